Source: an optimization exercise on an open RTL-to-GDS flow (aim: small area). Production flows keep margins and buffers that such runs may drop. Where RTL was checked, it was by simulation tests only, not by an equivalence proof against the original. Runs are listed by start time; runs that overlapped did not see each other's results, and the first one shown may already differ from the original design. The series may have gaps, and a smaller design here may also do less where the tests do not look. Function not checked in run 7: the RTL went through the layout flow alone. The flow treats the clock pin as an ideal source, which a real chip does not have. Power figures rest on the tool's default switching activity, not on a simulated workload.

$ cat config.mk
export PLATFORM = sky130hd
export DESIGN_NAME = pong
export DESIGN_NICKNAME = pong
export VERILOG_FILES = /design/flow/design.v
export SDC_FILE = /design/flow/constraint.sdc
export NUM_CORES = 4
export LEC_CHECK = 0
export CAP_MARGIN = 20
export CORE_MARGIN = 2
export CORE_UTILIZATION = 40
export SLEW_MARGIN = 20
$ cat constraint.sdc
create_clock -name core_clock -period 10.0 [get_ports {clk}]
set_input_delay 2.0000 -clock core_clock [delete_from_list [all_inputs] [get_ports {clk}]]
set_output_delay 2.0000 -clock core_clock [all_outputs]
set_load 0.01 [all_outputs]
$ cat design.v
`timescale 1ns / 1ps
module debouncer(    
    output reg clean,
    input button, clk
    );
 reg [2:0]count_val;
    wire max_val = &count_val;
    always @ (posedge clk)
        begin
            if (button == clean)
                count_val <= 0;
            else 
                count_val <= count_val + 4'd1;
                if (max_val) clean <= button;
        end    
endmodule
`timescale 1ns / 1ps
module vga_controller(
    input clk,   
    input reset,        
    output video_on,    
    output hsync,      
    output vsync,     
    output p_pixel,     
    output [9:0] x,     
    output [9:0] y     
    );
    parameter h_display = 640;              
    parameter h_front = 48;               
    parameter h_back = 16;               
    parameter h_retrace = 96;               
    parameter h_max = h_display + h_front + h_back + h_retrace - 1;  
    parameter v_display = 480;              
    parameter v_front = 10;               
    parameter v_back = 33;               
    parameter v_retrace = 2;                
    parameter v_max = v_display + v_front + v_back + v_retrace - 1;  
	reg  [1:0] r_25MHz;
	wire w_25MHz;
	always @(posedge clk or posedge reset)
		if(reset)
		  r_25MHz <= 0;
		else
		  r_25MHz <= r_25MHz + 1;
	assign w_25MHz = (r_25MHz == 0) ? 1 : 0;  
    reg [9:0] h_count_reg, h_count_next;
    reg [9:0] v_count_reg, v_count_next;
    reg v_sync_reg, h_sync_reg;
    wire v_sync_next, h_sync_next;
    always @(posedge clk or posedge reset)
        if(reset) begin
            v_count_reg <= 0;
            h_count_reg <= 0;
            v_sync_reg  <= 1'b0;
            h_sync_reg  <= 1'b0;
        end
        else begin
            v_count_reg <= v_count_next;
            h_count_reg <= h_count_next;
            v_sync_reg  <= v_sync_next;
            h_sync_reg  <= h_sync_next;
        end
    always @(posedge clk or posedge reset)
        if(reset) begin
            h_count_next <= 0;
            v_count_next <= 0;
        end
        else if(r_25MHz == 2'd3) begin
            if(h_count_next == h_max)                 
                h_count_next <= 0;
            else
                h_count_next <= h_count_next + 1;
            if(h_count_next == h_max)                 
                if((v_count_next == v_max))           
                    v_count_next <= 0;
                else
                    v_count_next <= v_count_next + 1;
        end
    assign h_sync_next = (h_count_reg >= (h_display+h_back) && h_count_reg <= (h_display+h_back+h_retrace-1));
    assign v_sync_next = (v_count_reg >= (v_display+v_back) && v_count_reg <= (v_display+v_back+v_retrace-1));
    assign video_on = (h_count_reg < h_display) && (v_count_reg < v_display);  
    assign hsync  = h_sync_reg;
    assign vsync  = v_sync_reg;
    assign x      = h_count_reg;
    assign y      = v_count_reg;
    assign p_pixel = w_25MHz;
endmodule
`timescale 1ns / 1ps
module pixel(
    input clk,  
    input reset,    
    input up,
    input down,
    input video_on,
    input [9:0] x,
    input [9:0] y,
    output reg [11:0] rgb,
    output reg [15:0] score_keep
    );
    parameter X_MAX = 639;
    parameter Y_MAX = 479;
    wire frame_refresh;
    assign frame_refresh = ((y == 481) && (x == 0)) ? 1 : 0; 
    parameter WALL_LEFT = 77;    
    parameter WALL_RIGHT = 84; 
    parameter PADDLE_LEFT = 620;
    parameter PADDLE_RIGHT = 624;    
    wire [9:0] paddle_top, paddle_bottom;
    parameter PADDLE_HEIGHT = 98;  
    reg [9:0] paddle_pos_reg, paddle_pos_next;
    parameter PADDLE_SPEED = 2;   
    reg [7:0] speed_counter;
    parameter BALL_DIMENSION = 12;  
    wire [9:0] ball_left, ball_right;    
    wire [9:0] ball_top, ball_bottom;
    reg [9:0] ball_pos_y_reg, ball_pos_x_reg;  
    wire [9:0] ball_pos_y_next, ball_pos_x_next;  
    reg signed [9:0] x_velocity_reg, x_velocity_next;  
    reg signed [9:0] y_velocity_reg, y_velocity_next;  
    parameter signed BALL_SPEED_POS = 2;  
    parameter signed BALL_SPEED_NEG = -2;
    wire [3:0] rom_address, ball_column;    
    reg [11:0] rom_data;              
    wire ball_pixel;                    
    always @(posedge clk or posedge reset)
        if(reset) begin
            paddle_pos_reg <= 0;
            ball_pos_x_reg <= 0;
            ball_pos_y_reg <= 0;
            x_velocity_reg <= 10'h002;
            y_velocity_reg <= 10'h002;
            speed_counter <= 0;   
            score_keep <= 16'b0000000000000000;
        end
        else begin
            paddle_pos_reg <= paddle_pos_next;
            ball_pos_x_reg <= ball_pos_x_next;
            ball_pos_y_reg <= ball_pos_y_next;
            x_velocity_reg <= x_velocity_next;
            y_velocity_reg <= y_velocity_next;
        if ((PADDLE_LEFT <= ball_right) && (ball_right <= PADDLE_RIGHT) &&
            (paddle_top <= ball_bottom) && (ball_top <= paddle_bottom) && (x_velocity_reg > 0)) begin
            speed_counter <= speed_counter + 1;
            score_keep <= score_keep + 16'b0000000000000001;
        end
        if (ball_right >= X_MAX) begin
            speed_counter <= 0;  
            score_keep <= 16'b0000000000000000;
        end
    end
    always @*
        case(rom_address)
            4'b0000 : rom_data = 12'b000111111000;  
            4'b0001 : rom_data = 12'b001111111100; 
            4'b0010 : rom_data = 12'b111111111111;
            4'b0011 : rom_data = 12'b111111111111;
            4'b0100 : rom_data = 12'b001111111100; 
            4'b0101 : rom_data = 12'b100011110001;
            4'b0110 : rom_data = 12'b110000000011;
            4'b0111 : rom_data = 12'b111111111111; 
            4'b1000 : rom_data = 12'b111111111111;
            4'b1001 : rom_data = 12'b001111111100;
            4'b1010 : rom_data = 12'b000111111000;
            default : rom_data = 12'b000000000000;
        endcase
    wire wall_active, paddle_active, square_ball_active, ball_active;
    wire [11:0] wall_color, paddle_color, ball_color, background_color;
    assign wall_active = ((WALL_LEFT <= x) && (x <= WALL_RIGHT)) ? 1 : 0;
    assign wall_color = 12'h111;       
    assign paddle_color = 12'h111;        
    assign ball_color = 12'h1FF;       
    assign background_color = 12'hCCC;        
    assign paddle_top = paddle_pos_reg;                              
    assign paddle_bottom = paddle_top + PADDLE_HEIGHT - 1;               
    assign paddle_active = (PADDLE_LEFT <= x) && (x <= PADDLE_RIGHT) &&      
                           (paddle_top <= y) && (y <= paddle_bottom);
    always @* begin
        paddle_pos_next = paddle_pos_reg;      
        if(frame_refresh)
            if(up & (paddle_top > PADDLE_SPEED))
                paddle_pos_next = paddle_pos_reg - PADDLE_SPEED;   
            else if(down & (paddle_bottom < (Y_MAX - PADDLE_SPEED)))
                paddle_pos_next = paddle_pos_reg + PADDLE_SPEED;   
    end
    assign ball_left = ball_pos_x_reg;
    assign ball_top = ball_pos_y_reg;
    assign ball_right = ball_left + BALL_DIMENSION - 1;
    assign ball_bottom = ball_top + BALL_DIMENSION - 1;
    assign square_ball_active = (ball_left <= x) && (x <= ball_right) &&
                                (ball_top <= y) && (y <= ball_bottom);
    assign rom_address = y[3:0] - ball_top[3:0];    
    assign ball_column = x[3:0] - ball_left[3:0];     
    assign ball_pixel = rom_data[ball_column];          
    assign ball_active = square_ball_active & ball_pixel;      
    assign ball_pos_x_next = (frame_refresh) ? ball_pos_x_reg + x_velocity_reg : ball_pos_x_reg;
    assign ball_pos_y_next = (frame_refresh) ? ball_pos_y_reg + y_velocity_reg : ball_pos_y_reg;
    always @* begin
        x_velocity_next = x_velocity_reg;
        y_velocity_next = y_velocity_reg;
        if(ball_top < 1) begin
            y_velocity_next = BALL_SPEED_POS;  
        end else if(ball_bottom > Y_MAX) begin
            y_velocity_next = BALL_SPEED_NEG;  
        end else if(ball_left <= WALL_RIGHT) begin
            x_velocity_next = BALL_SPEED_POS;  
            x_velocity_next = x_velocity_next + speed_counter;
        end else if ((PADDLE_LEFT <= ball_right) && (ball_right <= PADDLE_RIGHT) &&
             (paddle_top <= ball_bottom) && (ball_top <= paddle_bottom)) begin
            if (x_velocity_reg > 0) begin
                x_velocity_next = -(x_velocity_reg + speed_counter);
            end 
            y_velocity_next = y_velocity_reg;
        end
    end
    always @*
        if(~video_on)
            rgb = 12'h000;       
        else
            if(wall_active)
                rgb = wall_color;      
            else if(paddle_active)
                rgb = paddle_color;       
            else if(ball_active)
                rgb = ball_color;      
            else
                rgb = background_color;        
endmodule
`timescale 1ns / 1ps
module pong(
    input clk,       
    input reset,            
    input up,               
    input down,             
    output hsync,           
    output vsync,           
    output [11:0] rgb,
    output [15:0] score
    );
    wire wire_reset, w_up, w_down, w_vid_on, wire_pixel;
    wire [9:0] wire_x, wire_y;
    reg [11:0] reg_rgb;
    wire [11:0] wire_rgb;
    wire [15:0] wire_score;
    vga_controller vga(.clk(clk), .reset(wire_reset), .video_on(w_vid_on), .hsync(hsync), .vsync(vsync), .p_pixel(wire_pixel), .x(wire_x), .y(wire_y));
    pixel pix(.clk(clk), .reset(wire_reset), .up(w_up), .down(w_down), .video_on(w_vid_on), .x(wire_x), .y(wire_y), .rgb(wire_rgb), .score_keep(wire_score));
    debouncer dbright(.clk(clk), .button(reset), .clean(wire_reset));
    debouncer dbup(.clk(clk), .button(up), .clean(w_up));
    debouncer dbdown(.clk(clk), .button(down), .clean(w_down));
    always @(posedge clk)
        if(wire_pixel)
            reg_rgb <= wire_rgb;
    assign rgb = reg_rgb;
    assign score = wire_score;
endmodule
$ cat run.sh
#!/bin/bash
# synth_recipe.tcl (not shown) runs the flow's synth.tcl, then flattens the netlist and writes it again
# the make line also repeats each setting of config.mk as NAME=value (left out here)
make -C /OpenROAD-flow-scripts/flow DESIGN_CONFIG=/design/flow/config.mk WORK_HOME=/design/flow/orfs CLKGATE_MAP_FILE= SYNTH_SCRIPT=/design/flow/synth_recipe.tcl finish
==> results of run 1 <==
[cell type report]
| class | count | area [sq um] | area share |
|---|---|---|---|
| clock buffer | 23 | 478 | 0.0461 |
| clock inverter | 9 | 88.8 | 0.00856 |
| inverter | 91 | 344 | 0.0332 |
| multi-input combinational | 761 | 5690 | 0.549 |
| sequential | 123 | 3070 | 0.296 |
| tap | 285 | 357 | 0.0344 |
| timing repair buffer | 35 | 343 | 0.0331 |
[kinds of logic after synthesis]
| logic type | Yosys count | synth area share |
|---|---|---|
| AND/OR/NAND/NOR | 321 | 0.181 |
| AO/OA/AOI/OAI | 195 | 0.137 |
| adder cells (fa/ha/maj) | 142 | 0.197 |
| flip-flops | 123 | 0.332 |
| buffers and inverters | 118 | 0.0534 |
| XOR/XNOR | 89 | 0.0843 |
| multiplexers | 13 | 0.0150 |
| other | 1 | 0.000405 |
[cell usage after synthesis, types with 5 or more instances]
master / n / area share
a211oi_1: 9 / 0.0073
a21o_1: 21 / 0.017
a21oi_1: 46 / 0.025
a31oi_1: 9 / 0.0061
and2_1: 9 / 0.0061
and3_1: 7 / 0.0047
buf_2: 5 / 0.0027
buf_4: 8 / 0.0065
clkbuf_1: 12 / 0.0049
dfrtp_1: 106 / 0.29
dfxtp_1: 9 / 0.019
edfxtp_1: 7 / 0.023
fa_1: 6 / 0.013
ha_1: 136 / 0.18
inv_1: 91 / 0.037
mux2i_1: 6 / 0.0065
nand2_1: 63 / 0.026
nand2b_1: 10 / 0.0068
nand3_1: 32 / 0.017
nand4_1: 29 / 0.020
nand4b_1: 6 / 0.0057
nor2_1: 74 / 0.030
nor2b_1: 16 / 0.011
nor3_1: 26 / 0.014
nor4_1: 15 / 0.010
o21ai_0: 53 / 0.029
o221a_1: 6 / 0.0073
o22ai_1: 5 / 0.0034
o31ai_1: 5 / 0.0041
or2_2: 6 / 0.0041
or4_1: 5 / 0.0041
xnor2_1: 60 / 0.057
xor2_1: 29 / 0.027
[routing by layer]
layer | GRT usage | wire length, microns
met5 | 0 | 0
met1 | 0.279 | 11000
met3 | 0.0328 | 979
met4 | 0.0485 | 243
met2 | 0.276 | 9260
[final timing paths]
kind / endpoint / slack [ns]
max: pix.x_velocity_reg[8] / 6.17
min reg2reg: vga.v_count_next[6] / 0.39
max in group asynchronous: pix.ball_pos_x_reg[1] / 8.31
min: vga.v_count_next[6] / 0.39
min in group core_clock: dbup.count_val[0] / 0.42
max reg2reg: pix.x_velocity_reg[8] / 6.17
[per-stage QoR]
| step | setup slack [ns] | utilization | hold WS, ns | area [sq um] | std cells |
|---|---|---|---|---|---|
| detailed placement | 6.24 | 0.433 | 0.412 | 9810 | 1295 |
| global placement | 6.34 | 0.433 | 0.410 | 9810 | 1295 |
| CTS | 6.21 | 0.458 | 0.421 | 10400 | 1327 |
| global route | 5.93 | 0.458 | 0.447 | 10400 | 1327 |
| floorplan | 6.76 | - | 0.393 | 9250 | 1002 |
| finish | 6.17 | 0.458 | 0.394 | 10400 | 1327 |
[worst max-delay path: cells and delay by family (launching register included)]
kind,cells,cell delay [ns]
AOI/OAI and AO/OA,4,0.70
xor gates and xnor gates,1,0.29
adders and majority gates,2,0.62
DFF,1,0.49
muxes,1,0.24
and+or+nand+nor,4,1.41
==> run summary, run 1 <==
root buffer cell=clkbuf_16; Post-Syn Nets=1148; #FFs+latches synth=123; H-tree Lvls=4; Core ar.=22600 sq um; die area=24400 sq um; crit path DAT=4.16 ns; CTS max path bufs=2; setup TNS=0 ns; syn avg cell area=9.23 sq um; critical path class=reg2reg; Max Slew Vio Count=0; Max Fanout on Critical Path=9; die width=156 microns; cts repair resizes=0; Max stage delay on crit path=0.64 ns; Max Cap Viol=0; vias in the first global route=6845; residual DRC count=0; CTS sink cnt=123; Crit path top cell by count=ha_1; Final nets=1175; Achievable Freq=0.261 GHz; leading cell types in the layout, fill and taps excluded=136 x ha_1, 106 x dfrtp_1, 90 x inv_1; commonest non-fill, non-tap cell in the layout=ha_1; Mapped Cells=1002; worst min path class=reg2async; Post-synth EDFFs=7; Hold Fails Final Rpt=0; CP max-delay cell=or4_4; num ports=34; Skew-Pair Late Insertion Delay=0.42 ns; global placement routability congestion=0.891; R2R Path Start=pix.ball_pos_y_reg[1]; max reg flops=16; number of I/O port buffers=32; Post-DRT Antenna Nets=0; Die Span Y=156 microns; # hold bufs at CTS=0; vias=7266; Post-CTS Setup Inserts=0; Final period util=0.383; antenna violations before repair=0; Post-synth top flop=dfrtp_1; post-synthesis cell type count=76; CP Launch Point=pix.ball_pos_y_reg[1]; gr ovfl total=0; post-synthesis sequential area ratio=0.332; layout cell share with drive strength beyond 1=0.0528; CP required=10.33 ns; largest net degree at the start of global routing=71; Post-synth ARST share=0.870; ant diodes=0; Clock Pin Slew Worst Setup and Hold Paths=0.06 ns; clk_skew=0.0122 ns; Crit. End Element=flip-flop; Reg2Reg Depth=12; run status=finished clean; DP Wirelength=16200 microns; Tot GR Track Use=0.186; Synth-to-Final Area Change=12.1%; Synth Warn #=4; Starting Density=0.409; Max-slew headroom=0.404; CTS buffer count=17; crit start category=flip-flop; fill count=2123; post-synthesis cell area=9250 sq um; first-pass iteration count of the detailed router=5; Routed WL=21500 microns; Reg with most FFs=pix.score_keep; row count=55; WL per Instance=16.2 microns; CTS tree=yes; iteration-0 DRC count of the detailed router=574; RSZ-0062 raised after global routing=false; Setup-failing EPs final=0; post-layout minimum cycle time=3.83 ns; Vias per Instance=5.48; first-pass GRT wire length=35900 microns; Least-Margin Pin Slew=0.894 ns; crit-path cells=ha_1 > o21ai_0 > xor2_1 > ha_1 > a21oi_1 > o22a_1 > nand3_1 > nor4_4 > nand2_2 > or4_4 > o21ai_4 > mux2i_1
Power of run 1 is not shown: the default activity estimate is doubtful for this run.
==> run 2, diff against run 1 <==
==> design.v (replaced) <==
`timescale 1ns / 1ps
module debouncer(
    output reg clean,
    input button, clk
    );
    reg [2:0] count_val;
    always @(posedge clk) begin
        if (button == clean)
            count_val <= 3'd0;
        else
            count_val <= count_val + 3'd1;
        if (&count_val)
            clean <= button;
    end
endmodule
`timescale 1ns / 1ps
module vga_controller(
    input clk,
    input reset,
    output video_on,
    output reg hsync,
    output reg vsync,
    output p_pixel,
    output reg [9:0] x,
    output reg [9:0] y
    );
    reg [1:0] phase;
    reg started;
    assign p_pixel = (phase == 2'd0);
    wire advance = p_pixel & started;
    wire h_end = (x == 10'd799);
    wire v_end = (y == 10'd524);
    always @(posedge clk or posedge reset)
        if (reset) begin
            phase   <= 2'd0;
            started <= 1'b0;
            x       <= 10'd0;
            y       <= 10'd0;
            hsync   <= 1'b0;
            vsync   <= 1'b0;
        end
        else begin
            phase <= phase + 2'd1;
            if (p_pixel)
                started <= 1'b1;
            if (advance) begin
                x <= h_end ? 10'd0 : x + 10'd1;
                if (h_end)
                    y <= v_end ? 10'd0 : y + 10'd1;
            end
            hsync <= (x >= 10'd656) && (x <= 10'd751);
            vsync <= (y >= 10'd513) && (y <= 10'd514);
        end
    assign video_on = (x < 10'd640) && (y < 10'd480);
endmodule
`timescale 1ns / 1ps
module pixel(
    input clk,
    input reset,
    input up,
    input down,
    input video_on,
    input [9:0] x,
    input [9:0] y,
    output [1:0] col,
    output reg [15:0] score_keep
    );
    reg [9:0] bx;         
    reg [8:0] by;         
    reg       vneg;       
    reg [9:0] vx;         
    reg [7:0] pad;        
    wire [7:0] speed = score_keep[7:0];
    wire frame_refresh = (y == 10'd481) && (x == 10'd0);
    wire top_hit = (by[7:0] == 8'd0);
    wire bot_hit = by[7] & by[6] & by[5] & ~by[4] & by[3] & (by[2] | (by[1] & by[0]));
    wire left_hit = (bx <= 10'd84);
    wire right_hit = (bx >= 10'd628) && (bx <= 10'd1012);
    wire [9:0] dpy = {1'b0, by} + 10'd5 - {2'b00, pad};
    wire pad_x = (bx >= 10'd609) && (bx <= 10'd613);
    wire pad_hit = pad_x && (dpy <= 10'd53) && ~vx[9];
    always @(posedge clk or posedge reset)
        if (reset) begin
            bx <= 10'd0;
            by <= 9'd0;
            vneg <= 1'b0;
            vx <= 10'd2;
            pad <= 8'd0;
            score_keep <= 16'd0;
        end
        else begin
            if (frame_refresh) begin
                bx <= bx + vx;
                by <= vneg ? by - 9'd1 : by + 9'd1;
                if (up & (pad[7:1] != 7'd0))
                    pad <= pad - 8'd1;
                else if (down & ~(pad[7] & pad[5] & pad[4] & pad[3] & pad[2] & pad[1]))
                    pad <= pad + 8'd1;
            end
            if (top_hit)
                vneg <= 1'b0;
            else if (bot_hit)
                vneg <= 1'b1;
            else if (left_hit)
                vx <= 10'd2 + {2'b00, speed};
            else if (pad_hit)
                vx <= -(vx + {2'b00, speed});
            if (right_hit)
                score_keep <= 16'd0;
            else if (pad_hit)
                score_keep <= score_keep + 16'd1;
        end
    wire wall_active = (x >= 10'd77) && (x <= 10'd84);
    wire [8:0] py = y[9:1] - {1'b0, pad};
    wire [9:0] ppy = {1'b0, y[9:1]} - {2'b00, pad};
    wire paddle_active = (x >= 10'd620) && (x <= 10'd624) && (ppy <= 10'd48);
    wire [10:0] dx = {1'b0, x} - {1'b0, bx};
    wire [9:0] dy = {1'b0, y[9:1]} - {1'b0, by};
    wire [3:0] row = {dy[2:0], y[0]};
    wire [3:0] column = dx[3:0];
    reg [11:0] rom_data;
    always @*
        case (row)
            4'b0000 : rom_data = 12'b000111111000;
            4'b0001 : rom_data = 12'b001111111100;
            4'b0010 : rom_data = 12'b111111111111;
            4'b0011 : rom_data = 12'b111111111111;
            4'b0100 : rom_data = 12'b001111111100;
            4'b0101 : rom_data = 12'b100011110001;
            4'b0110 : rom_data = 12'b110000000011;
            4'b0111 : rom_data = 12'b111111111111;
            4'b1000 : rom_data = 12'b111111111111;
            4'b1001 : rom_data = 12'b001111111100;
            4'b1010 : rom_data = 12'b000111111000;
            default : rom_data = 12'b000000000000;
        endcase
    wire ball_active = (dx <= 11'd11) && (dy <= 10'd5) && rom_data[column];
    wire dark = wall_active | paddle_active;
    assign col[0] = video_on & (dark | ball_active);
    assign col[1] = video_on & ~dark;
endmodule
`timescale 1ns / 1ps
module pong(
    input clk,
    input reset,
    input up,
    input down,
    output hsync,
    output vsync,
    output [11:0] rgb,
    output [15:0] score
    );
    wire wire_reset, w_up, w_down, w_vid_on, wire_pixel;
    wire [9:0] wire_x, wire_y;
    wire [1:0] wire_col;
    reg  [1:0] reg_col;
    vga_controller vga(.clk(clk), .reset(wire_reset), .video_on(w_vid_on), .hsync(hsync), .vsync(vsync), .p_pixel(wire_pixel), .x(wire_x), .y(wire_y));
    pixel pix(.clk(clk), .reset(wire_reset), .up(w_up), .down(w_down), .video_on(w_vid_on), .x(wire_x), .y(wire_y), .col(wire_col), .score_keep(score));
    debouncer dbright(.clk(clk), .button(reset), .clean(wire_reset));
    debouncer dbup(.clk(clk), .button(up), .clean(w_up));
    debouncer dbdown(.clk(clk), .button(down), .clean(w_down));
    always @(posedge clk)
        if (wire_pixel)
            reg_col <= wire_col;
    wire c111 = reg_col[0];
    wire c1ff = reg_col[0] & reg_col[1];
    wire cccc = reg_col[1];
    wire cc00 = reg_col[1] & ~reg_col[0];
    assign rgb = {cc00, cc00, 1'b0, c111, cccc, cccc, c1ff, c111, cccc, cccc, c1ff, c111};
endmodule
==> run 2 against run 1 <==
  * First-iteration DRC count fell by 50%
  * Still clean on timing, DRC and antenna
  * Synthesized cell count fell by 15%
  * Largest cell class unchanged
  * Non-clock buffer count grew 1
  * Hold slack better by 0.014 ns
  * Cell area decreased by 20%
  * Cell count is 16% lower
  * Clock skew increased by 0.0018 ns
  * Critical endpoint is now pix.vx[0]
  * Register-to-register slack better by 0.23 ns
==> run summary, run 2 <==
crit path DAT=3.90 ns; critical path class=reg2reg; register area=2310 sq um; Post-DRT Antenna Nets=0; number of I/O port buffers=32; cts repair resizes=0; max reg flops=16; post-synthesis sequential area ratio=0.307; layout cell share with drive strength beyond 1=0.0533; leading cell types in the layout, fill and taps excluded=100 x ha_1, 78 x inv_1, 78 x dfrtp_1; root buffer cell=clkbuf_16; Max Cap Viol=0; fill count=1804; Reg with most FFs=pix.score_keep; Mapped Cells=855; Vias per Instance=5.30; Area contributors post-synth=dfrtp_1 26%, ha_1 17%, xnor2_1 5.6%, inv_1 3.9%, xor2_1 3.8%; Post-synth EDFFs=5; Placed Cells=1099; #FFs+latches synth=93; crit start category=flip-flop; Post-Syn Nets=966; WL per Instance=15.0 microns; cell taking the most area after synthesis=dfrtp_1; largest net degree at the start of global routing=80; worst min path class=reg2reg; antenna violations before repair=0; Max Slew Vio Count=0; Layout Cells excl Fill=1115; post-layout minimum cycle time=3.60 ns; Die Span Y=141 microns; Skew-Pair Late Insertion Delay=0.36 ns; CTS sink cnt=93; H-tree Lvls=3; ant diodes=0; global placement routability congestion=0.822; area of the multi-input gates=4780 sq um; Final nets=987; Max Fanout on Critical Path=17; row count=50; CTS tree=yes; post-synthesis cell area=7530 sq um; first-pass iteration count of the detailed router=5; Final period util=0.360; Synth Warn #=4; first-pass GRT wire length=28800 microns; Clock Pin Slew Worst Setup and Hold Paths=0.08 ns; Achievable Freq=0.278 GHz; iteration-0 DRC count of the detailed router=288; # hold bufs at CTS=0; met2 usage=0.292; Synth top cells by count=100 x ha_1, 79 x inv_1, 78 x dfrtp_1, 73 x nand2_1, 56 x nor2_1; CTS max path bufs=2; residual DRC count=0; DP Wirelength=12500 microns; met3 usage in global routing=0.0302; clk_skew=0.0140 ns; Starting Density=0.405; Post-synth top flop=dfrtp_1; run status=finished clean; post-synthesis cell type count=63; met1 usage=0.241; Routed WL=16800 microns; CP required=10.30 ns; Hold Fails Final Rpt=0; CTS buffer count=9; setup TNS=0 ns; Synth top area share=0.259; commonest non-fill, non-tap cell in the layout=ha_1; vias in the first global route=5842; Max-slew headroom=0.487; gr ovfl total=0; Tot GR Track Use=0.178; Synth-to-Final Area Change=10.7%; die width=141 microns; die area=19900 sq um; most frequent cell after synthesis=ha_1; Post-CTS Setup Inserts=0; Core ar.=18600 sq um; Setup-failing EPs final=0; Post-synth ARST share=0.849; num ports=34; vias=5904; syn avg cell area=8.80 sq um; RSZ-0062 raised after global routing=false; Least-Margin Pin Slew=0.770 ns; gr busiest metal=met2; Crit. End Element=flip-flop
-- run 2: cell types whose count changed in the layout (fill, tap and decap cells not counted), moves of 8 or more --
cell	previous run	this run
a21o_1	21	13
clkbuf_16	17	9
dfrtp_1	106	78
ha_1	136	100
inv_1	90	78
nand2_1	63	73
nand3_1	32	19
nand4_1	29	17
nor2_1	74	56
nor4_1	15	7
xnor2_1	60	48
-- run 2: area by class of cell --
| class | count | share of cell area |
|---|---|---|
| inverter | 79 | 0.0358 |
| timing repair buffer | 36 | 0.0425 |
| clock buffer | 9 | 0.0270 |
| clock inverter | 7 | 0.00886 |
| multi-input combinational | 657 | 0.574 |
| sequential | 93 | 0.277 |
| tap | 234 | 0.0352 |
-- run 2: layer usage --
metal,up-vias,part of all wire,wire [microns]
met4,0,0.017,281
li1,3039,-,-
met1,2762,0.49,8280
met5,-,0,0
met2,83,0.46,7650
met3,20,0.033,547
-- run 2: cells by family after synthesis --
| kind of cell | count (synthesis) | synth area share |
|---|---|---|
| xor+xnor | 81 | 0.0943 |
| mux | 8 | 0.0110 |
| buf+inv | 105 | 0.0585 |
| compound gates | 184 | 0.158 |
| simple gates | 276 | 0.186 |
| flops | 93 | 0.307 |
| fa+ha+maj | 107 | 0.185 |
| other cells | 1 | 0.000498 |
-- run 2: path summary, 6_finish.rpt --
kind	from	slack (ns)	endpoint	cells after the start
min in group asynchronous	dbright.clean	0.54	vga.started	2
max in group asynchronous	dbright.clean	8.89	vga.y[0]	2
min	vga.phase[0]	0.41	vga.phase[0]	1
max	pix.by[1]	6.40	pix.vx[0]	15
max reg2reg	pix.by[1]	6.40	pix.vx[0]	15
min reg2reg	vga.phase[0]	0.41	vga.phase[0]	1
-- run 2: critical path, cell delays in order, from the launching register on --
cell	delay [ns]
dfrtp_1	0.47
inv_1	0.13
ha_1	0.29
inv_1	0.06
ha_1	0.22
inv_1	0.07
fa_1	0.40
nor2b_1	0.21
o31ai_1	0.14
o2bb2ai_1	0.16
xnor2_1	0.16
nor4_4	0.28
buf_4	0.29
nand2_2	0.17
o21ai_2	0.22
o221a_2	0.27
-- run 2: through the flow --
step / setup slack [ns] / instance area [sq um] / hold slack, ns / utilization
2_1_floorplan: 6.77 / 7530 / 0.386 / -
3_3_place_gp: 6.50 / 8030 / 0.396 / 0.432
3_5_place_dp: 6.44 / 8030 / 0.400 / 0.432
4_1_cts: 6.43 / 8330 / 0.411 / 0.448
5_1_grt: 6.09 / 8330 / 0.432 / 0.448
6_report: 6.40 / 8330 / 0.407 / 0.448
Power of run 2 is not shown: the default activity estimate is doubtful for this run.
==> run 3, diff against run 2 <==
==> design.v (replaced) <==
`timescale 1ns / 1ps
module debouncer(
    output reg clean,
    output clean_next,
    input button, clk
    );
    reg [2:0] count_val;
    wire differ = button ^ clean;
    assign clean_next = (&count_val) ? button : clean;
    always @(posedge clk) begin
        count_val[0] <= differ & ~count_val[0];
        count_val[1] <= differ & (count_val[1] ^ count_val[0]);
        count_val[2] <= differ & (count_val[2] ^ (count_val[1] & count_val[0]));
        clean <= clean_next;
    end
endmodule
`timescale 1ns / 1ps
module vga_controller(
    input clk,
    input reset,
    output video_on,
    output reg hsync,
    output reg vsync,
    output p_pixel,
    output reg [9:0] x,
    output reg [9:0] y
    );
    function [9:0] inc10;
        input [9:0] a;
        input ci;
        integer i;
        reg c;
        begin
            c = ci;
            for (i = 0; i < 10; i = i + 1) begin
                inc10[i] = a[i] ^ c;
                c = a[i] & c;
            end
        end
    endfunction
    reg [1:0] phase;
    reg started;
    assign p_pixel = (phase == 2'd0);
    wire advance = p_pixel & started;
    wire h_end = (x == 10'd799);
    wire v_end = (y == 10'd524);
    wire h_wrap = advance & h_end;
    always @(posedge clk)
        if (reset) begin
            phase   <= 2'd0;
            started <= 1'b0;
            x       <= 10'd0;
            y       <= 10'd0;
            hsync   <= 1'b0;
            vsync   <= 1'b0;
        end
        else begin
            phase <= {phase[1] ^ phase[0], ~phase[0]};
            if (p_pixel)
                started <= 1'b1;
            x <= inc10(x, advance) & {10{~h_wrap}};
            y <= inc10(y, h_wrap) & {10{~(h_wrap & v_end)}};
            hsync <= (x >= 10'd656) && (x <= 10'd751);
            vsync <= (y >= 10'd513) && (y <= 10'd514);
        end
    assign video_on = (x < 10'd640) && (y < 10'd480);
endmodule
`timescale 1ns / 1ps
module pixel(
    input clk,
    input reset,
    input up,
    input down,
    input video_on,
    input [9:0] x,
    input [9:0] y,
    output [1:0] col,
    output reg [15:0] score_keep
    );
    function [10:0] add10;
        input [9:0] a;
        input [9:0] b;
        input ci;
        integer i;
        reg c;
        begin
            c = ci;
            for (i = 0; i < 10; i = i + 1) begin
                add10[i] = a[i] ^ b[i] ^ c;
                c = (a[i] & b[i]) | (c & (a[i] ^ b[i]));
            end
            add10[10] = c;
        end
    endfunction
    function [15:0] inc16;
        input [15:0] a;
        input ci;
        integer i;
        reg c;
        begin
            c = ci;
            for (i = 0; i < 16; i = i + 1) begin
                inc16[i] = a[i] ^ c;
                c = a[i] & c;
            end
        end
    endfunction
    reg [9:0] bx;         
    reg [8:0] by;         
    reg       vneg;       
    reg [9:0] vx;         
    reg [7:0] pad;        
    wire [7:0] speed = score_keep[7:0];
    wire frame_refresh = (y == 10'd481) && (x == 10'd0);
    wire vx_neg = vx[9] | (vx[8] & vx[7]);
    wire top_hit = (by[7:0] == 8'd0);
    wire bot_hit = by[7] & by[6] & by[5] & ~by[4] & by[3] & (by[2] | (by[1] & by[0]));
    wire left_hit = (bx <= 10'd84);
    wire right_hit = (bx >= 10'd628) && (bx <= 10'd1012);
    wire [10:0] dpy = add10({1'b0, by}, ~{2'b00, pad}, 1'b1);
    wire pad_rows = (dpy[9:0] >= 10'h3fb) || (dpy[9:0] <= 10'd48);
    wire pad_x = (bx >= 10'd609) && (bx <= 10'd613);
    wire pad_hit = pad_x && pad_rows && ~vx_neg;
    wire [8:0] ny = ~y[9:1];
    wire pad_up = up & (pad[7:1] != 7'd0);
    wire pad_down = down & ~(pad[7] & pad[5] & pad[4] & pad[3] & pad[2] & pad[1]);
    wire [10:0] sx = add10(bx, frame_refresh ? vx : ~x, frame_refresh & vx_neg);
    wire [10:0] sy = add10({1'b0, by}, {1'b0, frame_refresh ? {{8{vneg}}, 1'b1} : ny}, 1'b0);
    wire [10:0] sp = add10({2'b00, pad}, {1'b0, frame_refresh ? {{8{pad_up}}, pad_up | pad_down} : ny}, 1'b0);
    wire [10:0] sv = add10(left_hit ? 10'd2 : vx, {2'b00, speed}, 1'b0);
    wire vx_load = ~top_hit & ~bot_hit & (left_hit | pad_hit);
    always @(posedge clk)
        if (reset) begin
            bx <= 10'd0;
            by <= 9'd0;
            vneg <= 1'b0;
            vx <= 10'd2;
            pad <= 8'd0;
            score_keep <= 16'd0;
        end
        else begin
            if (frame_refresh) begin
                bx <= sx[9:0];
                by <= sy[8:0];
                pad <= sp[7:0];
            end
            if (top_hit)
                vneg <= 1'b0;
            else if (bot_hit)
                vneg <= 1'b1;
            if (vx_load)
                vx <= sv[9:0] ^ {10{~left_hit}};
            score_keep <= inc16(score_keep, pad_hit) & {16{~right_hit}};
        end
    wire wall_active = (x >= 10'd77) && (x <= 10'd84);
    wire paddle_active = (x >= 10'd620) && (x <= 10'd624) && ~sp[9] && (sp[8:0] >= 9'd463);
    wire ball_x = ~sx[10] && (sx[9:0] >= 10'd1012);
    wire ball_y = ~sy[9] && (sy[8:0] >= 9'd506);
    wire [3:0] row = {~sy[2:0], y[0]};
    wire [3:0] column = ~sx[3:0];
    reg [11:0] rom_data;
    always @*
        case (row)
            4'b0000 : rom_data = 12'b000111111000;
            4'b0001 : rom_data = 12'b001111111100;
            4'b0010 : rom_data = 12'b111111111111;
            4'b0011 : rom_data = 12'b111111111111;
            4'b0100 : rom_data = 12'b001111111100;
            4'b0101 : rom_data = 12'b100011110001;
            4'b0110 : rom_data = 12'b110000000011;
            4'b0111 : rom_data = 12'b111111111111;
            4'b1000 : rom_data = 12'b111111111111;
            4'b1001 : rom_data = 12'b001111111100;
            4'b1010 : rom_data = 12'b000111111000;
            default : rom_data = 12'b000000000000;
        endcase
    wire ball_active = ball_x && ball_y && rom_data[column];
    wire dark = wall_active | paddle_active;
    assign col[0] = video_on & (dark | ball_active);
    assign col[1] = video_on & ~dark;
endmodule
`timescale 1ns / 1ps
module pong(
    input clk,
    input reset,
    input up,
    input down,
    output hsync,
    output vsync,
    output [11:0] rgb,
    output [15:0] score
    );
    wire rst_now, rst_next;
    wire wire_reset, w_up, w_down, w_vid_on, wire_pixel;
    wire [9:0] wire_x, wire_y;
    wire [1:0] wire_col;
    reg  [1:0] reg_col;
    vga_controller vga(.clk(clk), .reset(wire_reset), .video_on(w_vid_on), .hsync(hsync), .vsync(vsync), .p_pixel(wire_pixel), .x(wire_x), .y(wire_y));
    pixel pix(.clk(clk), .reset(wire_reset), .up(w_up), .down(w_down), .video_on(w_vid_on), .x(wire_x), .y(wire_y), .col(wire_col), .score_keep(score));
    debouncer dbright(.clk(clk), .button(reset), .clean(rst_now), .clean_next(rst_next));
    assign wire_reset = rst_now | rst_next;
    debouncer dbup(.clk(clk), .button(up), .clean(w_up), .clean_next());
    debouncer dbdown(.clk(clk), .button(down), .clean(w_down), .clean_next());
    always @(posedge clk)
        if (wire_pixel)
            reg_col <= wire_col;
    wire c111 = reg_col[0];
    wire c1ff = reg_col[0] & reg_col[1];
    wire cccc = reg_col[1];
    wire cc00 = reg_col[1] & ~reg_col[0];
    assign rgb = {cc00, cc00, 1'b0, c111, cccc, cccc, c1ff, c111, cccc, cccc, c1ff, c111};
endmodule
==> run 3 against run 2 <==
  * Utilization increased by 1.0 points
  * Register-to-register slack got worse by 3.5 ns
  * Count of clock-buffer cells in the layout increased by 1
  * Synthesized cell count decreased by 29%
  * Sequential cell count unchanged
  * Critical endpoint is now pix.score_keep[15]
  * Routed wire length decreased by 25%
  * Non-clock buffer count unchanged
  * Still clean on timing, DRC and antenna
==> run summary, run 3 <==
commonest non-fill, non-tap cell in the layout=dfxtp_1; post-synthesis cell area=5660 sq um; crit start category=flip-flop; Reg2Reg Depth=34; Synth-to-Final Area Change=12.1%; vias=4254; #FFs+latches synth=93; post-layout minimum cycle time=7.09 ns; gr ovfl total=0; number of I/O port buffers=32; Max stage delay on crit path=0.70 ns; layout cell share with drive strength beyond 1=0.0561; Least-Margin Pin Slew=0.943 ns; Synth top area share=0.315; post-synthesis sequential area ratio=0.336; Crit path top cell by count=ha_1; worst min path class=reg2reg; cts repair resizes=0; ant diodes=0; syn avg cell area=9.29 sq um; Hold Path Depth=1; Synth Warn #=4; setup TNS=0 ns; crit path DAT=7.38 ns; Skew-Pair Late Insertion Delay=0.35 ns; Max Slew Vio Count=0; maximum VDD drop=129 uV; Post-DRT Antenna Nets=0; setup ws final=2.91 ns; Die Span Y=123 microns; Mapped Cells=609; critical path class=reg2reg; WL met2=5730 microns; CP max-delay cell=a211oi_2; internal reg-to-reg setup slack=2.91 ns; residual DRC count=0; Leak=0.00270 uW; DP Wirelength=9240 microns; M1 wire length=6070 microns; Tot GR Track Use=0.179; vias in the first global route=4142; Post-synth EDFFs=4; Max-slew headroom=0.372; Final period util=0.709; Post-Syn Nets=703; CTS tree=yes; die width=123 microns; run status=finished clean; Clock Pin Slew Worst Setup and Hold Paths=0.07 ns; Achievable Freq=0.141 GHz; Hold EP=dbup.count_val[0]; R2R Path Start=pix.by[0]; global placement routability congestion=0.877; Vias per Instance=5.29; Setup-failing EPs final=0; # hold bufs at CTS=0; Reg with most FFs=pix.score_keep; iteration-0 DRC count of the detailed router=311; H-tree Lvls=3; met3 routed WL=474 microns; leading cell types in the layout, fill and taps excluded=89 x dfxtp_1, 56 x nand2_1, 54 x inv_1; root buffer cell=clkbuf_16; Starting Density=0.409; CP required=10.29 ns; first-pass GRT wire length=20800 microns; clk_skew=0.00932 ns; Core ar.=13800 sq um; die area=15100 sq um; Post-synth top flop=dfxtp_1; Max Fanout on Critical Path=12; Final nets=714; WL per Instance=15.5 microns; post-synthesis cell type count=53; Min-Delay Startpoint=dbup.count_val[0]; Synth top cells by count=89 x dfxtp_1, 56 x nand2_1, 54 x inv_1, 51 x ha_1, 49 x a21oi_1; RSZ-0062 raised after global routing=false; Max Cap Viol=0; num ports=34; worst slack at placement=2.94 ns; Routed WL=12500 microns; Power per Cell Area=336 nW/um^2; most frequent cell after synthesis=dfxtp_1; Top Metal Used=met4; CTS sink cnt=93; largest net degree at the start of global routing=45; Post-synth ARST share=0; cell taking the most area after synthesis=dfxtp_1; max reg flops=16; Post-CTS Setup Inserts=0; Crit. End Element=flip-flop; RR Endpoint=pix.score_keep[15]; CTS max path bufs=2; row count=43; Hold Fails Final Rpt=0; CTS buffer count=9; Area contributors post-synth=dfxtp_1 31%, fa_1 14%, ha_1 11%, and2_1 5.0%, a21oi_1 4.3%; first-pass iteration count of the detailed router=4; antenna violations before repair=0
[run 3: cell types whose count changed after synthesis, sizes merged, moves of 18 or more]
cell | before | now
dfxtp | 9 | 89
nand3 | 20 | 2
ha | 100 | 51
dfrtp | 78 | 0
o21ai | 56 | 26
inv | 79 | 54
xnor2 | 48 | 2
nand2 | 74 | 56
and2 | 10 | 45
xor2 | 33 | 5
fa | 7 | 39
nor2 | 56 | 38
[run 3: worst max-delay path by stage]
stage	end	startpoint	slack, ns	cells after the start
detailed placement	pix.score_keep[15]	pix.by[0]	2.94	34
finish	pix.score_keep[15]	pix.by[0]	2.91	34
CTS	pix.score_keep[15]	pix.by[0]	2.88	34
global placement	pix.score_keep[15]	pix.by[0]	3.05	34
global route	pix.score_keep[15]	pix.by[0]	2.39	34
floorplan	pix.score_keep[15]	pix.by[0]	3.35	35
[run 3: cell type report]
cell class              instances  area [sq um]
fillers                      1270          7480
multi-input cells             426          3360
flip-flops and latches         93          1900
repair buffers                 36           350
clock buffers                  10           239
well taps                     180           225
inverters                      54           203
clock inverters                 5          60.1
[run 3: cells by family after synthesis]
family	count (synthesis)	share of synthesized area
AND/OR/NAND/NOR	200	0.185
AO/OA/AOI/OAI	123	0.134
flip-flops	93	0.336
adder cells (fa/ha/maj)	90	0.251
buffers and inverters	90	0.0707
XOR/XNOR	7	0.0108
multiplexers	5	0.0119
other	1	0.000663
[run 3: metal layers]
metal  vias to the layer above  track usage
met5                         -            0
met2                        87        0.276
met4                         0       0.0632
met1                      2064        0.251
li1                       2086            -
met3                        17       0.0346
[run 3: worst max-delay path: cells and delay by family, from the launching register on]
family                   cells  cell delay (ns)
adder cells (fa/ha/maj)     24             5.05
AND/OR/NAND/NOR              2             0.18
flip-flops                   1             0.35
buffers and inverters        5             0.32
XOR/XNOR                     1             0.14
AO/OA/AOI/OAI                2             1.02
[run 3: power by group]
group          leakage (uW)  switching (uW)  internal [uW]
registers          0.000760             112            470
logic               0.00179             689            512
clock network      0.000145             146            200
[run 3: per-stage QoR]
stage          hold WS (ns)  cells  total power, uW  utilization  area, sq um
2_1_floorplan         0.393    609             1470            -         5660
3_3_place_gp          0.404    789             1740        0.437         6040
3_5_place_dp          0.411    789             1790        0.437         6040
4_1_cts               0.421    804             2150        0.459         6340
5_1_grt               0.432    804             2350        0.459         6340
6_report              0.418    804             2130        0.459         6340
==> run 4, diff against run 3 <==
==> flow/run.sh (new file) <==
#!/bin/bash
# Standard synthesis unchanged, then the standard ORFS layout with:
#  - port buffers of the smallest buffer cell (buf_1) instead of the default choice
#  - a clock tree built from clkbuf_8 cells, without dummy load cells
set -euo pipefail
bash standard.sh synth > synth.log 2>&1
bash standard.sh \
  BUFFER_PORTS_ARGS="-buffer_cell sky130_fd_sc_hd__buf_1" \
  CTS_ARGS="-sink_clustering_enable -repair_clock_nets -dont_use_dummy_load -buf_list sky130_fd_sc_hd__clkbuf_8" \
  finish > layout.log 2>&1
==> standard.sh (new file) <==
#!/bin/bash
# synth_recipe.tcl (not shown) runs the flow's synth.tcl, then flattens the netlist and writes it again
# the make line also repeats each setting of config.mk as NAME=value (left out here)
make -C /OpenROAD-flow-scripts/flow DESIGN_CONFIG=/design/flow/config.mk WORK_HOME=/design/flow/orfs CLKGATE_MAP_FILE= SYNTH_SCRIPT=/design/flow/synth_recipe.tcl "${@:-finish}"
--- a/config.mk
+++ b/config.mk
@@ -7,5 +7,5 @@
 export LEC_CHECK = 0
 export CAP_MARGIN = 20
 export CORE_MARGIN = 2
-export CORE_UTILIZATION = 40
+export CORE_UTILIZATION = 65
 export SLEW_MARGIN = 20
removed: run.sh
==> run 4 against run 3 <==
  * Synthesized cell count did not move
  * Die area shrank 37%
  * Global-route usage rose by 8.2 points
  * Cell area decreased by 7.3%
  * Sequential cell count unchanged
  * Combinational power down 3%
  * Maximum frequency grew 1.9%
  * Critical path type unchanged
  * Highest routed layer unchanged
==> run summary, run 4 <==
root buffer cell=clkbuf_8; Starting Density=0.659; final instance area=5880 sq um; maximum VDD drop=131 uV; Least-Margin Pin Slew=0.947 ns; Post-synth ARST share=0; syn avg cell area=9.29 sq um; RSZ-0062 raised after global routing=false; Synth top area share=0.315; Post-synth EDFFs=4; Max-slew headroom=0.369; most frequent cell after synthesis=dfxtp_1; die width=97.3 microns; max reg flops=16; die area=9470 sq um; first-pass GRT wire length=19900 microns; Hold Path Depth=1; setup ws final=3.05 ns; Post-synth top flop=dfxtp_1; Mapped Cells=609; DP Wirelength=8550 microns; post-layout minimum cycle time=6.95 ns; layout cell share with drive strength beyond 1=0.0469; crit path DAT=7.22 ns; Tot GR Track Use=0.261; commonest non-fill, non-tap cell in the layout=dfxtp_1; # hold bufs at CTS=0; Core ar.=8590 sq um; post-synthesis cell type count=53; number of I/O port buffers=32; Hold Fails Final Rpt=0; vias=4257; row count=34; Power per Cell Area=331 nW/um^2; Placed Cells=717; Synth top cells by count=89 x dfxtp_1, 56 x nand2_1, 54 x inv_1, 51 x ha_1, 49 x a21oi_1; Reg2Reg Depth=34; CTS sink cnt=93; CP required=10.26 ns; Achievable Freq=0.144 GHz; CP max-delay cell=a211oi_2; run status=finished clean; CTS tree=yes; iteration-0 DRC count of the detailed router=215; setup TNS=0 ns; Max stage delay on crit path=0.69 ns; Leak=0.00254 uW; largest net degree at the start of global routing=45; Max Fanout on Critical Path=12; fill count=751; Final period util=0.695; Crit. End Element=flip-flop; Synth-to-Final Area Change=3.85%; crit start category=flip-flop; Crit path top cell by count=ha_1; Post-CTS Setup Inserts=0; Post-Syn Nets=703; Skew-Pair Late Insertion Delay=0.36 ns; #FFs+latches synth=93; Max Slew Vio Count=0; Setup-failing EPs final=0; WL per Instance=15.8 microns; area of the multi-input gates=3360 sq um; Vias per Instance=5.86; clk_skew=0.0325 ns; Layout Cells excl Fill=726; CTS buffer count=9; register area=1900 sq um; Reg with most FFs=pix.score_keep; Routed WL=11500 microns; Post-DRT Antenna Nets=0; post-synthesis cell area=5660 sq um; H-tree Lvls=3; Final nets=714; first-pass iteration count of the detailed router=5; Die Span Y=97.3 microns; gr ovfl total=0; Clock Pin Slew Worst Setup and Hold Paths=0.09 ns; cts repair resizes=0; ant diodes=0; worst slack at placement=3.03 ns; Area contributors post-synth=dfxtp_1 31%, fa_1 14%, ha_1 11%, and2_1 5.0%, a21oi_1 4.3%; critical path class=reg2reg; worst min path class=reg2reg; internal reg-to-reg setup slack=3.05 ns; Synth Warn #=4; cell taking the most area after synthesis=dfxtp_1; CTS max path bufs=2; Max Cap Viol=0; post-synthesis sequential area ratio=0.336; global placement routability congestion=0.872; leading cell types in the layout, fill and taps excluded=89 x dfxtp_1, 56 x nand2_1, 54 x inv_1; num ports=34; antenna violations before repair=0; vias in the first global route=4192; placed cell areas=5750 sq um; residual DRC count=0
## run 4: changes by cell type in the layout (fill, tap and decap cells not counted), sizes merged
| cell | before | now |
|---|---|---|
| clkinvlp | 1 | 0 |
| buf | 4 | 36 |
| clkbuf | 10 | 9 |
| inv | 55 | 54 |
| clkdlybuf4s50 | 32 | 0 |
| bufinv | 1 | 0 |
| clkinv | 2 | 0 |
## run 4: cell type report
class                      count  area share
tap                          108      0.0230
sequential                    93       0.324
clock buffer                   9      0.0211
timing repair buffer          36      0.0255
inverter                      54      0.0345
multi-input combinational    426       0.572
## run 4: cell families after synthesis
family / Yosys count / share of synthesized area
compound gates: 123 / 0.134
xor+xnor: 7 / 0.0108
fa+ha+maj: 90 / 0.251
buf+inv: 90 / 0.0707
flops: 93 / 0.336
mux: 5 / 0.0119
other cells: 1 / 0.000663
simple gates: 200 / 0.185
## run 4: path summary, 6_finish.rpt
check | start | to
setup / recovery | pix.by[0] | pix.score_keep[15]
hold / removal | vga.phase[0] | vga.phase[0]
setup reg to reg | pix.by[0] | pix.score_keep[15]
hold reg to reg | vga.phase[0] | vga.phase[0]
## run 4: worst max-delay path: cells and delay by family (launching register included)
family	cells	cell delay [ns]
XOR/XNOR	1	0.06
flip-flops	1	0.35
adder cells (fa/ha/maj)	24	4.94
buffers and inverters	5	0.32
AND/OR/NAND/NOR	2	0.20
AO/OA/AOI/OAI	2	1.01
## run 4: per-stage QoR
step | power, uW | hold WS (ns) | utilization
CTS | 1960 | 0.426 | 0.684
finish | 1950 | 0.422 | 0.684
global route | 2150 | 0.437 | 0.684
global placement | 1710 | 0.401 | 0.669
detailed placement | 1750 | 0.415 | 0.669
floorplan | 1470 | 0.393 | -
## run 4: where the power goes
part	internal [uW]	switching, uW
registers	470	116
logic	492	670
clock network	81.0	117
## run 4: routing by layer
metal,vias to the layer above,GRT usage,share of wire
li1,2076,-,-
met1,2031,0.378,0.46
met2,139,0.415,0.47
met3,11,0.0424,0.062
met4,0,0.0684,0.0094
met5,-,0,0
==> run 5, diff against run 4 <==
--- a/config.mk
+++ b/config.mk
@@ -7,5 +7,5 @@
 export LEC_CHECK = 0
 export CAP_MARGIN = 20
 export CORE_MARGIN = 2
-export CORE_UTILIZATION = 65
+export CORE_UTILIZATION = 40
 export SLEW_MARGIN = 20
==> run 5 against run 4 <==
  * Still clean on timing, DRC and antenna
  * Count of clock-buffer cells in the layout is the same
  * Global-route usage shrank 8.4 points
  * Sequential share of layout area shrank 0.49 points
  * Hold slack lost 0.0072 ns
  * Combinational power is essentially flat
  * Clock power grew 3%
  * Synthesized area is the same
  * Critical path type unchanged
  * Highest routed layer unchanged
==> run summary, run 5 <==
Post-synth top flop=dfxtp_1; switching pwr=917 uW; Max Cap Viol=0; Synth-to-Final Area Change=5.44%; Tot GR Track Use=0.178; Power per Cell Area=330 nW/um^2; largest net degree at the start of global routing=46; iteration-0 DRC count of the detailed router=423; CP required=10.29 ns; fill count=1329; CTS tree=yes; Crit path top cell by count=ha_1; Max-slew headroom=0.384; Area contributors post-synth=dfxtp_1 31%, fa_1 14%, ha_1 11%, and2_1 5.0%, a21oi_1 4.3%; critical path class=reg2reg; CP max-delay cell=a211oi_2; max reg flops=16; die area=15100 sq um; gr ovfl total=0; Layout Cells excl Fill=798; leading cell types in the layout, fill and taps excluded=89 x dfxtp_1, 56 x nand2_1, 54 x inv_1; Vias per Instance=5.33; clk_skew=0.0304 ns; post-layout minimum cycle time=7.13 ns; worst slack at placement=2.89 ns; die width=123 microns; H-tree Lvls=3; most frequent cell after synthesis=dfxtp_1; Post-DRT Antenna Nets=0; Post-synth ARST share=0; Final nets=714; cell taking the most area after synthesis=dfxtp_1; maximum VDD drop=110 uV; antenna violations before repair=0; Comb pwr share=0.601; Least-Margin Pin Slew=0.924 ns; Max stage delay on crit path=0.70 ns; row count=43; RSZ-0062 raised after global routing=false; Setup-failing EPs final=0; post-synthesis cell area=5660 sq um; num ports=34; Die Span Y=123 microns; DP Wirelength=9030 microns; Clock Pin Slew Worst Setup and Hold Paths=0.10 ns; first-pass GRT wire length=20500 microns; Core ar.=13800 sq um; Post-Syn Nets=703; Hold Fails Final Rpt=0; syn avg cell area=9.29 sq um; Synth Warn #=4; crit path DAT=7.43 ns; worst min path class=reg2reg; number of I/O port buffers=32; Post-CTS Setup Inserts=0; ant diodes=0; residual DRC count=0; internal power=1050 uW; Max Fanout on Critical Path=12; run status=finished clean; layout cell share with drive strength beyond 1=0.0469; # hold bufs at CTS=0; Post-synth EDFFs=4; Skew-Pair Late Insertion Delay=0.39 ns; Reg with most FFs=pix.score_keep; Mapped Cells=609; clock share of power=0.104; global placement routability congestion=0.860; CTS max path bufs=2; Max Slew Vio Count=0; worst hold slack=0.415 ns; CTS buffer count=9; Starting Density=0.409; commonest non-fill, non-tap cell in the layout=dfxtp_1; Leak=0.00254 uW; crit start category=flip-flop; post-synthesis sequential area ratio=0.336; Routed WL=12200 microns; WL per Instance=15.3 microns; Net Sw Frac=0.466; Achievable Freq=0.140 GHz; Final period util=0.713; post-synthesis cell type count=53; first-pass iteration count of the detailed router=5; CTS sink cnt=93; cts repair resizes=0; Synth top cells by count=89 x dfxtp_1, 56 x nand2_1, 54 x inv_1, 51 x ha_1, 49 x a21oi_1; Placed Cells=789; vias=4251; sequential share of power=0.295; setup ws final=2.87 ns; Crit. End Element=flip-flop; vias in the first global route=4058; root buffer cell=clkbuf_8; #FFs+latches synth=93; setup TNS=0 ns; Synth top area share=0.315
run 5: final timing paths:
check / start / to / slack, ns / cells past startpoint
max: pix.by[0] / pix.score_keep[15] / 2.87 / 34
max reg2reg: pix.by[0] / pix.score_keep[15] / 2.87 / 34
min reg2reg: vga.phase[0] / vga.phase[0] / 0.41 / 1
min: vga.phase[0] / vga.phase[0] / 0.41 / 1
run 5: metal layers:
layer / up-vias / part of all wire / GRT usage
met5: - / 0 / 0
li1: 2080 / - / -
met2: 95 / 0.45 / 0.265
met1: 2058 / 0.49 / 0.256
met3: 18 / 0.042 / 0.0286
met4: 0 / 0.018 / 0.0718
run 5: cell families (layout without fill, tap and decap cells):
logic type | count (synthesis) | count (layout) | share of synthesized area
AOI/OAI and AO/OA | 123 | 123 | 0.134
and+or+nand+nor | 200 | 200 | 0.185
DFF | 93 | 93 | 0.336
muxes | 5 | 5 | 0.0119
buffers and inverters | 90 | 99 | 0.0707
other | 1 | 1 | 0.000663
xor gates and xnor gates | 7 | 7 | 0.0108
adders and majority gates | 90 | 90 | 0.251
run 5: power groups by stage:
| stage | clock network [uW] | registers [uW] | logic (uW) |
|---|---|---|---|
| detailed placement | 0 | 588 | 1180 |
| global placement | 0 | 582 | 1150 |
| global route | 230 | 599 | 1360 |
| floorplan | 0 | 553 | 922 |
| CTS | 212 | 580 | 1190 |
| finish | 204 | 581 | 1180 |
run 5: worst max-delay path: cells and delay by family, from the launching register on:
kind,cells,cell delay (ns)
xor gates and xnor gates,1,0.06
DFF,1,0.35
adders and majority gates,24,5.08
buffers and inverters,5,0.33
and+or+nand+nor,2,0.20
AOI/OAI and AO/OA,2,1.04
run 5: stage by stage:
step                utilization  power [uW]  cell area (sq um)
detailed placement        0.423        1760               5840
CTS                       0.432        1980               5970
global placement          0.423        1730               5840
global route              0.432        2190               5970
floorplan                     -        1470               5660
finish                    0.432        1970               5970
run 5: area by class of cell:
cell class	instances	area, sq um	area share
clock buffer	9	124	0.0208
inverter	54	203	0.0340
multi-input combinational	426	3360	0.564
sequential	93	1900	0.319
tap	180	225	0.0377
timing repair buffer	36	150	0.0252
==> run 6, diff against run 5 <==
==> flow/run.sh (replaced) <==
#!/bin/bash
# Standard synthesis unchanged, then the standard ORFS layout with:
#  - port buffers of the smallest buffer cell (buf_1) instead of the default choice
#  - a clock tree built from clkbuf_8 cells, without dummy load cells
#  - non-critical cells downsized after global routing (RECOVER_POWER)
set -euo pipefail
bash standard.sh synth > synth.log 2>&1
bash standard.sh \
  BUFFER_PORTS_ARGS="-buffer_cell sky130_fd_sc_hd__buf_1" \
  CTS_ARGS="-sink_clustering_enable -repair_clock_nets -dont_use_dummy_load -buf_list sky130_fd_sc_hd__clkbuf_8" \
  RECOVER_POWER=100 \
  finish > layout.log 2>&1
==> run 6 against run 5 <==
  * Now fails the layout checks on max-capacitance violations, max-slew violations
  * Sequential cell count stayed put
  * Global-route usage stayed put
  * Via count stayed put
  * Clock skew is 0.0014 ns lower
  * Total power is 0.45% lower
  * Combinational power hardly changed
  * Sequential share of layout area is 0.17 points higher
  * Cell count stayed put
  * Worst setup slack worse by 0.52 ns
  * Critical path depth is 11 lower
  * Highest routed layer unchanged
  * Utilization is 0.23 points lower
  * Die area stayed put
==> run summary, run 6 <==
Synth top cells by count=89 x dfxtp_1, 56 x nand2_1, 54 x inv_1, 51 x ha_1, 49 x a21oi_1; CTS tree=yes; Post-synth ARST share=0; largest net degree at the start of global routing=46; Tot GR Track Use=0.178; Max Fanout on Critical Path=44; Area contributors post-synth=dfxtp_1 31%, fa_1 14%, ha_1 11%, and2_1 5.0%, a21oi_1 4.3%; iteration-0 DRC count of the detailed router=408; Achievable Freq=0.131 GHz; ant diodes=0; antenna violations before repair=0; maximum VDD drop=103 uV; Crit. End Element=flip-flop; RSZ-0062 raised after global routing=false; final instance area=5940 sq um; CTS max path bufs=2; worst min path class=reg2reg; Routed WL=12300 microns; Power per Cell Area=330 nW/um^2; Skew-Pair Late Insertion Delay=0.39 ns; max reg flops=16; Core ar.=13800 sq um; Post-DRT Antenna Nets=0; cell taking the most area after synthesis=dfxtp_1; post-synthesis cell area=5660 sq um; residual DRC count=0; Starting Density=0.409; commonest non-fill, non-tap cell in the layout=dfxtp_1; CTS sink cnt=93; SO Faults=max-capacitance violations, max-slew violations; number of I/O port buffers=32; Max Slew Vio Count=91; placed cell areas=5840 sq um; # hold bufs at CTS=0; Die Span Y=123 microns; first-pass iteration count of the detailed router=5; crit path DAT=7.86 ns; gr ovfl total=0; #FFs+latches synth=93; layout cell share with drive strength beyond 1=0.0372; Max Cap Viol=2; Max-slew headroom=-0.501; Mapped Cells=609; first-pass GRT wire length=20500 microns; cts repair resizes=0; Post-synth top flop=dfxtp_1; Synth Warn #=4; Post-CTS Setup Inserts=0; die width=123 microns; post-layout minimum cycle time=7.65 ns; Reg with most FFs=pix.score_keep; run status=complete, but fails checks; Synth top area share=0.315; Post-synth EDFFs=4; crit start category=flip-flop; Leak=0.00249 uW; H-tree Lvls=3; syn avg cell area=9.29 sq um; clk_skew=0.0289 ns; CTS buffer count=9; DP Wirelength=9030 microns; post-synthesis cell type count=53; Final period util=0.765; global placement routability congestion=0.860; Final nets=714; root buffer cell=clkbuf_8; vias in the first global route=4058; Hold Fails Final Rpt=0; vias=4251; Synth-to-Final Area Change=4.89%; WL per Instance=15.4 microns; Post-Syn Nets=703; post-synthesis sequential area ratio=0.336; row count=43; Vias per Instance=5.33; Setup-failing EPs final=0; most frequent cell after synthesis=dfxtp_1; num ports=34; CP required=10.21 ns; setup TNS=0 ns; worst hold slack=0.414 ns; critical path class=reg2reg; leading cell types in the layout, fill and taps excluded=89 x dfxtp_1, 56 x nand2_1, 54 x inv_1; die area=15100 sq um; Least-Margin Pin Slew=2.25 ns; Clock Pin Slew Worst Setup and Hold Paths=0.09 ns
run 6: kinds of logic after synthesis:
kind of cell               Yosys count  synth area share
muxes                                5            0.0119
adders and majority gates           90             0.251
other                                1          0.000663
buffers and inverters               90            0.0707
DFF                                 93             0.336
AOI/OAI and AO/OA                  123             0.134
xor gates and xnor gates             7            0.0108
and+or+nand+nor                    200             0.185
run 6: cell type report:
cell class | instances | area (sq um)
Fill cell | 1336 | 7890
Timing Repair Buffer | 36 | 139
Clock buffer | 9 | 124
Sequential cell | 93 | 1900
Tap cell | 180 | 225
Inverter | 54 | 203
Multi-Input combinational cell | 426 | 3340
run 6: per-layer routing:
layer  vias up  global-route usage  wire (microns)
li1       2078                   -               -
met1      2055               0.256            5980
met2       100               0.265            5530
met3        18              0.0286             530
met4         0              0.0718             211
met5         -                   0               0
run 6: worst paths after layout:
kind,start,to,slack (ns),cells past startpoint
max,vga.x[5],reg_col[0],2.35,23
min,vga.phase[0],vga.phase[0],0.41,1
max reg2reg,vga.x[5],reg_col[0],2.35,23
min reg2reg,vga.phase[0],vga.phase[0],0.41,1
run 6: metrics by stage:
step | worst slack (ns) | power (uW) | utilization | instances
final | 2.35 | 1960 | 0.429 | 798
after global routing | 1.58 | 2180 | 0.429 | 798
after CTS | 2.86 | 1980 | 0.432 | 798
after detailed placement | 2.89 | 1760 | 0.423 | 789
after global placement | 3.06 | 1730 | 0.423 | 789
after floorplan | 3.35 | 1470 | - | 609
run 6: critical path, stage by stage, from the launching register on:
cell and delay (ns):
dfxtp_1 0.44, nor4_1 0.39, nand2_1 0.13, nor3_1 0.16, clkbuf_1 1.38, a21oi_1 0.28
fa_1 0.48, inv_1 0.08, fa_1 0.17, inv_1 0.05, fa_1 0.38, inv_1 0.08
fa_1 0.17, inv_1 0.05, fa_1 0.41, fa_1 0.42, fa_1 0.43, fa_1 0.40
inv_1 0.08, fa_1 0.20, fa_1 0.44, nor4_1 0.40, o2111ai_1 0.25, a21oi_1 0.22
run 6: report_power, final:
group / leakage [uW] / internal, uW / switching [uW]
combinational: 0.00167 / 498 / 675
clock: 0.0000647 / 80.9 / 123
sequential: 0.000760 / 470 / 113
total: 0.00249 / 1050 / 910
==> run 7, diff against run 6 <==
--- a/design.v
+++ b/design.v
@@ -109,7 +109,7 @@
     reg [8:0] by;         
     reg       vneg;       
     reg [9:0] vx;         
-    reg [7:0] pad;        
+    reg [7:0] npad;       
     wire [7:0] speed = score_keep[7:0];
     wire frame_refresh = (y == 10'd481) && (x == 10'd0);
     wire vx_neg = vx[9] | (vx[8] & vx[7]);
@@ -117,16 +117,16 @@
     wire bot_hit = by[7] & by[6] & by[5] & ~by[4] & by[3] & (by[2] | (by[1] & by[0]));
     wire left_hit = (bx <= 10'd84);
     wire right_hit = (bx >= 10'd628) && (bx <= 10'd1012);
-    wire [10:0] dpy = add10({1'b0, by}, ~{2'b00, pad}, 1'b1);
+    wire [10:0] dpy = add10({1'b0, by}, {2'b11, npad}, 1'b1);
     wire pad_rows = (dpy[9:0] >= 10'h3fb) || (dpy[9:0] <= 10'd48);
     wire pad_x = (bx >= 10'd609) && (bx <= 10'd613);
     wire pad_hit = pad_x && pad_rows && ~vx_neg;
     wire [8:0] ny = ~y[9:1];
-    wire pad_up = up & (pad[7:1] != 7'd0);
-    wire pad_down = down & ~(pad[7] & pad[5] & pad[4] & pad[3] & pad[2] & pad[1]);
+    wire pad_up = up & (npad[7:1] != 7'h7f);
+    wire pad_down = down & (npad[7] | npad[5] | npad[4] | npad[3] | npad[2] | npad[1]);
     wire [10:0] sx = add10(bx, frame_refresh ? vx : ~x, frame_refresh & vx_neg);
     wire [10:0] sy = add10({1'b0, by}, {1'b0, frame_refresh ? {{8{vneg}}, 1'b1} : ny}, 1'b0);
-    wire [10:0] sp = add10({2'b00, pad}, {1'b0, frame_refresh ? {{8{pad_up}}, pad_up | pad_down} : ny}, 1'b0);
+    wire [10:0] sp = add10({2'b01, npad}, {1'b0, frame_refresh ? {{8{pad_down & ~pad_up}}, pad_up | pad_down} : y[9:1]}, ~frame_refresh);
     wire [10:0] sv = add10(left_hit ? 10'd2 : vx, {2'b00, speed}, 1'b0);
     wire vx_load = ~top_hit & ~bot_hit & (left_hit | pad_hit);
     always @(posedge clk)
@@ -135,14 +135,14 @@
             by <= 9'd0;
             vneg <= 1'b0;
             vx <= 10'd2;
-            pad <= 8'd0;
+            npad <= 8'hff;
             score_keep <= 16'd0;
         end
         else begin
             if (frame_refresh) begin
                 bx <= sx[9:0];
                 by <= sy[8:0];
-                pad <= sp[7:0];
+                npad <= sp[7:0];
             end
             if (top_hit)
                 vneg <= 1'b0;
@@ -153,7 +153,7 @@
             score_keep <= inc16(score_keep, pad_hit) & {16{~right_hit}};
         end
     wire wall_active = (x >= 10'd77) && (x <= 10'd84);
-    wire paddle_active = (x >= 10'd620) && (x <= 10'd624) && ~sp[9] && (sp[8:0] >= 9'd463);
+    wire paddle_active = (x >= 10'd620) && (x <= 10'd624) && sp[9] && (sp[8:0] <= 9'd48);
     wire ball_x = ~sx[10] && (sx[9:0] >= 10'd1012);
     wire ball_y = ~sy[9] && (sy[8:0] >= 9'd506);
     wire [3:0] row = {~sy[2:0], y[0]};
==> flow/run.sh (replaced) <==
#!/bin/bash
# Standard synthesis unchanged, then the standard ORFS layout with:
#  - port buffers of the smallest buffer cell (buf_1) instead of the default choice
#  - a clock tree built from clkbuf_8 cells, without dummy load cells
set -euo pipefail
bash standard.sh synth > synth.log 2>&1
bash standard.sh \
  BUFFER_PORTS_ARGS="-buffer_cell sky130_fd_sc_hd__buf_1" \
  CTS_ARGS="-sink_clustering_enable -repair_clock_nets -dont_use_dummy_load -buf_list sky130_fd_sc_hd__clkbuf_8" \
  finish > layout.log 2>&1
==> run 7 against run 6 <==
  * The run now finishes clean
  * Count of clock-buffer cells in the layout is the same
  * Global-route usage fell by 0.32 points
  * Sequential cell count is the same
  * Cell area grew 2.5%
  * Cell count up 0.50%
  * Maximum frequency rose by 5.3%
  * Die area grew 1.4%
  * Hold slack improved by 0.0097 ns
  * Critical path depth increased by 9
  * Utilization grew 0.73 points
  * Via count is 0.12% higher
  * Non-clock buffer count grew 1
==> run summary, run 7 <==
Synth Area in Compound Gates=0.129; Die Span Y=124 microns; first-pass iteration count of the detailed router=4; Leak=0.00261 uW; root buffer cell=clkbuf_8; #FFs+latches synth=93; Net Sw Frac=0.447; Max Cap Viol=0; num ports=34; WL per Instance=15.3 microns; critical path class=reg2reg; DP Wirelength=9240 microns; worst hold slack=0.424 ns; Reg with most FFs=pix.score_keep; layout cell share with drive strength beyond 1=0.0482; die width=124 microns; internal power=881 uW; # hold bufs at CTS=0; Clock Pin Slew Worst Setup and Hold Paths=0.08 ns; Starting Density=0.412; most frequent cell after synthesis=dfxtp_1; Final Util=0.437; Comb pwr share=0.541; die area=15300 sq um; Area contributors post-synth=dfxtp_1 31%, fa_1 14%, ha_1 11%, and2_1 5.7%, inv_1 3.3%; Post-DRT Antenna Nets=0; Final nets=718; vias=4256; CTS buffer count=9; iteration-0 DRC count of the detailed router=222; XOR/XNOR Fraction of Synth Area=0.0107; CTS sink cnt=93; Vias per Instance=5.31; RSZ-0062 raised after global routing=false; gr ovfl total=0; Tot Pwr=1590 uW; Post-synth ARST share=0; Post-Synth Adder-Cell Area=0.248; run status=finished clean; largest net degree at the start of global routing=41; Crit. End Element=flip-flop; Max Slew Vio Count=0; first-pass GRT wire length=20500 microns; antenna violations before repair=0; worst path bufs/invs=3; Synth top cells by count=89 x dfxtp_1, 52 x and2_1, 51 x inv_1, 51 x nor2_1, 50 x ha_1; setup TNS=0 ns; Least-Margin Pin Slew=0.791 ns; Synth Area in Simple Gates=0.207; Max-slew headroom=0.473; Max Fanout on Critical Path=5; post-synthesis sequential area ratio=0.331; CTS tree=yes; Synth-to-Final Area Change=5.93%; Max stage delay on crit path=0.64 ns; internal reg-to-reg setup slack=2.73 ns; leading cell types in the layout, fill and taps excluded=89 x dfxtp_1, 52 x and2_1, 51 x inv_1, 51 x nor2_1, 50 x ha_1; CP delay by family, top=adder cells; clock share of power=0.127; global placement routability congestion=0.873; Post-Syn Nets=702; sequential share of power=0.332; clk_skew=0.0308 ns; syn avg cell area=9.45 sq um; Synth top area share=0.310; Tot GR Track Use=0.174; Post-synth EDFFs=4; Routed WL=12200 microns; Mapped Cells=608; Final period util=0.727; Crit path top cell by count=ha_1; post-synthesis cell area=5740 sq um; Achievable Freq=0.138 GHz; post-synthesis cell type count=61; commonest non-fill, non-tap cell in the layout=dfxtp_1; Power per Cell Area=262 nW/um^2; residual DRC count=0; CTS max path bufs=2; CP required=10.24 ns; largest family of logic cells by synthesized area=adder cells; Hold Fails Final Rpt=0; Core ar.=13900 sq um; vias in the first global route=4153; row count=43; ant diodes=0; Post-synth top flop=dfxtp_1; worst min path class=reg2reg; cell taking the most area after synthesis=dfxtp_1; Setup-failing EPs final=0; switching pwr=711 uW; max reg flops=16; Synth Warn #=4; maximum VDD drop=135 uV; post-layout minimum cycle time=7.27 ns; cts repair resizes=0; CP max-delay cell=a2111oi_0; crit start category=flip-flop; Skew-Pair Late Insertion Delay=0.38 ns; Post-CTS Setup Inserts=0; mux cell area share after synthesis=0.00959; crit path DAT=7.51 ns; H-tree Lvls=3; number of I/O port buffers=32
-- run 7: cells by family (layout without fill, tap and decap cells) --
group / count (synthesis) / count (layout)
xor+xnor: 7 / 7
simple gates: 219 / 219
buf+inv: 83 / 97
other cells: 1 / 1
flops: 93 / 93
fa+ha+maj: 90 / 90
compound gates: 110 / 110
mux: 5 / 5
-- run 7: metal layers --
layer / vias up / part of all wire / GRT usage
li1: 2098 / - / -
met1: 2066 / 0.49 / 0.244
met2: 75 / 0.45 / 0.267
met3: 17 / 0.040 / 0.0261
met4: 0 / 0.019 / 0.0774
met5: - / 0 / 0
-- run 7: metrics by stage --
step	area, sq um	setup WS (ns)	instances
final	6080	2.73	802
after CTS	6080	2.59	802
after global placement	5960	2.73	793
after detailed placement	5960	2.60	793
after global routing	6080	2.40	802
after floorplan	5740	3.38	608
-- run 7: path summary, 6_finish.rpt --
kind | from | endpoint | cells after the start
setup reg to reg | pix.by[0] | pix.score_keep[15] | 32
hold reg to reg | vga.phase[0] | vga.phase[0] | 1
setup / recovery | pix.by[0] | pix.score_keep[15] | 32
hold / removal | vga.phase[0] | vga.phase[0] | 1
-- run 7: power groups by stage --
stage / logic [uW] / clock network, uW / registers (uW)
final: 862 / 202 / 529
after floorplan: 665 / 0 / 507
after global placement: 839 / 0 / 533
after CTS: 869 / 210 / 528
after global routing: 984 / 223 / 541
after detailed placement: 863 / 0 / 536
-- run 7: layout make-up --
type / count / area, sq um
clock buffer: 9 / 124
sequential: 93 / 1900
timing repair buffer: 37 / 158
inverter: 51 / 191
multi-input combinational: 432 / 3480
tap: 180 / 225
fill: 1363 / 7850
==> run 8, diff against run 7 <==
--- a/design.v
+++ b/design.v
@@ -106,43 +106,44 @@
         end
     endfunction
     reg [9:0] bx;         
-    reg [8:0] by;         
+    reg [7:0] by;         
     reg       vneg;       
     reg [9:0] vx;         
-    reg [7:0] npad;       
+    reg [7:0] pad;        
     wire [7:0] speed = score_keep[7:0];
     wire frame_refresh = (y == 10'd481) && (x == 10'd0);
     wire vx_neg = vx[9] | (vx[8] & vx[7]);
-    wire top_hit = (by[7:0] == 8'd0);
-    wire bot_hit = by[7] & by[6] & by[5] & ~by[4] & by[3] & (by[2] | (by[1] & by[0]));
+    wire top_hit = (by == 8'd1);
+    wire bot_hit = by[7] & by[6] & by[5] & by[3] & by[2];
+    wire by_wrapped = (by == 8'd0);
     wire left_hit = (bx <= 10'd84);
     wire right_hit = (bx >= 10'd628) && (bx <= 10'd1012);
-    wire [10:0] dpy = add10({1'b0, by}, {2'b11, npad}, 1'b1);
-    wire pad_rows = (dpy[9:0] >= 10'h3fb) || (dpy[9:0] <= 10'd48);
+    wire [10:0] dpy = add10({2'b00, by}, ~{2'b00, pad}, 1'b1);
+    wire pad_rows = ((dpy[9:0] >= 10'h3fc) || (dpy[9:0] <= 10'd49)) && ~by_wrapped;
     wire pad_x = (bx >= 10'd609) && (bx <= 10'd613);
     wire pad_hit = pad_x && pad_rows && ~vx_neg;
     wire [8:0] ny = ~y[9:1];
-    wire pad_up = up & (npad[7:1] != 7'h7f);
-    wire pad_down = down & (npad[7] | npad[5] | npad[4] | npad[3] | npad[2] | npad[1]);
+    wire pad_up = up & (pad[7:1] != 7'd0);
+    wire pad_down = down & ~(pad[7] & pad[5] & pad[4] & pad[3] & pad[2] & pad[1]);
     wire [10:0] sx = add10(bx, frame_refresh ? vx : ~x, frame_refresh & vx_neg);
-    wire [10:0] sy = add10({1'b0, by}, {1'b0, frame_refresh ? {{8{vneg}}, 1'b1} : ny}, 1'b0);
-    wire [10:0] sp = add10({2'b01, npad}, {1'b0, frame_refresh ? {{8{pad_down & ~pad_up}}, pad_up | pad_down} : y[9:1]}, ~frame_refresh);
+    wire [10:0] sy = add10({2'b00, by}, {1'b0, frame_refresh ? {{8{vneg}}, 1'b1} : ny}, 1'b0);
+    wire [10:0] sp = add10({2'b00, pad}, {1'b0, frame_refresh ? {{8{pad_up}}, pad_up | pad_down} : ny}, 1'b0);
     wire [10:0] sv = add10(left_hit ? 10'd2 : vx, {2'b00, speed}, 1'b0);
     wire vx_load = ~top_hit & ~bot_hit & (left_hit | pad_hit);
     always @(posedge clk)
         if (reset) begin
             bx <= 10'd0;
-            by <= 9'd0;
+            by <= 8'd1;
             vneg <= 1'b0;
             vx <= 10'd2;
-            npad <= 8'hff;
+            pad <= 8'd0;
             score_keep <= 16'd0;
         end
         else begin
             if (frame_refresh) begin
                 bx <= sx[9:0];
-                by <= sy[8:0];
-                npad <= sp[7:0];
+                by <= sy[7:0];
+                pad <= sp[7:0];
             end
             if (top_hit)
                 vneg <= 1'b0;
@@ -153,25 +154,25 @@
             score_keep <= inc16(score_keep, pad_hit) & {16{~right_hit}};
         end
     wire wall_active = (x >= 10'd77) && (x <= 10'd84);
-    wire paddle_active = (x >= 10'd620) && (x <= 10'd624) && sp[9] && (sp[8:0] <= 9'd48);
+    wire paddle_active = (x >= 10'd620) && (x <= 10'd624) && ~sp[9] && (sp[8:0] >= 9'd463);
     wire ball_x = ~sx[10] && (sx[9:0] >= 10'd1012);
-    wire ball_y = ~sy[9] && (sy[8:0] >= 9'd506);
+    wire ball_y = (sy[9:0] >= 10'd507) && (sy[9:0] <= 10'd512) && ~by_wrapped;
     wire [3:0] row = {~sy[2:0], y[0]};
     wire [3:0] column = ~sx[3:0];
     reg [11:0] rom_data;
     always @*
         case (row)
-            4'b0000 : rom_data = 12'b000111111000;
-            4'b0001 : rom_data = 12'b001111111100;
-            4'b0010 : rom_data = 12'b111111111111;
-            4'b0011 : rom_data = 12'b111111111111;
-            4'b0100 : rom_data = 12'b001111111100;
-            4'b0101 : rom_data = 12'b100011110001;
-            4'b0110 : rom_data = 12'b110000000011;
-            4'b0111 : rom_data = 12'b111111111111;
-            4'b1000 : rom_data = 12'b111111111111;
-            4'b1001 : rom_data = 12'b001111111100;
-            4'b1010 : rom_data = 12'b000111111000;
+            4'b0000 : rom_data = 12'b111111111111;   
+            4'b0001 : rom_data = 12'b111111111111;   
+            4'b0010 : rom_data = 12'b001111111100;   
+            4'b0011 : rom_data = 12'b100011110001;   
+            4'b0100 : rom_data = 12'b110000000011;   
+            4'b0101 : rom_data = 12'b111111111111;   
+            4'b0110 : rom_data = 12'b111111111111;   
+            4'b0111 : rom_data = 12'b001111111100;   
+            4'b1000 : rom_data = 12'b000111111000;   
+            4'b1110 : rom_data = 12'b000111111000;   
+            4'b1111 : rom_data = 12'b001111111100;   
             default : rom_data = 12'b000000000000;
         endcase
     wire ball_active = ball_x && ball_y && rom_data[column];
==> run 8 against run 7 <==
  * Hold slack got worse by 0.011 ns
  * Non-clock buffer count shrank 2
  * Still clean on timing, DRC and antenna
  * Critical path type unchanged
  * Worst setup slack gained 0.11 ns
  * Largest cell class unchanged
  * Via count down 1.7%
==> run summary, run 8 <==
Max Fanout on Critical Path=13; Tot GR Track Use=0.179; setup TNS=0 ns; post-synthesis cell area=5570 sq um; Post-synth ARST share=0; die area=14900 sq um; row count=43; num ports=34; # hold bufs at CTS=0; antenna violations before repair=0; mux cell area share after synthesis=0.00202; Max Cap Viol=0; Final period util=0.716; worst min path class=reg2reg; WL per Instance=15.7 microns; post-synthesis cell type count=59; Routed WL=12300 microns; DP Wirelength=8950 microns; gr ovfl total=0; vias in the first global route=4113; die width=122 microns; most frequent cell after synthesis=dfxtp_1; root buffer cell=clkbuf_8; Synth top area share=0.317; Die Span Y=122 microns; CP delay by family, top=adder cells; post-synthesis sequential area ratio=0.338; maximum VDD drop=101 uV; CTS sink cnt=92; Post-Syn Nets=685; Layout Cells excl Fill=783; #FFs+latches synth=92; cell taking the most area after synthesis=dfxtp_1; Power per Cell Area=297 nW/um^2; Skew-Pair Late Insertion Delay=0.38 ns; CP required=10.28 ns; largest family of logic cells by synthesized area=adder cells; Max Slew Vio Count=0; Synth Area in Simple Gates=0.221; Synth top cells by count=88 x dfxtp_1, 48 x ha_1, 48 x nand2_1, 47 x and2_1; syn avg cell area=9.35 sq um; Achievable Freq=0.140 GHz; Starting Density=0.406; Core ar.=13700 sq um; first-pass GRT wire length=20500 microns; worst path bufs/invs=4; Synth-to-Final Area Change=5.55%; Post-DRT Antenna Nets=0; leading cell types in the layout, fill and taps excluded=88 x dfxtp_1, 48 x nand2_1, 48 x ha_1; post-layout minimum cycle time=7.16 ns; iteration-0 DRC count of the detailed router=433; Reg with most FFs=pix.score_keep; cts repair resizes=0; Post-CTS Setup Inserts=0; Crit. End Element=flip-flop; residual DRC count=0; Synth Area in Compound Gates=0.118; Mapped Cells=595; Leak=0.00243 uW; CP max-delay cell=fa_1; H-tree Lvls=3; clk_skew=0.0239 ns; Vias per Instance=5.34; commonest non-fill, non-tap cell in the layout=dfxtp_1; Post-synth top flop=dfxtp_1; area of the multi-input gates=3330 sq um; CTS buffer count=9; Post-Synth Adder-Cell Area=0.245; CTS max path bufs=2; Synth Warn #=4; Post-synth EDFFs=4; global placement routability congestion=0.895; Final nets=695; crit path DAT=7.44 ns; Area contributors post-synth=dfxtp_1 32%, fa_1 14%, ha_1 11%, and2_1 5.3%, nand2_1 3.2%; Least-Margin Pin Slew=0.988 ns; vias=4182; worst hold slack=0.413 ns; layout cell share with drive strength beyond 1=0.0431; Placed Cells=774; RSZ-0062 raised after global routing=false; crit start category=flip-flop; Setup-failing EPs final=0; Clock Pin Slew Worst Setup and Hold Paths=0.09 ns; Max-slew headroom=0.341; CTS tree=yes; Hold Fails Final Rpt=0; run status=finished clean; fill count=1341; max reg flops=16; Max stage delay on crit path=0.43 ns; critical path class=reg2reg; XOR/XNOR Fraction of Synth Area=0.0110; largest net degree at the start of global routing=42; Crit path top cell by count=ha_1; number of I/O port buffers=32; first-pass iteration count of the detailed router=5; ant diodes=0; register area=1880 sq um
## run 8: changes by cell type in the layout (fill, tap and decap cells not counted), sizes merged, moves of 7 or more
cell | previous run | this run
a21oi | 19 | 29
inv | 51 | 44
nand2 | 38 | 48
nand3 | 2 | 12
nor2 | 51 | 44
o211ai | 9 | 2
o21ai | 27 | 11
## run 8: routing by layer
layer | vias up | GRT usage | share of wire
met1 | 2014 | 0.242 | 0.48
met4 | 0 | 0.0539 | 0.015
met2 | 96 | 0.280 | 0.46
li1 | 2057 | - | -
met5 | - | 0 | 0
met3 | 15 | 0.0482 | 0.050
## run 8: power by group
group / internal [uW] / switching (uW)
sequential: 466 / 121
clock: 80.8 / 121
combinational: 396 / 560
total: 943 / 801
## run 8: through the flow
step                area, sq um  power, uW  setup slack [ns]  utilization
finish                     5870       1740              2.84        0.428
global route               5870       1920              2.42        0.428
CTS                        5870       1750              2.85        0.428
detailed placement         5750       1540              2.86        0.419
global placement           5750       1520              2.98        0.419
floorplan                  5570       1310              3.60            -
## run 8: kinds of logic (layout without fill, tap and decap cells)
kind of cell,after synthesis,in the layout
other,1,1
buffers and inverters,81,89
AND/OR/NAND/NOR,227,227
adder cells (fa/ha/maj),86,86
multiplexers,1,1
XOR/XNOR,7,7
flip-flops,92,92
AO/OA/AOI/OAI,100,100
## run 8: cell type report
cell class                 count  share of cell area
multi-input combinational    422               0.567
sequential                    92               0.320
clock buffer                   9              0.0211
inverter                      45              0.0288
tap                          180              0.0383
timing repair buffer          35              0.0243
## run 8: path summary, 6_finish.rpt
check	to	start	cells after the start	slack, ns
worst min-delay path	vga.phase[0]	vga.phase[0]	1	0.41
worst min register to register	vga.phase[0]	vga.phase[0]	1	0.41
worst max-delay path	pix.score_keep[15]	pix.by[0]	32	2.84
worst max register to register	pix.score_keep[15]	pix.by[0]	32	2.84
==> run 9, diff against run 8 <==
==> flow/run.sh (replaced) <==
#!/bin/bash
# Standard synthesis unchanged, then the standard ORFS layout with:
#  - port buffers of the smallest buffer cell (buf_1) instead of the default choice
#  - a clock tree built from clkbuf_8 cells, without dummy load cells, whose
#    root buffer is then replaced by a clkbuf_4
set -euo pipefail
HERE=$(pwd)
bash standard.sh synth > synth.log 2>&1
bash standard.sh \
  BUFFER_PORTS_ARGS="-buffer_cell sky130_fd_sc_hd__buf_1" \
  CTS_ARGS="-sink_clustering_enable -repair_clock_nets -dont_use_dummy_load -buf_list sky130_fd_sc_hd__clkbuf_8" \
  POST_CTS_TCL="$HERE/flow/small_root.tcl" \
  finish > layout.log 2>&1
==> flow/small_root.tcl (new file) <==
# After CTS: the root clock buffer only drives the leaf buffers' inputs, so
# use a clkbuf_4 there instead of the clkbuf_8 the tree was built from.
set root [get_cells clkbuf_0_clk]
replace_cell $root sky130_fd_sc_hd__clkbuf_4
detailed_placement
check_placement -verbose
==> run 9 against run 8 <==
  * Still clean
  * Critical path depth stayed put
  * Synthesized area unchanged
  * Global-route usage unchanged
  * First-iteration DRC count down 8.5%
  * Clock skew fell by 0.00065 ns
  * Worst setup slack improved by 0.0033 ns
==> run summary, run 9 <==
placed cell areas=5750 sq um; Area contributors post-synth=dfxtp_1 32%, fa_1 14%, ha_1 11%, and2_1 5.3%, nand2_1 3.2%; Max Cap Viol=0; Synth top cells by count=88 x dfxtp_1, 48 x ha_1, 48 x nand2_1, 47 x and2_1; first-pass iteration count of the detailed router=4; post-synthesis sequential area ratio=0.338; Routed WL=12300 microns; maximum VDD drop=93.2 uV; run status=finished clean; R2R Path Start=pix.by[0]; Core ar.=13700 sq um; clk_skew=0.0233 ns; antenna violations before repair=1; Skew-Pair Late Insertion Delay=0.47 ns; Net Sw Frac=0.461; Max Slew Vio Count=0; fill count=1341; crit start category=flip-flop; switching pwr=803 uW; Synth Area in Compound Gates=0.118; Post-synth ARST share=0; Final period util=0.716; Power per Cell Area=297 nW/um^2; cell taking the most area after synthesis=dfxtp_1; DP Wirelength=8950 microns; post-synthesis cell type count=59; worst path bufs/invs=4; Post-synth EDFFs=4; max reg flops=16; post-layout minimum cycle time=7.16 ns; Synth top area share=0.317; Max-slew headroom=0.344; vias=4166; number of I/O port buffers=32; commonest non-fill, non-tap cell in the layout=dfxtp_1; Die Span Y=122 microns; RSZ-0062 raised after global routing=false; WL per Instance=15.7 microns; Max Fanout on Critical Path=13; Tot GR Track Use=0.179; CTS sink cnt=92; Vias per Instance=5.31; Post-Synth Adder-Cell Area=0.245; Post-synth top flop=dfxtp_1; Hold Fails Final Rpt=0; Crit path top cell by count=ha_1; layout cell share with drive strength beyond 1=0.0431; final instance area=5870 sq um; Setup-failing EPs final=0; Post-DRT Antenna Nets=0; sequential share of power=0.337; largest net degree at the start of global routing=42; residual DRC count=0; post-synthesis cell area=5570 sq um; Achievable Freq=0.140 GHz; internal power=938 uW; first-pass GRT wire length=20500 microns; XOR/XNOR Fraction of Synth Area=0.0110; worst min path class=reg2reg; Clock Pin Slew Worst Setup and Hold Paths=0.09 ns; Synth-to-Final Area Change=5.49%; Comb pwr share=0.550; Crit. End Element=flip-flop; syn avg cell area=9.35 sq um; leading cell types in the layout, fill and taps excluded=88 x dfxtp_1, 48 x nand2_1, 48 x ha_1; CP max-delay cell=fa_1; Synth Warn #=4; global placement routability congestion=0.895; clock share of power=0.113; Starting Density=0.406; CTS tree=yes; critical path class=reg2reg; gr ovfl total=0; largest family of logic cells by synthesized area=adder cells; die width=122 microns; Min-Delay Startpoint=vga.phase[0]; Reg with most FFs=pix.score_keep; Post-Syn Nets=685; iteration-0 DRC count of the detailed router=396; CP required=10.37 ns; setup TNS=0 ns; row count=43; CP Launch Point=pix.by[0]; Final nets=695; vias in the first global route=4113; die area=14900 sq um; CP delay by family, top=adder cells; Mapped Cells=595; Leak=0.00243 uW; most frequent cell after synthesis=dfxtp_1; Least-Margin Pin Slew=0.984 ns; num ports=34; mux cell area share after synthesis=0.00202; #FFs+latches synth=92; crit path DAT=7.53 ns; Max stage delay on crit path=0.43 ns; Synth Area in Simple Gates=0.221
-- run 9: layout make-up --
| class | instances | area [sq um] | area share |
|---|---|---|---|
| Clock buffer | 9 | 118 | 0.0200 |
| Multi-Input combinational cell | 422 | 3330 | 0.568 |
| Tap cell | 180 | 225 | 0.0384 |
| Timing Repair Buffer | 35 | 143 | 0.0243 |
| Inverter | 45 | 169 | 0.0288 |
| Sequential cell | 92 | 1880 | 0.321 |
| Antenna cell | 1 | 2.50 | 0.000426 |
-- run 9: cell families (layout without fill, tap and decap cells) --
group,Yosys count,count (layout)
AOI/OAI and AO/OA,100,100
buffers and inverters,81,89
muxes,1,1
other,1,2
xor gates and xnor gates,7,7
adders and majority gates,86,86
and+or+nand+nor,227,227
DFF,92,92
-- run 9: stage by stage --
stage	hold WS (ns)	std cells	total power, uW	worst slack, ns	utilization
after detailed placement	0.406	774	1540	2.86	0.419
after floorplan	0.393	595	1310	3.60	-
after global routing	0.445	784	1920	2.42	0.428
final	0.413	784	1740	2.84	0.428
after global placement	0.402	774	1520	2.98	0.419
-- run 9: final timing paths --
| path | endpoint | slack [ns] | cells past startpoint |
|---|---|---|---|
| worst max-delay path | pix.score_keep[15] | 2.84 | 32 |
| worst min register to register | vga.phase[0] | 0.41 | 1 |
| worst min-delay path | vga.phase[0] | 0.41 | 1 |
| worst max register to register | pix.score_keep[15] | 2.84 | 32 |
-- run 9: power groups by stage --
stage          clock network [uW]  registers, uW  logic [uW]
6_report                      196            587         958
2_1_floorplan                   0            549         758
3_3_place_gp                    0            591         925
3_5_place_dp                    0            594         947
5_1_grt                       220            604        1090
-- run 9: per-layer routing --
layer | wire length, microns | up-vias | GRT usage | part of all wire
met3 | 592 | 13 | 0.0482 | 0.048
met2 | 5680 | 84 | 0.280 | 0.46
met4 | 169 | 0 | 0.0539 | 0.014
li1 | - | 2061 | - | -
met5 | 0 | - | 0 | 0
met1 | 5880 | 2008 | 0.242 | 0.48

-- separate check: timing with driven ports --
No port has a modelled driver above. Below, the same layouts with a new extraction and two added sets of constraints. Step 1 assumes that a clkbuf_16 drives the clock port and a buf_2 every other input. Step 2, shift: input delay + t, output delay - t, t = (earliest + latest rising clock arrival at the registers) / 2. This alone moves slack from input paths to output paths. Three values: ideal ports, drivers, drivers and shift; two values: the first two.
run | shift t [ns] | setup slack, ns | slew at the worst register clock pin (ns) | worst data-port slew with drivers (ns)
run 1 | 0.458 | 6.171 / 6.171 / 6.171 | 0.06 / 0.06 | 0.03
run 2 | 0.401 | 6.402 / 6.402 / 6.402 | 0.08 / 0.08 | 0.03
run 3 | 0.388 | 2.914 / 2.914 / 2.914 | 0.07 / 0.07 | 0.03
run 4 | 0.380 | 3.045 / 3.045 / 3.045 | 0.10 / 0.10 | 0.03
run 5 | 0.409 | 2.869 / 2.869 / 2.869 | 0.10 / 0.10 | 0.03
run 6 | 0.409 | 2.345 / 2.345 / 2.345 | 0.10 / 0.10 | 0.03
run 7 | 0.397 | 2.729 / 2.729 / 2.729 | 0.09 / 0.09 | 0.04
run 8 | 0.403 | 2.840 / 2.840 / 2.840 | 0.09 / 0.09 | 0.03
run 9 | 0.497 | 2.843 / 2.843 / 2.843 | 0.09 / 0.09 | 0.03
